This is an optimization exercise on Yosys and OpenROAD, whose aim is small area, not a production implementation. Where RTL was checked, it was by simulation tests only, not by an equivalence proof against the original. Runs are listed by start time; runs that overlapped did not see each other's results, and the first one shown may already differ from the original design. Not every run is shown, and edits may drop behaviour that the tests do not exercise. Only the layout flow was run in runs 2 and 4 to 8; the RTL was not checked for function there. The clock port is modelled as an ideal driver; clocking choices that lean on that would not hold on a real chip.

==> design.v <==
module iic #(
    parameter CLK_MAIN = 50000000,    
    parameter SCL_DIV = 800000,      
    parameter MAX_IIC_SEND_BYTE = 2
)(
    input  wire clk, 
    input  wire rst_n,
    input  wire iic_start,
    input  wire iic_read_now,
    input  wire [15:0] iic_send_cnt,
    input  wire [15:0] iic_read_cnt,
    input  wire [MAX_IIC_SEND_BYTE * 8 - 1 : 0] iic_cmd_pack,   
    output reg iic_data_valid,
    output reg [7:0] iic_data,
    input wire iic_error_reset,
    output reg iic_error,
    output wire scl,
    output wire sda_oe,
    output wire sda_out,
    input  wire sda_in,
    input  wire [6:0] slave_address
);
    wire [7:0] cmd_array [MAX_IIC_SEND_BYTE-1 : 0];
    genvar i;
    generate
        for (i = 0; i < MAX_IIC_SEND_BYTE; i = i + 1) begin
            assign cmd_array[i] = iic_cmd_pack[i*8 +:8];
        end
    endgenerate
    localparam [63:0] PHASE_INC_WIDE = (64'd1 << 32) * SCL_DIV / CLK_MAIN;
    localparam [31:0] ACC_INC = PHASE_INC_WIDE[31:0];
    reg [31:0] acc; 
    wire [32:0] next_acc = acc + ACC_INC;            
    wire tick = next_acc[32];
    reg scl_en;      
    always @(posedge clk or negedge rst_n) begin
        if (!rst_n) begin
            acc <= 0;
        end else begin
            acc <= scl_en ? next_acc[31:0] : 0;
        end
    end
    reg scl_shadow;
    always @(posedge clk or negedge rst_n) begin
        if (!rst_n) 
            scl_shadow <= 1;
        else if (tick) 
            scl_shadow <=  ~scl_shadow;
    end
    assign scl = scl_shadow;
    wire one_quarter_scl = (acc[31] && !acc[30]);   
    reg pre_one_quarter_scl;
    always @(posedge clk or negedge rst_n) begin
        if (!rst_n) pre_one_quarter_scl <= 0;
        else pre_one_quarter_scl <= one_quarter_scl;
    end
    wire one_quarter_scl_tick = (one_quarter_scl && !pre_one_quarter_scl); 
    reg one_quarter_scl_tick_delay;
    always @(posedge clk or negedge rst_n) begin
        if (!rst_n) one_quarter_scl_tick_delay <= 0;
        else one_quarter_scl_tick_delay <= one_quarter_scl_tick;
    end
    localparam  IDLE    = 4'h0,
                START   = 4'h1,
                SEND    = 4'h2,
                R_ACK   = 4'h3,
                READ    = 4'h4,
                W_ACK   = 4'h5,
                RESTART = 4'h6,
                STOP    = 4'h7,
                ERROR   = 4'h8;
    reg [3:0] state;
    reg [3:0] next_state;
    reg [7:0] data_shift;
    reg [3:0] bit_cnt_send;
    reg [3:0] bit_cnt_read;
    reg [16:0] var_send_cnt;
    reg [15:0] var_read_cnt;
    reg [16:0] CONST_SEND_CNT;  
    reg restart_once;
    reg read_now;
    reg sda_shadow;
    assign sda_oe = (state == START)    ||
                    (state == SEND)     ||
                    (state == STOP)     ||
                    (state == RESTART)  ||
                    (state == W_ACK);
    assign sda_out = sda_shadow;
    always @(posedge clk or negedge rst_n) begin
        if (!rst_n) begin
            sda_shadow <= 1;
            scl_en <= 0;
            state <= IDLE;
            next_state <= R_ACK;
            bit_cnt_send <= 0;
            bit_cnt_read <= 0;
            var_send_cnt <= 0;
            var_read_cnt <= 0;
            CONST_SEND_CNT <= 0;
            restart_once <= 0;
            iic_data_valid <= 0;
            read_now <= 0;
            data_shift <= 0;
            iic_data <= 0;
            iic_error <= 0;
        end else case (state)
            IDLE:  
                begin
                    if (iic_start) begin
                        scl_en <= 1;                         
                        read_now <= iic_read_now;
                        var_send_cnt <= iic_send_cnt + 1;    
                        var_read_cnt <= iic_read_cnt;
                        CONST_SEND_CNT <= iic_send_cnt + 1;      
                        sda_shadow <= 1;
                        state <= START;
                    end
                end
            START:  
                begin
                    if (scl_shadow && one_quarter_scl_tick) begin
                        data_shift <= {slave_address, 1'b0};
                        sda_shadow <= 0;
                    end
                    if (!scl_shadow && one_quarter_scl_tick) begin
                        state <= SEND;
                    end
                end
            SEND:  
                begin
                    sda_shadow <= data_shift[7 - bit_cnt_send]; 
                    if (!scl_shadow && one_quarter_scl_tick) begin
                        if (bit_cnt_send == 7) begin
                            bit_cnt_send <= 0;
                            state <= R_ACK;
                        end else begin
                            bit_cnt_send <= bit_cnt_send + 1;
                        end
                    end
                end
            R_ACK:  
                begin
                    if (scl_shadow && one_quarter_scl_tick) begin
                        if (!sda_in) begin                   
                            if (var_send_cnt == 0) begin     
                                if (read_now) begin          
                                    if (restart_once) begin
                                        next_state <= READ;
                                    end else begin
                                        sda_shadow <= 1;
                                        next_state <= RESTART;
                                    end
                                end else begin               
                                    sda_shadow <= 0;
                                    next_state <= STOP;
                                end
                            end else begin               
                                var_send_cnt <= var_send_cnt - 1;
                                data_shift <= cmd_array[CONST_SEND_CNT - var_send_cnt];
                                next_state <= SEND;
                            end
                        end else begin                   
                            iic_error <= 1;
                            sda_shadow <= 0;
                            next_state <= STOP;
                        end
                    end
                    if (!scl_shadow && one_quarter_scl_tick) state <= next_state;
                end
            READ:  
                begin
                    if (scl_shadow && one_quarter_scl_tick) iic_data[7-bit_cnt_read] <= sda_in;  
                    if (!scl_shadow && one_quarter_scl_tick) begin
                        if (bit_cnt_read == 7) begin
                            state <= W_ACK;
                            bit_cnt_read <= 0;
                            sda_shadow <= (var_read_cnt == 0) ? 1 : 0;  
                        end else begin
                            bit_cnt_read <= bit_cnt_read + 1;
                        end
                    end
                end
            W_ACK:  
                begin
                    iic_data_valid <= (scl_shadow && one_quarter_scl_tick) ? 1 : 0;
                    if (!scl_shadow && one_quarter_scl_tick) begin
                        if (var_read_cnt == 0) begin
                            sda_shadow <= 0; 
                            state <= STOP;
                        end else begin
                            var_read_cnt <= var_read_cnt - 1;
                            state <= READ;
                        end
                    end
                end
            RESTART:  
                begin
                    if (scl_shadow && one_quarter_scl_tick) begin
                        data_shift <= {slave_address, 1'b1};
                        sda_shadow <= 0;
                    end
                    if (!scl_shadow && one_quarter_scl_tick) state <= SEND;
                    restart_once <= 1;
                end
            STOP:  
                begin
                    if (scl_shadow && one_quarter_scl_tick) begin
                        scl_en <= 0;         
                        sda_shadow <= 1;
                    end
                    if (scl_shadow && one_quarter_scl_tick_delay) begin
                        read_now <= 0;
                        restart_once <= 0;
                        state <= iic_error ? ERROR : IDLE;   
                    end
                end
            ERROR:
                begin
                    if (iic_error_reset) begin
                        iic_error <= 0;
                        state <= IDLE;
                    end
                end
            default: state <= IDLE;
        endcase
    end
endmodule
==> run.sh <==
#!/bin/bash
# synth_recipe.tcl (not shown) runs the flow's synth.tcl, then flattens the netlist and writes it again
# the make line also repeats each setting of config.mk as NAME=value (left out here)
make -C /OpenROAD-flow-scripts/flow DESIGN_CONFIG=/design/flow/config.mk WORK_HOME=/design/flow/orfs CLKGATE_MAP_FILE= SYNTH_SCRIPT=/design/flow/synth_recipe.tcl finish
==> config.mk <==
export PLATFORM = sky130hd
export DESIGN_NAME = iic
export DESIGN_NICKNAME = iic
export VERILOG_FILES = /design/flow/design.v
export SDC_FILE = /design/flow/constraint.sdc
export NUM_CORES = 4
export LEC_CHECK = 0
export CAP_MARGIN = 20
export CORE_MARGIN = 2
export CORE_UTILIZATION = 40
export SLEW_MARGIN = 20
==> constraint.sdc <==
create_clock -name core_clock -period 20.0 [get_ports {clk}]
set_input_delay 4.0000 -clock core_clock [delete_from_list [all_inputs] [get_ports {clk}]]
set_output_delay 4.0000 -clock core_clock [all_outputs]
set_load 0.01 [all_outputs]
==> impl_metrics.csv, run 1 <==
group,metric,value,unit
timing,hold_viol,0,
place,io_buffers,73,
critical_path,path_max_fanout,16,
timing,clock_skew,5.20,ps
routing,dr_total_vias,5279,
synth,syn_inst,696,
routing,wirelength,14.2,mm
synth,synth_edf_count,0,
clock_tree,cts_max_level,3,
critical_path,end_kind,"output pin",
synth,async_flop_share,100,%
global_routing,grt_pass1_wl,23.8,mm
floorplanning,die_x,129,um
synth,synth_flop_cell,"dfrtp_1",
critical_path,cpPeakStageDelay,620,ps
synth,yosysSeqAreaShare,41.8,%
global_routing,antenna_found_initial,0,
final_layout,finalNetCount,827,
synth,ys_ff_latch,104,
routing,wl_per_cell,14.9,um
timing,grt_setup_unrepaired,"no",
floorplanning,core_area,0.0152,sq mm
global_routing,grt_usage,17.5,%
critical_path,crit_family,"flip-flops",
global_routing,grt_max_degree,66,
final_layout,area_delta_synth_final,19.0,%
final_layout,num_antenna_cells,0,
critical_path,r2r_setup_slack,17240,ps
final_layout,stdcell_count,948,
synth,synth.avg_cell_area,8.95,sq um
place,place_congestion,0.824,
floorplanning,row_count,45,
synth,netlist_area,0.00623,sq mm
critical_path,crit_type,"flop to output pin",
floorplanning,start_util,41.0,%
global_routing,grt_pass1_vias,5052,
clock_tree,cts_resized,0,
floorplanning,io_pins,74,
clock_tree,cts_hold_buf,0,
timing,fmax,0.163,GHz
place,dp.cells,932,
clock_tree,cts_root_buf,"clkbuf_16",
routing,vias_per_cell,5.57,
run_status,outcome,"timing/DRC/antenna clean",
routing,ant_nets,0,
final_layout,layout-drive-gt1-share,7.76,%
timing,setup-violations-final,0,
synth,yosysWarnings,1,
hold_path,holdCritPathClass,"flop to flop",
routing,dr.pass1.iters,5,
timing,drv_slew,0,
synth,synth_cell_types,68,
clock_tree,path_clk_slew,70,ps
critical_path,crit_buf_inv,1,
synth,synth_fp_nets,768,
routing,drt_iter0_drc,407,
floorplanning,dieArea,0.0166,sq mm
clock_tree,clock_latency,350,ps
clock_tree,clk_path_buf_depth,2,
critical_path,cp.arrival,2150,ps
critical_path,cp.required,16000,ps
critical_path,critPathLaunchType,"flop",
routing,drc,0,
timing,worst_slew_margin_rel,32.9,%
clock_tree,numCtsBuffers,9,
run,cap_violations,0,
timing,tightest_slew,1010,ps
critical_path,crit_chain,"nor2_1 -> a211oi_1 -> clkdlybuf4s50_1",
timing,tns,0,ps
timing,finalCriticalPeriod,6150,ps
timing,fin_crit_sh,30.7,%
floorplanning,die_h,129,um
clock_tree,tritoncts,"done",
place,place_hpwl,10.1,mm
clock_tree,post_cts_buffers,0,
critical_path,crit_slowest_cell,"dfrtp_1",
clock_tree,clock-sinks,104,
global_routing,gr-total-overflow,0,
kinds of logic after synthesis:
group	count (synthesis)	share of synthesized area (%)
AO/OA/AOI/OAI	185	18.1
multiplexers	35	6.39
XOR/XNOR	34	4.78
buffers and inverters	39	2.59
AND/OR/NAND/NOR	288	24.1
flip-flops	104	41.8
adder cells (fa/ha/maj)	11	2.21
final timing paths:
path,cells past startpoint,endpoint,startpoint
setup / recovery,3,sda_oe,state[0]
hold / removal,1,one_quarter_scl_tick_delay,pre_one_quarter_scl
setup reg to reg,5,var_read_cnt[15],state[3]
hold reg to reg,1,one_quarter_scl_tick_delay,pre_one_quarter_scl
max in group asynchronous,2,var_send_cnt[6],rst_n
min in group asynchronous,1,var_read_cnt[8],rst_n
routing by layer:
| metal | up-vias | GRT usage, % | part of all wire [%] | wire length [um] |
|---|---|---|---|---|
| met5 | - | 0 | 0 | 0 |
| met1 | 2510 | 24.1 | 48 | 6810 |
| met2 | 110 | 28.4 | 47 | 6630 |
| li1 | 2644 | - | - | - |
| met3 | 15 | 2.37 | 3.4 | 486 |
| met4 | 0 | 6.01 | 1.6 | 222 |
state kept, by name, indices dropped and copies added (netlist names):
signal / cells
sda_shadow: 1
bit_cnt_send: 4
one_quarter_scl_tick_delay: 1
bit_cnt_read: 4
iic_data_valid: 1
state: 4
iic_error: 1
var_send_cnt: 17
acc: 30
iic_data: 8
restart_once: 1
CONST_SEND_CNT: 1
pre_one_quarter_scl: 1
var_read_cnt: 16
scl_shadow: 1
read_now: 1
data_shift: 8
next_state: 3
scl_en: 1
cell usage after synthesis (3+ instances only):
master    instances  share of area (%)
inv_1            11               0.66
a21oi_1          62                5.0
dfstp_2           4                1.7
and2_1           22                2.2
o211ai_1          4               0.48
a21boi_0          9                1.1
and3_1            9               0.90
nand3b_1          3               0.36
or4_1             4               0.48
xor2_1           14                2.0
or2_2             4               0.40
ha_1             11                2.2
o32ai_1           3               0.42
nor3b_1           3               0.36
nor2_1           39                2.3
dfrtp_1         100                 40
nand2b_1         17                1.7
nand2_1          86                5.2
o21ai_0          58                4.7
o21a_1            3               0.36
buf_2             6               0.48
a21o_1            3               0.36
nor3_1           21                1.7
nor2b_1           7               0.70
buf_1             4               0.24
a22o_1            5               0.70
nor4_1            7               0.70
mux2i_1          15                2.4
xnor2_1          20                2.8
o31ai_1           5               0.60
a31oi_1           7               0.70
o22ai_1           4               0.40
nand4_1          10                1.0
clkbuf_1         17                1.0
nand3_1          35                2.8
mux2_2           18                3.3
or3_1             6               0.60
final cells by class:
type                    instances  area [sq um]
fillers                      1413          7790
well taps                     188           235
inverters                      11          41.3
flip-flops and latches        104          2610
multi-input cells             553          3460
clock inverters                 3          65.1
repair buffers                 76           751
clock buffers                  13           250
cell usage in the layout, fill, tap and decap left out, drive strengths merged, types with 14 or more instances in the layout:
| cell type | count |
|---|---|
| dfrtp | 100 |
| nand2 | 87 |
| nor3 | 23 |
| nor2 | 39 |
| o21ai | 59 |
| a21oi | 64 |
| nand2b | 17 |
| mux2i | 15 |
| nand3 | 35 |
| and2 | 22 |
| mux2 | 18 |
| clkdlybuf4s50 | 72 |
| xor2 | 14 |
| xnor2 | 20 |
per-stage QoR:
stage / util [%] / setup slack [ps] / instance area (sq um) / hold slack, ps
floorplan: - / 14710 / 6230 / 433
global placement: 46.7 / 13810 / 7100 / 457
detailed placement: 46.7 / 13770 / 7100 / 452
CTS: 48.8 / 13860 / 7410 / 463
global route: 48.8 / 13730 / 7410 / 502
finish: 48.8 / 13850 / 7410 / 463
Power of run 1 is not shown: the default activity estimate is doubtful for this run.
==> run 2, diff against run 1 <==
==> design.v (replaced) <==
module iic #(
    parameter CLK_MAIN = 50000000,
    parameter SCL_DIV = 800000,
    parameter MAX_IIC_SEND_BYTE = 2
)(
    input  wire clk,
    input  wire rst_n,
    input  wire iic_start,
    input  wire iic_read_now,
    input  wire [15:0] iic_send_cnt,
    input  wire [15:0] iic_read_cnt,
    input  wire [MAX_IIC_SEND_BYTE * 8 - 1 : 0] iic_cmd_pack,
    output reg iic_data_valid,
    output reg [7:0] iic_data,
    input wire iic_error_reset,
    output reg iic_error,
    output wire scl,
    output wire sda_oe,
    output wire sda_out,
    input  wire sda_in,
    input  wire [6:0] slave_address
);
    localparam [63:0] PHASE_INC_WIDE = (64'd1 << 32) * SCL_DIV / CLK_MAIN;
    localparam [29:0] INC = PHASE_INC_WIDE[31:2];
    localparam [3:0] IDLE    = 4'd0,
                     START   = 4'd1,
                     SEND    = 4'd2,
                     R_ACK   = 4'd3,
                     READ    = 4'd4,
                     W_ACK   = 4'd5,
                     RESTART = 4'd6,
                     STOP    = 4'd7,
                     STOP2   = 4'd8;    
    reg [3:0] state;
    wire run = (state != IDLE) && (state != STOP2);
    reg  [29:0] acc;
    wire [30:0] acc_c;
    wire [29:0] acc_s;
    assign acc_c[0] = 1'b0;
    genvar gi;
    generate
        for (gi = 0; gi < 30; gi = gi + 1) begin : g_acc
            if (INC[gi]) begin : g_one
                assign acc_s[gi] = ~(acc[gi] ^ acc_c[gi]);
                assign acc_c[gi+1] = acc[gi] | acc_c[gi];
            end else begin : g_zero
                assign acc_s[gi] = acc[gi] ^ acc_c[gi];
                assign acc_c[gi+1] = acc[gi] & acc_c[gi];
            end
        end
    endgenerate
    wire [30:0] next_acc = {acc_c[30], acc_s};
    wire tick = next_acc[30];
    always @(posedge clk)
        acc <= run ? next_acc[29:0] : 30'd0;
    reg qt;
    always @(posedge clk)
        qt <= run & ~acc[29] & next_acc[29];
    reg scl_shadow;
    always @(posedge clk or negedge rst_n)
        if (!rst_n) scl_shadow <= 1'b1;
        else if (tick) scl_shadow <= ~scl_shadow;
    assign scl = scl_shadow;
    wire qh = qt & scl_shadow;
    wire ql = qt & ~scl_shadow;
    reg [7:0]  data_shift;
    reg [2:0]  bit_cnt;
    reg [15:0] var_read_cnt;
    reg [1:0]  sendc;        
    reg        read_now;
    reg        restart_once;
    reg        sda_shadow;
    assign sda_oe = (state == START) || (state == SEND) || (state == STOP) ||
                    (state == STOP2) || (state == RESTART) || (state == W_ACK);
    assign sda_out = sda_shadow;
    wire [16:0] rcnt_b;
    wire [15:0] rcnt_dec;
    assign rcnt_b[0] = 1'b1;
    generate
        for (gi = 0; gi < 16; gi = gi + 1) begin : g_rc
            assign rcnt_dec[gi] = var_read_cnt[gi] ^ rcnt_b[gi];
            assign rcnt_b[gi+1] = ~var_read_cnt[gi] & rcnt_b[gi];
        end
    endgenerate
    wire rcnt_zero = rcnt_b[16];
    always @(posedge clk) begin
        if (state == IDLE) begin
            read_now     <= iic_read_now;
            var_read_cnt <= iic_read_cnt;
            sendc        <= iic_send_cnt[0] ? 2'd2 : 2'd1;
        end
        if (state == IDLE || state == STOP2)
            restart_once <= 1'b0;
        if (state == RESTART)
            restart_once <= 1'b1;
        if ((state == START && qh))
            data_shift <= {slave_address, 1'b0};
        if ((state == RESTART && qh))
            data_shift <= {slave_address, 1'b1};
        if (state == R_ACK && qh && !sda_in && sendc != 2'd0)
            data_shift <= (sendc == 2'd3) ? iic_cmd_pack[15:8] : iic_cmd_pack[7:0];
        if (state == R_ACK && ql && !iic_error && sendc != 2'd0)
            sendc <= (sendc == 2'd2) ? 2'd3 : 2'd0;
        if (state == W_ACK && ql)
            var_read_cnt <= rcnt_dec;
    end
    always @(posedge clk or negedge rst_n) begin
        if (!rst_n) begin
            state <= IDLE;
            sda_shadow <= 1'b1;
            bit_cnt <= 3'd0;
            iic_data_valid <= 1'b0;
            iic_data <= 8'd0;
            iic_error <= 1'b0;
        end else begin
            iic_data_valid <= (state == W_ACK) && qh;
            case (state)
                IDLE:
                    if (iic_error) begin
                        if (iic_error_reset) iic_error <= 1'b0;
                    end else if (iic_start)
                        state <= START;
                START: begin
                    if (qh) sda_shadow <= 1'b0;
                    if (ql) state <= SEND;
                end
                SEND: begin
                    sda_shadow <= data_shift[~bit_cnt];
                    if (ql) begin
                        bit_cnt <= bit_cnt + 3'd1;
                        if (bit_cnt == 3'd7) state <= R_ACK;
                    end
                end
                R_ACK: begin
                    if (qh) begin
                        if (sda_in) begin
                            iic_error <= 1'b1;
                            sda_shadow <= 1'b0;
                        end else if (sendc == 2'd0) begin
                            if (!read_now) sda_shadow <= 1'b0;
                            else if (!restart_once) sda_shadow <= 1'b1;
                        end
                    end
                    if (ql) begin
                        if (iic_error) state <= STOP;
                        else if (sendc != 2'd0) state <= SEND;
                        else if (!read_now) state <= STOP;
                        else if (restart_once) state <= READ;
                        else state <= RESTART;
                    end
                end
                READ: begin
                    if (qh) iic_data[~bit_cnt] <= sda_in;
                    if (ql) begin
                        bit_cnt <= bit_cnt + 3'd1;
                        if (bit_cnt == 3'd7) begin
                            state <= W_ACK;
                            sda_shadow <= rcnt_zero;
                        end
                    end
                end
                W_ACK:
                    if (ql) begin
                        if (rcnt_zero) begin
                            sda_shadow <= 1'b0;
                            state <= STOP;
                        end else
                            state <= READ;
                    end
                RESTART: begin
                    if (qh) sda_shadow <= 1'b0;
                    if (ql) state <= SEND;
                end
                STOP:
                    if (qh) begin
                        sda_shadow <= 1'b1;
                        state <= STOP2;
                    end
                STOP2:
                    state <= IDLE;
                default: state <= IDLE;
            endcase
        end
    end
endmodule
==> run 2 against run 1 <==
Sequential share of layout area grew 4.2 points. Maximum frequency shrank 6.4%. Cell area shrank 34%. Still clean. Critical path type unchanged. Flip-flop and latch count shrank 26.
==> impl_metrics.csv, run 2 <==
group,metric,value,unit
run_status,outcome,"timing/DRC/antenna clean",
clock_tree,path_clk_slew,80,ps
synth,synthXorXnorAreaFrac,0.866,%
critical_path,crit_type,"flop to output pin",
clock_tree,cts_root_buf,"clkbuf_8",
synth,yosysWarnings,1,
timing,finalCriticalPeriod,6570,ps
critical_path,cpPeakStageDelay,740,ps
place,place_congestion,0.828,
final_layout,largestRegisters,"acc x30, var_read_cnt x16",
final_layout,num_antenna_cells,0,
timing,tightest_slew,972,ps
global_routing,gr-total-overflow,0,
clock_tree,clock-sinks,78,
synth,yosysSeqAreaShare,47.7,%
final_layout,largest_reg_flops,30,
global_routing,grt_max_degree,34,
floorplanning,io_pins,74,
floorplanning,row_count,36,
place,place_ws,13770,ps
clock_tree,cts_hold_buf,0,
synth,synth.avg_cell_area,10.3,sq um
routing,wirelength,7.19,mm
critical_path,cp.arrival,2570,ps
synth,yosys.area_share.adder,15.2,%
synth,async_flop_share,24.4,%
timing,setup-violations-final,0,
run,cap_violations,0,
global_routing,antenna_found_initial,0,
timing,clock_skew,18.6,ps
critical_path,end_kind,"output pin",
clock_tree,numCtsBuffers,9,
floorplanning,start_util,41.2,%
synth,synth_cell_types,51,
synth,ys_ff_latch,78,
synth,synth_fp_nets,503,
final_layout,seqCellArea,0.00193,sq mm
synth,synth_flop_cell,"dfxtp_1",
synth,synth.area.mux_share,4.98,%
clock_tree,clk_path_buf_depth,2,
routing,dr.pass1.iters,4,
synth,yosysMostFrequentCell,"ha_1",
floorplanning,dieArea,0.0109,sq mm
synth,synth-compound-area-share,9.71,%
final_layout,regMostFlops,"acc",
routing,drc,0,
timing,drv_slew,0,
routing,ant_nets,0,
timing,fmax,0.152,GHz
clock_tree,post_cts_buffers,0,
final_layout,final_cell_mix,"clkdlybuf4s50_1, ha_1, inv_1",
place,io_buffers,58,
final_layout,multi_input_area,0.00185,sq mm
final_layout,layout-drive-gt1-share,7.30,%
synth,syn_inst,393,
final_layout,layout_commonest_cell,"clkdlybuf4s50_1",
clock_tree,tritoncts,"done",
clock_tree,cts_max_level,3,
synth,netlist_area,0.00405,sq mm
critical_path,critPathLaunchType,"flop",
synth,synthSimpleGateAreaFrac,15.1,%
routing,drt_iter0_drc,94,
routing,dr_total_vias,2843,
timing,grt_setup_unrepaired,"no",
clock_tree,clock_latency,350,ps
synth,synth_top_area_cell,"edfxtp_1",
critical_path,cp.required,16000,ps
clock_tree,cts_resized,0,
global_routing,grt_pass1_wl,12.8,mm
critical_path,crit_slowest_cell,"or3_1",
timing,tns,0,ps
place,place_hpwl,5.21,mm
hold_path,holdCritPathClass,"flop to flop",
synth,synth_top_family_by_area,"adder cells",
timing,fin_crit_sh,32.8,%
synth,synth_edf_count,27,
floorplanning,die_x,105,um
final_layout,finalNetCount,557,
critical_path,path_max_fanout,22,
final_layout,nFillCells,973,
synth,synthTopCellsByArea,"edfxtp_1, dfxtp_1, ha_1",
floorplanning,core_area,0.00982,sq mm
global_routing,grt_usage,14.4,%
final_layout,area_delta_synth_final,21.0,%
timing,worst_slew_margin_rel,34.7,%
synth,synth_common_cells,"ha_1, inv_1, nand2_1",
synth,synth.top_cell.area_share,20.0,%
timing,hold_viol,0,
floorplanning,die_h,105,um
critical_path,crit_chain,"or3_1 -> a21oi_1 -> clkdlybuf4s50_1",
timing,setup_ws,13430,ps
routing,wl_per_cell,12.3,um
routing,vias_per_cell,4.86,
global_routing,grt_pass1_vias,2759,
[run 2: cell types whose count changed after synthesis, moves of 17 or more]
cell / previous run / this run
inv_1: 11 / 47
ha_1: 11 / 49
dfrtp_1: 100 / 17
edfxtp_1: 0 / 27
a21oi_1: 62 / 11
xnor2_1: 20 / 3
nand2_1: 86 / 34
dfxtp_1: 0 / 32
o21ai_0: 58 / 25
nand3_1: 35 / 1
[run 2: final timing paths]
path / slack, ps / depth (start not counted) / startpoint / endpoint
worst max-delay path: 13430 / 3 / state[1] / sda_oe
worst max register to register: 14050 / 43 / acc[0] / qt
max in group asynchronous: 15310 / 1 / rst_n / state[1]
worst min register to register: 430 / 1 / acc[0] / acc[0]
worst min-delay path: 430 / 1 / acc[0] / acc[0]
min in group asynchronous: 4130 / 1 / rst_n / iic_data[7]
[run 2: layout make-up]
type	instances	share of cell area, %
multi-input cells	251	37.9
clock inverters	5	0.690
flip-flops and latches	78	39.4
inverters	47	3.60
repair buffers	60	12.2
well taps	133	3.40
clock buffers	11	2.89
[run 2: cells by family after synthesis]
kind of cell    count (synthesis)
compound gates                 63
xor+xnor                        4
fa+ha+maj                      49
buf+inv                        64
flops                          78
mux                            17
simple gates                  118
[run 2: layer usage]
metal	track usage, %	vias up	part of all wire [%]
met1	19.5	1323	50
met2	21.5	55	44
met5	0	-	0
met4	6.76	0	1.9
li1	-	1454	-
met3	3.68	11	4.5
[run 2: stage by stage]
stage,utilization [%],area (sq um),hold WS [ps],instances
5_1_grt,49.9,4900,438,585
2_1_floorplan,-,4050,398,393
4_1_cts,49.9,4900,425,585
3_5_place_dp,48.1,4720,414,569
3_3_place_gp,48.1,4720,409,569
6_report,49.9,4900,426,585
[run 2: critical path, delay by kind of cell (launching register included)]
family	cells	cell delay (ps)
DFF	1	650
and+or+nand+nor	1	740
AOI/OAI and AO/OA	1	260
buffers and inverters	1	570
Power of run 2 is not shown: the default activity estimate is doubtful for this run.
==> run 3, diff against run 2 <==
--- a/design.v
+++ b/design.v
@@ -23,13 +23,13 @@
     localparam [63:0] PHASE_INC_WIDE = (64'd1 << 32) * SCL_DIV / CLK_MAIN;
     localparam [29:0] INC = PHASE_INC_WIDE[31:2];
-    localparam [3:0] IDLE    = 4'd0,
-                     START   = 4'd1,
-                     SEND    = 4'd2,
-                     R_ACK   = 4'd3,
-                     READ    = 4'd4,
-                     W_ACK   = 4'd5,
-                     RESTART = 4'd6,
-                     STOP    = 4'd7,
-                     STOP2   = 4'd8;    
+    localparam [3:0] IDLE    = 4'b0000,
+                     R_ACK   = 4'b0001,
+                     READ    = 4'b0010,
+                     START   = 4'b1000,
+                     SEND    = 4'b1001,
+                     RESTART = 4'b1010,
+                     W_ACK   = 4'b1011,
+                     STOP    = 4'b1100,
+                     STOP2   = 4'b1101;    
     reg [3:0] state;
     wire run = (state != IDLE) && (state != STOP2);
@@ -71,6 +71,5 @@
     reg        restart_once;
     reg        sda_shadow;
-    assign sda_oe = (state == START) || (state == SEND) || (state == STOP) ||
-                    (state == STOP2) || (state == RESTART) || (state == W_ACK);
+    assign sda_oe = state[3];
     assign sda_out = sda_shadow;
     wire [16:0] rcnt_b;
@@ -84,4 +83,10 @@
     endgenerate
     wire rcnt_zero = rcnt_b[16];
+    wire bit_last = (bit_cnt == 3'd0);
+    always @(posedge clk)
+        if (state != SEND && state != READ)
+            bit_cnt <= 3'd7;
+        else if (ql)
+            bit_cnt <= {bit_cnt[2] ^ (bit_cnt[1:0] == 2'b00), bit_cnt[1] ^ ~bit_cnt[0], ~bit_cnt[0]};
     always @(posedge clk) begin
         if (state == IDLE) begin
@@ -109,5 +114,4 @@
             state <= IDLE;
             sda_shadow <= 1'b1;
-            bit_cnt <= 3'd0;
             iic_data_valid <= 1'b0;
             iic_data <= 8'd0;
@@ -126,9 +130,6 @@
                 end
                 SEND: begin
-                    sda_shadow <= data_shift[~bit_cnt];
-                    if (ql) begin
-                        bit_cnt <= bit_cnt + 3'd1;
-                        if (bit_cnt == 3'd7) state <= R_ACK;
-                    end
+                    sda_shadow <= data_shift[bit_cnt];
+                    if (ql && bit_last) state <= R_ACK;
                 end
                 R_ACK: begin
@@ -151,8 +152,7 @@
                 end
                 READ: begin
-                    if (qh) iic_data[~bit_cnt] <= sda_in;
+                    if (qh) iic_data[bit_cnt] <= sda_in;
                     if (ql) begin
-                        bit_cnt <= bit_cnt + 3'd1;
-                        if (bit_cnt == 3'd7) begin
+                        if (bit_last) begin
                             state <= W_ACK;
                             sda_shadow <= rcnt_zero;
==> flow/run.sh (new file) <==
#!/bin/bash
# Own layout flow: the standard synthesis, then the combinational logic re-mapped
# with a stronger ABC script (registers untouched), then the standard ORFS layout
# with the port buffers made of the smallest buffer.
set -euo pipefail
W=$(pwd)
R=$W/orfs/results/$FLOW_PLATFORM/iic/base
LIB=$FLOW_HOME/platforms/$FLOW_PLATFORM/lib/sky130_fd_sc_hd__tt_025C_1v80.lib
YOSYS=yosys
[ -x "$FLOW_HOME/../tools/install/yosys/bin/yosys" ] && YOSYS=$FLOW_HOME/../tools/install/yosys/bin/yosys

bash standard.sh "$R/1_2_yosys.v" > synth_standard.log 2>&1
cp "$R/1_2_yosys.v" "$W/1_2_yosys_standard.v"

sed -e "s|@LIB@|$LIB|g" -e "s|@IN@|$W/1_2_yosys_standard.v|g" -e "s|@TOP@|$FLOW_TOP|g" \
    -e "s|@ABC@|$W/flow/reopt.abc|g" -e "s|@STAT@|$W/reopt_stat.txt|g" -e "s|@OUT@|$W/1_2_yosys_reopt.v|g" \
    flow/reopt.ys > reopt_run.ys
"$YOSYS" -s reopt_run.ys > reopt.log 2>&1
cp "$W/1_2_yosys_reopt.v" "$R/1_2_yosys.v"

bash standard.sh BUFFER_PORTS_ARGS="-buffer_cell sky130_fd_sc_hd__buf_1" finish > layout.log 2>&1
==> flow/reopt.abc (new file) <==
strash
&get -n
&deepsyn -T 60
&put
strash
&get -n
&dch -f
&nf -R 1000
&put
topo
==> flow/reopt.ys (new file) <==
# Re-map the combinational logic of the standard synthesis netlist with a stronger
# ABC script. Registers (cell instances, names and types) are left untouched.
read_liberty -ignore_miss_func @LIB@
read_verilog @IN@
hierarchy -top @TOP@
setattr -mod -set keep_hierarchy 1 sky130_fd_sc_hd__df* sky130_fd_sc_hd__edf* sky130_fd_sc_hd__sdf* sky130_fd_sc_hd__dl*
flatten
opt_clean -purge
opt
abc -script @ABC@ -liberty @LIB@ -dont_use *probe* -dont_use *lpflow* -dont_use *clkbuf* -dont_use *clkinv* -dont_use *clkdly* -dont_use *dlygate* -dont_use *dlymetal*
opt_clean -purge
setundef -zero
splitnets
opt_clean -purge
hilomap -singleton -hicell sky130_fd_sc_hd__conb_1 HI -locell sky130_fd_sc_hd__conb_1 LO
select @TOP@
tee -o @STAT@ stat -liberty @LIB@
write_verilog -noattr -nohex -nodec -selected @OUT@
==> standard.sh (new file) <==
#!/bin/bash
# synth_recipe.tcl (not shown) runs the flow's synth.tcl, then flattens the netlist and writes it again
# the make line also repeats each setting of config.mk as NAME=value (left out here)
make -C /OpenROAD-flow-scripts/flow DESIGN_CONFIG=/design/flow/config.mk WORK_HOME=/design/flow/orfs CLKGATE_MAP_FILE= SYNTH_SCRIPT=/design/flow/synth_recipe.tcl "${@:-finish}"
removed: run.sh
==> run 3 against run 2 <==
Hold slack gained 16 ps. Sequential share of layout area grew 8.5 points. Global-route usage is 1.0 points higher. Clock skew fell by 9.5 ps. Clock-buffer cell count grew 1. Setup slack gained 1300 ps. Register-to-register slack better by 980 ps. Utilization fell by 1.5 points. Synthesized area fell by 15%.
==> impl_metrics.csv, run 3 <==
group,metric,value,unit
critical_path,cp.arrival,5380,ps
critical_path,rr_endpoint,"qt",
global_routing,grt_pass1_wl,11.9,mm
global_routing,grt_max_degree,32,
clock_tree,path_clk_slew,80,ps
critical_path,crit_buf_inv,2,
final_layout,regMostFlops,"acc",
timing,timing.hold.ws,442,ps
synth,synth_fp_nets,422,
critical_path,crit_chain,"buf_1 -> nor4_1 -> buf_4 -> nand3_1 -> o22ai_1 -> nor2_1",
place,place_congestion,0.805,
routing,wirelength,6.94,mm
global_routing,grt_usage,15.4,%
clock_tree,clk_path_buf_depth,2,
run_status,outcome,"timing/DRC/antenna clean",
critical_path,cpPeakStageDelay,430,ps
routing,drt_iter0_drc,129,
timing,setup-violations-final,0,
critical_path,cp.required,20100,ps
timing,grt_setup_unrepaired,"no",
timing,clock_skew,9.14,ps
run,cap_violations,0,
synth,yosysWarnings,1,
clock_tree,tritoncts,"done",
synth,synth.avg_cell_area,9.52,sq um
clock_tree,cts_resized,0,
hold_path,hold_path_startpoint,"acc[0]",
routing,dr_total_vias,2804,
timing,finalCriticalPeriod,5280,ps
routing,vias_per_cell,5.18,
clock_tree,cts_hold_buf,0,
place,io_buffers,58,
critical_path,r2r_setup_slack,15030,ps
clock_tree,cts_root_buf,"clkbuf_8",
critical_path,end_kind,"flop",
clock_tree,numCtsBuffers,9,
critical_path,path_max_fanout,10,
clock_tree,clock_latency,340,ps
final_layout,layout-drive-gt1-share,4.82,%
routing,ant_nets,0,
global_routing,antenna_found_initial,0,
timing,worst_slew_margin_rel,33.0,%
floorplanning,io_pins,74,
critical_path,crit_slowest_cell,"nor4_1",
final_layout,num_antenna_cells,0,
timing,drv_slew,0,
hold_path,whs_path_depth,1,
floorplanning,dieArea,0.00935,sq mm
final_layout,layout_commonest_cell,"nor2_1",
clock_tree,post_cts_buffers,0,
critical_path,reg2regPathDepth,20,
place,place_hpwl,5.04,mm
critical_path,crit_type,"input port to flop",
timing,hold_viol,0,
timing,fin_crit_sh,26.4,%
hold_path,hold_end,"acc[0]",
critical_path,critPathLaunchType,"input port",
routing,dr.pass1.iters,4,
timing,tightest_slew,1000,ps
final_layout,finalNetCount,492,
final_layout,area_delta_synth_final,16.3,%
floorplanning,row_count,33,
routing,drc,0,
hold_path,holdCritPathClass,"flop to flop",
final_layout,nFillCells,834,
final_layout,final_cell_mix,"nor2_1, buf_1, dfxtp_1",
global_routing,grt_pass1_vias,2689,
floorplanning,start_util,41.6,%
global_routing,gr-total-overflow,0,
synth,netlist_area,0.00344,sq mm
critical_path,crit_family,"simple AND/OR/NAND/NOR gates",
clock_tree,clock-sinks,78,
synth,syn_inst,361,
final_layout,largest_reg_flops,30,
clock_tree,cts_max_level,3,
floorplanning,die_x,96.7,um
final_layout,largestRegisters,"acc x30, var_read_cnt x16",
routing,wl_per_cell,12.8,um
timing,fmax,0.189,GHz
timing,tns,0,ps
floorplanning,die_h,96.7,um
floorplanning,core_area,0.00826,sq mm
critical_path,reg2reg_from,"acc[0]",
run 3: cell type report:
| cell class | count | area, sq um | share of cell area [%] |
|---|---|---|---|
| clock buffer | 12 | 176 | 4.41 |
| clock inverter | 4 | 25.0 | 0.626 |
| inverter | 6 | 22.5 | 0.564 |
| multi-input combinational | 277 | 1500 | 37.6 |
| sequential | 78 | 1910 | 47.9 |
| tap | 105 | 131 | 3.29 |
| timing repair buffer | 59 | 225 | 5.64 |
run 3: routing by layer:
layer  routed length [um]  part of all wire (%)  GRT usage, %  up-vias
met5                    0                     0             0        -
met4                  107                   1.5          5.96        0
met3                  278                   4.0          4.12        9
met2                 3390                    49          25.9       42
met1                 3160                    46          18.9     1298
li1                     -                     -             -     1455
run 3: through the flow:
stage                     setup WS [ps]  cell area (sq um)  std cells  utilization (%)
after CTS                         14730               4000        541             48.4
after detailed placement          14360               3790        525             46.0
after floorplan                   14210               3440        361                -
after global placement            14380               3790        525             46.0
final                             14720               4000        541             48.4
after global routing              14560               4000        541             48.4
run 3: worst max path at each step:
stage	start	endpoint	cells past startpoint
2_1_floorplan	sda_in	data_shift[1]	4
3_3_place_gp	sda_in	data_shift[5]	6
3_5_place_dp	sda_in	data_shift[5]	6
4_1_cts	sda_in	data_shift[5]	6
5_1_grt	acc[0]	qt	20
6_report	sda_in	data_shift[1]	6
Power of run 3 is not shown: the default activity estimate is doubtful for this run.
==> run 4, diff against run 3 <==
--- a/design.v
+++ b/design.v
@@ -56,5 +56,5 @@
     reg qt;
     always @(posedge clk)
-        qt <= run & ~acc[29] & next_acc[29];
+        qt <= ~acc[29] & next_acc[29];
     reg scl_shadow;
     always @(posedge clk or negedge rst_n)
@@ -66,4 +66,5 @@
     reg [7:0]  data_shift;
     reg [2:0]  bit_cnt;
+    wire bit_last = (bit_cnt == 3'd0);
     reg [15:0] var_read_cnt;
     reg [1:0]  sendc;        
@@ -73,7 +74,8 @@
     assign sda_oe = state[3];
     assign sda_out = sda_shadow;
+    wire rcnt_step = (state == READ) && ql && bit_last;
     wire [16:0] rcnt_b;
     wire [15:0] rcnt_dec;
-    assign rcnt_b[0] = 1'b1;
+    assign rcnt_b[0] = rcnt_step;
     generate
         for (gi = 0; gi < 16; gi = gi + 1) begin : g_rc
@@ -82,15 +84,16 @@
         end
     endgenerate
-    wire rcnt_zero = rcnt_b[16];
-    wire bit_last = (bit_cnt == 3'd0);
+    wire rcnt_zero = rcnt_b[16];    
     always @(posedge clk)
         if (state != SEND && state != READ)
             bit_cnt <= 3'd7;
-        else if (ql)
-            bit_cnt <= {bit_cnt[2] ^ (bit_cnt[1:0] == 2'b00), bit_cnt[1] ^ ~bit_cnt[0], ~bit_cnt[0]};
+        else
+            bit_cnt <= {bit_cnt[2] ^ (ql & ~bit_cnt[1] & ~bit_cnt[0]),
+                        bit_cnt[1] ^ (ql & ~bit_cnt[0]),
+                        bit_cnt[0] ^ ql};
     always @(posedge clk) begin
+        var_read_cnt <= (state == IDLE) ? iic_read_cnt : rcnt_dec;
         if (state == IDLE) begin
             read_now     <= iic_read_now;
-            var_read_cnt <= iic_read_cnt;
             sendc        <= iic_send_cnt[0] ? 2'd2 : 2'd1;
         end
@@ -107,6 +110,4 @@
         if (state == R_ACK && ql && !iic_error && sendc != 2'd0)
             sendc <= (sendc == 2'd2) ? 2'd3 : 2'd0;
-        if (state == W_ACK && ql)
-            var_read_cnt <= rcnt_dec;
     end
     always @(posedge clk or negedge rst_n) begin
@@ -162,5 +163,5 @@
                 W_ACK:
                     if (ql) begin
-                        if (rcnt_zero) begin
+                        if (sda_shadow) begin    
                             sda_shadow <= 1'b0;
                             state <= STOP;
--- a/flow/run.sh
+++ b/flow/run.sh
@@ -19,3 +19,4 @@
 cp "$W/1_2_yosys_reopt.v" "$R/1_2_yosys.v"
 
-bash standard.sh BUFFER_PORTS_ARGS="-buffer_cell sky130_fd_sc_hd__buf_1" finish > layout.log 2>&1
+CTS="-sink_clustering_enable -repair_clock_nets -dont_use_dummy_load -buf_list sky130_fd_sc_hd__clkbuf_4 -root_buf sky130_fd_sc_hd__clkbuf_4 -sink_clustering_size 12 -sink_clustering_max_diameter 50"
+bash standard.sh BUFFER_PORTS_ARGS="-buffer_cell sky130_fd_sc_hd__buf_1" CTS_ARGS="$CTS" finish > layout.log 2>&1
--- a/flow/reopt.ys
+++ b/flow/reopt.ys
@@ -8,5 +8,5 @@
 opt_clean -purge
 opt
-abc -script @ABC@ -liberty @LIB@ -dont_use *probe* -dont_use *lpflow* -dont_use *clkbuf* -dont_use *clkinv* -dont_use *clkdly* -dont_use *dlygate* -dont_use *dlymetal*
+abc -script @ABC@ -liberty @LIB@ -dont_use *probe* -dont_use *lpflow* -dont_use *clkbuf* -dont_use *clkinv* -dont_use *clkdly* -dont_use *dlygate* -dont_use *dlymetal* @TOP@
 opt_clean -purge
 setundef -zero
--- a/config.mk
+++ b/config.mk
@@ -8,4 +8,4 @@
 export CAP_MARGIN = 20
 export CORE_MARGIN = 2
-export CORE_UTILIZATION = 40
+export CORE_UTILIZATION = 60
 export SLEW_MARGIN = 20
==> run 4 against run 3 <==
Global-route usage is 7.0 points higher. Flip-flop and latch count stayed put. Register-to-register slack worse by 110 ps. Clock-buffer cell count is 3 lower. Largest cell class unchanged. Highest routed layer unchanged. Critical path depth is 5 lower. Sequential share of layout area is 0.28 points higher.
==> impl_metrics.csv, run 4 <==
group,metric,value,unit
timing,grt_setup_unrepaired,"no",
timing,fin_crit_sh,25.9,%
timing,setup-violations-final,0,
final_layout,num_antenna_cells,0,
critical_path,end_kind,"output pin",
floorplanning,core_area,0.00517,sq mm
floorplanning,die_x,77.6,um
clock_tree,post_cts_buffers,0,
clock_tree,cts_root_buf,"clkbuf_4",
floorplanning,die_h,77.6,um
synth,yosysWarnings,1,
synth,synth_fp_nets,424,
routing,vias_per_cell,5.50,
timing,hold_viol,0,
global_routing,grt_pass1_wl,10.7,mm
final_layout,finalNetCount,495,
timing,finalCriticalPeriod,5190,ps
critical_path,crit_family,"flip-flops",
clock_tree,tritoncts,"done",
critical_path,cpPeakStageDelay,590,ps
global_routing,grt_pass1_vias,2544,
final_layout,regMostFlops,"acc",
synth,syn_inst,363,
clock_tree,cts_hold_buf,0,
floorplanning,row_count,26,
global_routing,grt_max_degree,34,
floorplanning,io_pins,74,
final_layout,final_cell_mix,"nor2_1, buf_1, dfxtp_1",
clock_tree,cts_max_level,3,
place,io_buffers,58,
floorplanning,dieArea,0.00602,sq mm
critical_path,crit_slowest_cell,"dfstp_2",
clock_tree,cts_resized,0,
global_routing,antenna_found_initial,0,
final_layout,largest_reg_flops,30,
routing,drc,0,
clock_tree,clock_latency,420,ps
global_routing,grt_usage,22.4,%
place,place_hpwl,4.56,mm
critical_path,cp.required,16000,ps
timing,drv_slew,0,
run,cap_violations,0,
timing,worst_slew_margin_rel,34.7,%
floorplanning,start_util,62.8,%
routing,drt_iter0_drc,142,
timing,tightest_slew,980,ps
hold_path,holdCritPathClass,"flop to flop",
place,place_congestion,0.887,
final_layout,largestRegisters,"acc x30, var_read_cnt x16",
clock_tree,numCtsBuffers,9,
critical_path,path_max_fanout,6,
run_status,outcome,"timing/DRC/antenna clean",
final_layout,layout-drive-gt1-share,3.24,%
synth,synth.avg_cell_area,8.95,sq um
critical_path,crit_buf_inv,1,
routing,wirelength,6.25,mm
global_routing,gr-total-overflow,0,
routing,ant_nets,0,
routing,dr.pass1.iters,5,
timing,tns,0,ps
clock_tree,clock-sinks,78,
critical_path,crit_chain,"buf_1",
critical_path,cp.arrival,1190,ps
routing,wl_per_cell,12.5,um
critical_path,crit_type,"flop to output pin",
critical_path,critPathLaunchType,"flop",
timing,clock_skew,35.4,ps
timing,fmax,0.193,GHz
routing,dr_total_vias,2760,
clock_tree,clk_path_buf_depth,2,
clock_tree,path_clk_slew,120,ps
final_layout,layout_commonest_cell,"nor2_1",
synth,netlist_area,0.00325,sq mm
final_layout,area_delta_synth_final,12.1,%
run 4: worst paths after layout:
check	to	depth (start not counted)	from	slack (ps)
hold / removal	acc[0]	1	acc[0]	440
setup / recovery	scl	1	scl_shadow	14810
hold reg to reg	acc[0]	1	acc[0]	440
min in group asynchronous	iic_data[2]	1	rst_n	3640
max in group asynchronous	iic_error	1	rst_n	15800
setup reg to reg	acc[29]	19	acc[0]	14920
run 4: stage by stage:
| step | util, % | hold WS, ps | instances | setup slack, ps | area (sq um) |
|---|---|---|---|---|---|
| 6_report | 70.4 | 439 | 502 | 14810 | 3640 |
| 3_3_place_gp | 69.1 | 418 | 493 | 14610 | 3570 |
| 3_5_place_dp | 69.1 | 428 | 493 | 14580 | 3570 |
| 4_1_cts | 70.4 | 446 | 502 | 14790 | 3640 |
| 5_1_grt | 70.4 | 474 | 502 | 14540 | 3640 |
| 2_1_floorplan | - | 409 | 363 | 14210 | 3250 |
run 4: layer usage:
layer / routed length (um) / global-route usage (%)
met5: 0 / 0
met4: 102 / 10.7
met3: 257 / 4.77
met2: 2930 / 36.6
met1: 2960 / 28.2
run 4: area by class of cell:
class,instances,area (sq um)
Timing Repair Buffer,60,233
Fill cell,411,1530
Tap cell,70,87.6
Inverter,5,18.8
Multi-Input combinational cell,280,1480
Sequential cell,78,1750
Clock buffer,9,67.6
Power of run 4 is not shown: the default activity estimate is doubtful for this run.
==> run 5, diff against run 4 <==
--- a/design.v
+++ b/design.v
@@ -108,4 +108,6 @@
         if (state == R_ACK && qh && !sda_in && sendc != 2'd0)
             data_shift <= (sendc == 2'd3) ? iic_cmd_pack[15:8] : iic_cmd_pack[7:0];
+        if (state == SEND && ql)
+            data_shift <= {data_shift[6:0], 1'b0};
         if (state == R_ACK && ql && !iic_error && sendc != 2'd0)
             sendc <= (sendc == 2'd2) ? 2'd3 : 2'd0;
@@ -131,5 +133,5 @@
                 end
                 SEND: begin
-                    sda_shadow <= data_shift[bit_cnt];
+                    sda_shadow <= data_shift[7];
                     if (ql && bit_last) state <= R_ACK;
                 end
==> run 5 against run 4 <==
Still clean on timing, DRC and antenna. Synthesized area down 1.0%. Maximum frequency down 3.7%. Setup slack worse by 200 ps. Sequential share of layout area up 0.22 points. Flip-flop and latch count unchanged.
==> impl_metrics.csv, run 5 <==
group,metric,value,unit
run_status,outcome,"timing/DRC/antenna clean",
final_layout,num_antenna_cells,0,
critical_path,reg2reg_from,"scl_shadow",
routing,wirelength,6.27,mm
timing,drv_slew,0,
critical_path,crit_chain,"buf_1 -> nor2_1 -> nand4_1 -> inv_1 -> nor2_1 -> o31ai_1 -> buf_4 -> a222oi_1 -> o21ai_0",
place,io_buffers,58,
timing,grt_setup_unrepaired,"no",
critical_path,rr_endpoint,"sda_shadow",
critical_path,cp.required,20270,ps
global_routing,grt_max_degree,28,
hold_path,hold_end,"acc[0]",
timing,finalCriticalPeriod,5390,ps
synth,synth_fp_nets,413,
final_layout,finalNetCount,484,
hold_path,whs_path_depth,1,
routing,wl_per_cell,12.8,um
hold_path,hold_path_startpoint,"acc[0]",
routing,ant_nets,0,
critical_path,r2r_setup_slack,15070,ps
routing,dr_total_vias,2788,
synth,yosysWarnings,1,
floorplanning,dieArea,0.00596,sq mm
critical_path,path_max_fanout,9,
final_layout,area_delta_synth_final,12.1,%
final_layout,layout_commonest_cell,"buf_1",
timing,worst_slew_margin_rel,38.1,%
clock_tree,path_clk_slew,90,ps
global_routing,grt_pass1_vias,2577,
clock_tree,clk_path_buf_depth,2,
floorplanning,io_pins,74,
clock_tree,cts_hold_buf,0,
final_layout,fin_area,0.00360,sq mm
critical_path,crit_type,"input port to flop",
clock_tree,cts_resized,0,
floorplanning,core_area,0.00514,sq mm
critical_path,cpPeakStageDelay,440,ps
routing,drt_iter0_drc,192,
floorplanning,start_util,62.6,%
final_layout,regMostFlops,"acc",
clock_tree,clock_latency,400,ps
global_routing,grt_pass1_wl,11.0,mm
routing,drc,0,
clock_tree,numCtsBuffers,9,
timing,hold_viol,0,
routing,vias_per_cell,5.68,
critical_path,cp_common_cell,"nor2_1",
clock_tree,cts_root_buf,"clkbuf_4",
critical_path,reg2regPathDepth,12,
final_layout,final_cell_mix,"buf_1, dfxtp_1, o21ai_0",
timing,tns,0,ps
floorplanning,die_h,77.2,um
critical_path,critPathLaunchType,"input port",
routing,dr.pass1.iters,5,
critical_path,crit_slowest_cell,"nor2_1",
global_routing,antenna_found_initial,0,
final_layout,largestRegisters,"acc x30, var_read_cnt x16",
floorplanning,die_x,77.2,um
floorplanning,row_count,26,
synth,netlist_area,0.00322,sq mm
critical_path,cp.arrival,5650,ps
run,cap_violations,0,
synth,synth.avg_cell_area,9.14,sq um
timing,fin_crit_sh,26.9,%
clock_tree,cts_max_level,3,
final_layout,utilization,70.1,%
clock_tree,clock-sinks,78,
timing,fmax,0.186,GHz
clock_tree,tritoncts,"done",
hold_path,holdCritPathClass,"flop to flop",
place,place_hpwl,4.43,mm
place,place_congestion,0.858,
final_layout,largest_reg_flops,30,
final_layout,nFillCells,440,
global_routing,gr-total-overflow,0,
timing,tightest_slew,922,ps
critical_path,end_kind,"flop",
place,dpl-instance-area,0.00354,sq mm
synth,syn_inst,352,
global_routing,grt_usage,22.5,%
timing,clock_skew,30.3,ps
final_layout,layout-drive-gt1-share,3.09,%
timing,setup-violations-final,0,
clock_tree,post_cts_buffers,0,
==> run 5: critical path: cells and delay by family <==
| kind | cells | cell delay [ps] |
|---|---|---|
| AOI/OAI and AO/OA | 3 | 500 |
| and+or+nand+nor | 3 | 660 |
| buffers and inverters | 3 | 480 |
==> run 5: stage by stage <==
stage | hold slack [ps] | instances | setup slack (ps)
floorplan | 409 | 352 | 14700
global placement | 418 | 482 | 14220
detailed placement | 427 | 482 | 14200
CTS | 439 | 491 | 14640
global route | 446 | 491 | 14400
finish | 436 | 491 | 14610
==> run 5: metal layers <==
metal | vias up | share of wire (%) | GRT usage [%]
li1 | 1428 | - | -
met1 | 1294 | 49 | 29.9
met2 | 58 | 46 | 36.0
met3 | 8 | 4.4 | 3.88
met4 | 0 | 0.85 | 10.0
met5 | - | 0 | 0
==> run 5: worst max path at each step <==
stage	start	endpoint	slack, ps	cells past startpoint
after floorplan	sda_in	data_shift[0]	14700	7
after global placement	sda_in	data_shift[0]	14220	9
after detailed placement	sda_in	data_shift[0]	14200	9
after CTS	sda_in	data_shift[0]	14640	9
after global routing	sda_in	data_shift[0]	14400	9
final	sda_in	data_shift[0]	14610	9
==> run 5: final cells by class <==
cell class | instances | area, sq um | area share [%]
flip-flops and latches | 78 | 1740 | 48.4
multi-input cells | 266 | 1440 | 40.0
repair buffers | 60 | 233 | 6.46
well taps | 70 | 87.6 | 2.43
clock buffers | 9 | 67.6 | 1.87
inverters | 8 | 30.0 | 0.833
Power of run 5 is not shown: the default activity estimate is doubtful for this run.
==> run 6, diff against run 5 <==
--- a/flow/run.sh
+++ b/flow/run.sh
@@ -19,4 +19,8 @@
 cp "$W/1_2_yosys_reopt.v" "$R/1_2_yosys.v"
 
-CTS="-sink_clustering_enable -repair_clock_nets -dont_use_dummy_load -buf_list sky130_fd_sc_hd__clkbuf_4 -root_buf sky130_fd_sc_hd__clkbuf_4 -sink_clustering_size 12 -sink_clustering_max_diameter 50"
-bash standard.sh BUFFER_PORTS_ARGS="-buffer_cell sky130_fd_sc_hd__buf_1" CTS_ARGS="$CTS" finish > layout.log 2>&1
+# clock: the sinks split into 3 groups, each driven by one clkbuf_8 placed at its centre
+# (flow/clock_buffers.tcl, run before CTS); CTS itself then only checks the port net
+export CLK_GX=2 CLK_GY=2 CLK_BUF=sky130_fd_sc_hd__clkbuf_8
+CTS="-clk_nets clk -dont_use_dummy_load -buf_list sky130_fd_sc_hd__clkbuf_8"
+bash standard.sh BUFFER_PORTS_ARGS="-buffer_cell sky130_fd_sc_hd__buf_1" CTS_ARGS="$CTS" \
+    PRE_CTS_TCL="$W/flow/clock_buffers.tcl" finish > layout.log 2>&1
==> flow/clock_buffers.tcl (new file) <==
# Split the clock sinks into a grid of groups and drive each group with one clock buffer
set dbu [[ord::get_db_tech] getDbUnitsPerMicron]
set gx $::env(CLK_GX); set gy $::env(CLK_GY); set cb $::env(CLK_BUF)
set sinks {}
foreach pin [get_pins -hierarchical */CLK] {
  set inst [[sta::sta_to_db_pin $pin] getInst]
  set loc [$inst getLocation]
  lappend sinks [list [get_full_name $pin] [expr [lindex $loc 0]/double($dbu)] [expr [lindex $loc 1]/double($dbu)]]
}
set n [llength $sinks]
set sx [lsort -real -index 1 $sinks]
set per [expr int(ceil($n / double($gx)))]
set g 0
for {set i 0} {$i < $gx} {incr i} {
  set col [lsort -real -index 2 [lrange $sx [expr $i*$per] [expr ($i+1)*$per-1]]]
  set per2 [expr int(ceil([llength $col] / double($gy)))]
  for {set j 0} {$j < $gy} {incr j} {
    set grp [lrange $col [expr $j*$per2] [expr ($j+1)*$per2-1]]
    if {[llength $grp] == 0} continue
    set xs 0; set ys 0; set pins {}
    foreach s $grp { set xs [expr $xs+[lindex $s 1]]; set ys [expr $ys+[lindex $s 2]]; lappend pins [get_pins [lindex $s 0]] }
    set cx [expr $xs/[llength $grp]]; set cy [expr $ys/[llength $grp]]
    insert_buffer -buffer_cell $cb -net clk -load_pins $pins -location [list $cx $cy] -buffer_name clkbuf_g$g
    puts "clock group $g: [llength $grp] sinks at $cx $cy"
    incr g
  }
}
--- a/config.mk
+++ b/config.mk
@@ -9,3 +9,4 @@
 export CORE_MARGIN = 2
 export CORE_UTILIZATION = 60
+export GPL_TIMING_DRIVEN = 0
 export SLEW_MARGIN = 20
==> run 6 against run 5 <==
Synthesized area stayed put. Synthesized cell count did not move. Sequential share of layout area up 0.25 points. Critical path type unchanged. Utilization fell by 0.37 points. Hold slack gained 11 ps. Flip-flop and latch count did not move. Wire length up 0.53%. Register-to-register slack gained 40 ps. Maximum frequency shrank 6.1%. Cell area shrank 0.52%. Largest cell class unchanged.
==> impl_metrics.csv, run 6 <==
group,metric,value,unit
critical_path,cp.arrival,5770,ps
floorplanning,core_area,0.00514,sq mm
floorplanning,row_count,26,
floorplanning,dieArea,0.00596,sq mm
synth,synth_fp_nets,413,
timing,worst_slew_margin_rel,37.7,%
final_layout,layout-drive-gt1-share,1.93,%
critical_path,cp-endpoint,"data_shift[0]",
global_routing,grt_max_degree,28,
run_status,outcome,"timing/DRC/antenna clean",
final_layout,num_antenna_cells,0,
synth,syn_inst,352,
synth,synth.avg_cell_area,9.14,sq um
critical_path,cp.required,20040,ps
place,place_congestion,0.873,
final_layout,largestRegisters,"acc x30, var_read_cnt x16",
hold_path,holdCritPathClass,"flop to flop",
final_layout,final_cell_mix,"buf_1, dfxtp_1, o21ai_0",
timing,clock_skew,6.97,ps
routing,vias_per_cell,5.76,
critical_path,crit_chain,"buf_1 -> nor2_1 -> nand4_1 -> inv_1 -> nor2_1 -> o31ai_2 -> a222oi_1 -> o21ai_0",
critical_path,crit_buf_inv,2,
global_routing,grt_usage,21.3,%
timing,setup-violations-final,0,
final_layout,layout_commonest_cell,"buf_1",
routing,wl_per_cell,13.0,um
clock_tree,path_clk_slew,110,ps
run,cap_violations,0,
global_routing,grt_pass1_vias,2589,
critical_path,end_kind,"flop",
routing,dr_total_vias,2790,
synth,yosysWarnings,1,
routing,ant_nets,0,
critical_path,cpPeakStageDelay,470,ps
routing,wirelength,6.30,mm
clock_tree,cts_resized,0,
hold_path,whs_path_depth,1,
clock_tree,cts_hold_buf,0,
place,place_hpwl,4.60,mm
timing,tightest_slew,927,ps
place,io_buffers,58,
global_routing,antenna_found_initial,0,
final_layout,finalNetCount,477,
critical_path,reg2regPathDepth,12,
critical_path,cp_common_cell,"nor2_1",
routing,dr.pass1.iters,5,
clock_tree,clock_latency,170,ps
floorplanning,die_h,77.2,um
critical_path,crit_cells,8,
final_layout,regMostFlops,"acc",
clock_tree,post_cts_buffers,0,
timing,drv_slew,0,
critical_path,path_max_fanout,9,
critical_path,crit_family,"compound AO/OA/AOI/OAI gates",
global_routing,grt_pass1_wl,10.9,mm
critical_path,crit_start,"sda_in",
global_routing,gr-total-overflow,0,
critical_path,crit_type,"input port to flop",
final_layout,area_delta_synth_final,11.5,%
timing,tns,0,ps
timing,fmax,0.174,GHz
critical_path,crit_slowest_cell,"nor2_1",
timing,fin_crit_sh,28.7,%
timing,finalCriticalPeriod,5730,ps
floorplanning,die_x,77.2,um
critical_path,r2r_setup_slack,15110,ps
timing,hold_viol,0,
critical_path,rr_endpoint,"sda_shadow",
floorplanning,io_pins,74,
synth,netlist_area,0.00322,sq mm
final_layout,largest_reg_flops,30,
timing,timing.hold.ws,447,ps
critical_path,critPathLaunchType,"input port",
routing,drc,0,
floorplanning,start_util,62.6,%
critical_path,reg2reg_from,"scl_shadow",
routing,drt_iter0_drc,204,
timing,grt_setup_unrepaired,"no",
## run 6: final cells by class, clock buffers not listed
type | instances | area [sq um]
multi-input cells | 266 | 1450
repair buffers | 58 | 218
fillers | 443 | 1560
inverters | 8 | 30.0
flip-flops and latches | 78 | 1740
well taps | 70 | 87.6
## run 6: worst min path at each step
stage,slack (ps),end,startpoint
global route,480,acc[0],acc[0]
global placement,420,acc[0],acc[0]
CTS,440,acc[0],acc[0]
finish,450,acc[0],acc[0]
detailed placement,440,acc[0],acc[0]
floorplan,410,acc[0],acc[0]
## run 6: per-stage QoR
stage          utilization (%)  cell area (sq um)  cells  setup slack, ps
2_1_floorplan                -               3220    352            14700
3_3_place_gp              68.5               3520    480            14020
3_5_place_dp              68.6               3520    480            13990
4_1_cts                   69.6               3580    484            13980
5_1_grt                   69.7               3580    484            14050
6_report                  69.7               3580    484            14270
## run 6: metal layers
metal  wire length [um]  track usage [%]  share of wire [%]  up-vias
li1                   -                -                  -     1410
met1               2830             27.9                 45     1258
met2               2970             38.6                 47      108
met3                407             1.41                6.5       14
met4                 85             4.29                1.3        0
met5                  0                0                  0        -
Power of run 6 is not shown: the default activity estimate is doubtful for this run.
==> run 7, diff against run 6 <==
--- a/flow/run.sh
+++ b/flow/run.sh
@@ -19,8 +19,4 @@
 cp "$W/1_2_yosys_reopt.v" "$R/1_2_yosys.v"
 
-# clock: the sinks split into 3 groups, each driven by one clkbuf_8 placed at its centre
-# (flow/clock_buffers.tcl, run before CTS); CTS itself then only checks the port net
-export CLK_GX=2 CLK_GY=2 CLK_BUF=sky130_fd_sc_hd__clkbuf_8
-CTS="-clk_nets clk -dont_use_dummy_load -buf_list sky130_fd_sc_hd__clkbuf_8"
-bash standard.sh BUFFER_PORTS_ARGS="-buffer_cell sky130_fd_sc_hd__buf_1" CTS_ARGS="$CTS" \
-    PRE_CTS_TCL="$W/flow/clock_buffers.tcl" finish > layout.log 2>&1
+CTS="-sink_clustering_enable -repair_clock_nets -dont_use_dummy_load -buf_list {sky130_fd_sc_hd__clkbuf_4 sky130_fd_sc_hd__clkbuf_8} -root_buf sky130_fd_sc_hd__clkbuf_8 -sink_clustering_size 12 -sink_clustering_max_diameter 50"
+bash standard.sh BUFFER_PORTS_ARGS="-buffer_cell sky130_fd_sc_hd__buf_1" CTS_ARGS="$CTS" finish > layout.log 2>&1
removed: flow/clock_buffers.tcl
==> run 7 against run 6 <==
First-iteration DRC count rose by 2.9%. Cell count grew 1.0%. Via count grew 0.97%. Register-to-register slack about the same. Still clean. Critical path type unchanged. Synthesized cell count unchanged.
==> impl_metrics.csv, run 7 <==
group,metric,value,unit
run_status,outcome,"timing/DRC/antenna clean",
critical_path,critPathLaunchType,"input port",
critical_path,cp.arrival,5760,ps
final_layout,final_cell_mix,"buf_1, dfxtp_1, o21ai_0",
routing,drc,0,
place,io_buffers,58,
global_routing,grt_pass1_wl,11.1,mm
final_layout,stdcell_count,489,
critical_path,rr_endpoint,"var_read_cnt[15]",
final_layout,fin_area,0.00365,sq mm
clock_tree,cts_max_level,3,
timing,grt_setup_unrepaired,"no",
final_layout,layout_commonest_cell,"buf_1",
final_layout,layout-drive-gt1-share,3.10,%
timing,finalCriticalPeriod,5570,ps
critical_path,crit_type,"input port to flop",
critical_path,reg2reg_from,"scl_shadow",
floorplanning,row_count,26,
final_layout,regMostFlops,"acc",
timing,tightest_slew,950,ps
global_routing,grt_pass1_vias,2578,
place,place_congestion,0.873,
timing,tns,0,ps
routing,wl_per_cell,13.1,um
floorplanning,io_pins,74,
global_routing,grt_max_degree,28,
hold_path,whs_path_depth,1,
routing,vias_per_cell,5.76,
timing,clock_skew,18.0,ps
run,cap_violations,0,
floorplanning,die_x,77.2,um
timing,setup_ws,14430,ps
floorplanning,start_util,62.6,%
routing,wirelength,6.41,mm
place,place_hpwl,4.60,mm
clock_tree,tritoncts,"done",
timing,drv_slew,0,
final_layout,num_antenna_cells,0,
timing,worst_slew_margin_rel,36.2,%
final_layout,area_delta_synth_final,13.6,%
global_routing,antenna_found_initial,0,
timing,fmax,0.179,GHz
critical_path,r2r_setup_slack,15110,ps
floorplanning,dieArea,0.00596,sq mm
timing,setup-violations-final,0,
hold_path,hold_end,"acc[0]",
final_layout,largest_reg_flops,30,
final_layout,finalNetCount,482,
floorplanning,die_h,77.2,um
clock_tree,clock-sinks,78,
timing,fin_crit_sh,27.9,%
hold_path,holdCritPathClass,"flop to flop",
synth,netlist_area,0.00322,sq mm
clock_tree,cts_root_buf,"clkbuf_8",
routing,dr.pass1.iters,5,
floorplanning,core_area,0.00514,sq mm
synth,synth.avg_cell_area,9.14,sq um
global_routing,gr-total-overflow,0,
critical_path,cp.required,20180,ps
timing,hold_viol,0,
synth,yosysWarnings,1,
routing,drt_iter0_drc,210,
global_routing,grt_usage,23.2,%
synth,syn_inst,352,
critical_path,reg2regPathDepth,12,
critical_path,path_max_fanout,9,
clock_tree,clk_path_buf_depth,2,
clock_tree,numCtsBuffers,9,
place,dpl-instance-area,0.00352,sq mm
critical_path,end_kind,"flop",
clock_tree,post_cts_buffers,0,
final_layout,largestRegisters,"acc x30, var_read_cnt x16",
synth,synth_fp_nets,413,
clock_tree,cts_resized,0,
place,place_ws,13990,ps
routing,ant_nets,0,
hold_path,hold_path_startpoint,"acc[0]",
clock_tree,clock_latency,340,ps
clock_tree,path_clk_slew,70,ps
routing,dr_total_vias,2817,
clock_tree,cts_hold_buf,0,
place,dp.cells,480,
[run 7: cell types whose count changed in the layout (fill, tap and decap cells not counted), sizes merged]
cell	change
clkbuf	+5
[run 7: worst max-delay path: stages]
cell and delay, ps:
buf_1 220, nor2_1 100, nand4_1 120, inv_1 60
nor2_1 460, o31ai_2 320, a222oi_1 330, o21ai_0 130
[run 7: final cells by class]
cell class | count | area (sq um)
inverter | 8 | 30.0
timing repair buffer | 58 | 218
multi-input combinational | 266 | 1450
fill | 431 | 1490
sequential | 78 | 1740
clock buffer | 9 | 124
tap | 70 | 87.6
[run 7: how the worst max path moves through the flow]
stage                start       endpoint  cells after the start
floorplan           sda_in  data_shift[0]                      7
global route        sda_in  data_shift[0]                      8
detailed placement  sda_in  data_shift[0]                      8
CTS                 sda_in  data_shift[0]                      8
global placement    sda_in  data_shift[0]                      8
finish              sda_in  data_shift[0]                      8
[run 7: per-layer routing]
layer | vias to the layer above | routed length, um | GRT usage (%) | part of all wire [%]
met5 | - | 0 | 0 | 0
met4 | 0 | 91 | 7.32 | 1.4
met3 | 14 | 460 | 7.88 | 7.2
met2 | 103 | 3010 | 38.5 | 47
met1 | 1279 | 2850 | 28.3 | 44
li1 | 1421 | - | - | -
[run 7: per-stage QoR]
step	hold WS (ps)	utilization (%)
finish	448	71.1
global placement	417	68.5
global route	474	71.1
CTS	447	71.0
detailed placement	435	68.6
floorplan	409	-
Power of run 7 is not shown: the default activity estimate is doubtful for this run.
==> run 8, diff against run 7 <==
==> flow/run.sh (replaced) <==
#!/bin/bash
# Own layout flow: the standard synthesis, then the combinational logic re-mapped
# with a stronger ABC script (registers untouched), then the standard ORFS layout
# with the port buffers made of the smallest buffer and a one-level clock tree.
set -euo pipefail
W=$(pwd)
R=$W/orfs/results/$FLOW_PLATFORM/iic/base
LIB=$FLOW_HOME/platforms/$FLOW_PLATFORM/lib/sky130_fd_sc_hd__tt_025C_1v80.lib
YOSYS=yosys
[ -x "$FLOW_HOME/../tools/install/yosys/bin/yosys" ] && YOSYS=$FLOW_HOME/../tools/install/yosys/bin/yosys

bash standard.sh "$R/1_2_yosys.v" > synth_standard.log 2>&1
cp "$R/1_2_yosys.v" "$W/1_2_yosys_standard.v"

# four re-mappings with different deepsyn seeds in parallel; the smallest is kept
for seed in 0 1 2 3; do
  sed -e "s|@SEED@|$seed|g" flow/reopt.abc > reopt_$seed.abc
  sed -e "s|@LIB@|$LIB|g" -e "s|@IN@|$W/1_2_yosys_standard.v|g" -e "s|@TOP@|$FLOW_TOP|g" \
      -e "s|@ABC@|$W/reopt_$seed.abc|g" -e "s|@STAT@|$W/reopt_stat_$seed.txt|g" \
      -e "s|@OUT@|$W/1_2_yosys_reopt_$seed.v|g" flow/reopt.ys > reopt_run_$seed.ys
  "$YOSYS" -s reopt_run_$seed.ys > reopt_$seed.log 2>&1 &
done
wait
best=""; best_area=""
for seed in 0 1 2 3; do
  a=$(sed -n "s/.*Chip area for module '.*': *\([0-9.]*\).*/\1/p" reopt_stat_$seed.txt | head -1)
  echo "seed $seed area $a" >> reopt_choice.txt
  if [ -n "$a" ] && { [ -z "$best" ] || awk -v a="$a" -v b="$best_area" 'BEGIN{exit !(a<b)}'; }; then
    best=$seed; best_area=$a
  fi
done
echo "kept seed $best area $best_area" >> reopt_choice.txt
cp "$W/1_2_yosys_reopt_$best.v" "$R/1_2_yosys.v"

# clock: the sinks split into a 2 x 2 grid of groups, each driven by one clkbuf_8 at its centre
# (flow/clock_buffers.tcl, run before CTS); CTS itself then only checks the port net
export CLK_GX=2 CLK_GY=2 CLK_BUF=sky130_fd_sc_hd__clkbuf_8
CTS="-clk_nets clk -dont_use_dummy_load -buf_list sky130_fd_sc_hd__clkbuf_8"
bash standard.sh BUFFER_PORTS_ARGS="-buffer_cell sky130_fd_sc_hd__buf_1" CTS_ARGS="$CTS" \
    PRE_CTS_TCL="$W/flow/clock_buffers.tcl" finish > layout.log 2>&1
==> flow/clock_buffers.tcl (new file) <==
# Split the clock sinks into a grid of groups and drive each group with one clock buffer
set dbu [[ord::get_db_tech] getDbUnitsPerMicron]
set gx $::env(CLK_GX); set gy $::env(CLK_GY); set cb $::env(CLK_BUF)
set sinks {}
foreach pin [get_pins -hierarchical */CLK] {
  set inst [[sta::sta_to_db_pin $pin] getInst]
  set loc [$inst getLocation]
  lappend sinks [list [get_full_name $pin] [expr [lindex $loc 0]/double($dbu)] [expr [lindex $loc 1]/double($dbu)]]
}
set n [llength $sinks]
set sx [lsort -real -index 1 $sinks]
set per [expr int(ceil($n / double($gx)))]
set g 0
for {set i 0} {$i < $gx} {incr i} {
  set col [lsort -real -index 2 [lrange $sx [expr $i*$per] [expr ($i+1)*$per-1]]]
  set per2 [expr int(ceil([llength $col] / double($gy)))]
  for {set j 0} {$j < $gy} {incr j} {
    set grp [lrange $col [expr $j*$per2] [expr ($j+1)*$per2-1]]
    if {[llength $grp] == 0} continue
    set xs 0; set ys 0; set pins {}
    foreach s $grp { set xs [expr $xs+[lindex $s 1]]; set ys [expr $ys+[lindex $s 2]]; lappend pins [get_pins [lindex $s 0]] }
    set cx [expr $xs/[llength $grp]]; set cy [expr $ys/[llength $grp]]
    insert_buffer -buffer_cell $cb -net clk -load_pins $pins -location [list $cx $cy] -buffer_name clkbuf_g$g
    puts "clock group $g: [llength $grp] sinks at $cx $cy"
    incr g
  }
}
==> flow/reopt.abc (replaced) <==
strash
&get -n
&deepsyn -T 90 -S @SEED@
&put
strash
&get -n
&dch -f
&nf -R 1000
&put
topo
==> run 8 against run 7 <==
Largest cell class unchanged. Synthesized cell count unchanged. Critical path depth is the same. Synthesized area is the same. Critical path type unchanged. Sequential share of layout area is 0.92 points higher. Still clean on timing, DRC and antenna.
==> impl_metrics.csv, run 8 <==
group,metric,value,unit
run_status,outcome,"timing/DRC/antenna clean",
timing,hold_viol,0,
global_routing,grt_usage,21.3,%
floorplanning,row_count,26,
run,cap_violations,0,
place,dp.cells,480,
global_routing,gr-total-overflow,0,
clock_tree,cts_hold_buf,0,
critical_path,path_max_fanout,9,
timing,grt_setup_unrepaired,"no",
synth,synth_fp_nets,413,
synth,synth.avg_cell_area,9.14,sq um
final_layout,stdcell_count,484,
floorplanning,die_h,77.2,um
clock_tree,post_cts_buffers,0,
timing,setup-violations-final,0,
critical_path,cpPeakStageDelay,470,ps
routing,wl_per_cell,13.0,um
clock_tree,path_clk_slew,110,ps
global_routing,antenna_found_initial,0,
timing,tightest_slew,927,ps
global_routing,grt_pass1_wl,10.9,mm
timing,finalCriticalPeriod,5730,ps
final_layout,nFillCells,443,
critical_path,crit_family,"compound AO/OA/AOI/OAI gates",
global_routing,grt_pass1_vias,2589,
routing,drt_iter0_drc,204,
synth,yosysWarnings,1,
synth,syn_inst,352,
timing,fmax,0.174,GHz
place,io_buffers,58,
timing,worst_slew_margin_rel,37.7,%
final_layout,num_antenna_cells,0,
routing,wirelength,6.30,mm
critical_path,rr_endpoint,"sda_shadow",
routing,dr.pass1.iters,5,
final_layout,final_cell_mix,"buf_1, dfxtp_1, o21ai_0",
hold_path,hold_end,"acc[0]",
clock_tree,clock_latency,170,ps
floorplanning,start_util,62.6,%
final_layout,area_delta_synth_final,11.5,%
timing,setup_ws,14270,ps
floorplanning,die_x,77.2,um
critical_path,crit_slowest_cell,"nor2_1",
floorplanning,io_pins,74,
routing,ant_nets,0,
final_layout,largestRegisters,"acc x30, var_read_cnt x16",
final_layout,largest_reg_flops,30,
critical_path,critPathLaunchType,"input port",
global_routing,grt_max_degree,28,
critical_path,crit_type,"input port to flop",
critical_path,cp.arrival,5770,ps
final_layout,regMostFlops,"acc",
critical_path,cp.required,20040,ps
final_layout,layout-drive-gt1-share,1.93,%
critical_path,crit_chain,"buf_1 -> nor2_1 -> nand4_1 -> inv_1 -> nor2_1 -> o31ai_2 -> a222oi_1 -> o21ai_0",
hold_path,hold_path_startpoint,"acc[0]",
critical_path,end_kind,"flop",
critical_path,r2r_setup_slack,15110,ps
place,place_hpwl,4.60,mm
routing,drc,0,
hold_path,whs_path_depth,1,
clock_tree,cts_resized,0,
timing,fin_crit_sh,28.7,%
critical_path,cp_common_cell,"nor2_1",
place,place_ws,13990,ps
hold_path,holdCritPathClass,"flop to flop",
place,place_congestion,0.873,
routing,vias_per_cell,5.76,
critical_path,reg2regPathDepth,12,
synth,netlist_area,0.00322,sq mm
floorplanning,core_area,0.00514,sq mm
floorplanning,dieArea,0.00596,sq mm
final_layout,finalNetCount,477,
timing,tns,0,ps
critical_path,crit_buf_inv,2,
timing,drv_slew,0,
timing,clock_skew,6.97,ps
routing,dr_total_vias,2790,
critical_path,reg2reg_from,"scl_shadow",
final_layout,layout_commonest_cell,"buf_1",
run 8: final cells by class, clock buffers not listed:
type,instances,area (sq um),area share [%]
Sequential cell,78,1740,48.7
Multi-Input combinational cell,266,1450,40.5
Timing Repair Buffer,58,218,6.07
Tap cell,70,87.6,2.44
Inverter,8,30.0,0.838
run 8: worst max-delay path by stage:
stage,to,start,cells past startpoint,slack (ps)
final,data_shift[0],sda_in,8,14270
after global routing,data_shift[0],sda_in,8,14050
after CTS,data_shift[0],sda_in,8,13980
after detailed placement,data_shift[0],sda_in,8,13990
after global placement,data_shift[0],sda_in,8,14020
after floorplan,data_shift[0],sda_in,7,14700
run 8: worst register-to-register path, cell delays in order, from the launching register on:
cell and delay, ps:
dfstp_2 430, nand2b_1 260, or3_1 400, or3_1 410, or3_1 400, or3_1 370
or2_0 310, or4_1 530, or4_1 510, or3_1 370, or2_0 290, or3_1 390
a31oi_1 170
run 8: routing by layer:
layer | vias to the layer above | share of wire, % | GRT usage, %
met5 | - | 0 | 0
met4 | 0 | 1.3 | 4.29
met3 | 14 | 6.5 | 1.41
met2 | 108 | 47 | 38.6
met1 | 1258 | 45 | 27.9
li1 | 1410 | - | -
run 8: per-stage QoR:
stage / utilization [%] / hold WS [ps] / instance area, sq um
2_1_floorplan: - / 409 / 3220
3_3_place_gp: 68.5 / 417 / 3520
3_5_place_dp: 68.6 / 435 / 3520
4_1_cts: 69.6 / 435 / 3580
5_1_grt: 69.7 / 485 / 3580
6_report: 69.7 / 447 / 3580
Power of run 8 is not shown: the default activity estimate is doubtful for this run.
==> run 9, diff against run 8 <==
--- a/design.v
+++ b/design.v
@@ -64,7 +64,6 @@
     wire qh = qt & scl_shadow;
     wire ql = qt & ~scl_shadow;
-    reg [7:0]  data_shift;
-    reg [2:0]  bit_cnt;
-    wire bit_last = (bit_cnt == 3'd0);
+    reg [8:0]  data_shift;
+    wire bit_last = (data_shift[6:0] == 7'd0);
     reg [15:0] var_read_cnt;
     reg [1:0]  sendc;        
@@ -85,11 +84,4 @@
     endgenerate
     wire rcnt_zero = rcnt_b[16];    
-    always @(posedge clk)
-        if (state != SEND && state != READ)
-            bit_cnt <= 3'd7;
-        else
-            bit_cnt <= {bit_cnt[2] ^ (ql & ~bit_cnt[1] & ~bit_cnt[0]),
-                        bit_cnt[1] ^ (ql & ~bit_cnt[0]),
-                        bit_cnt[0] ^ ql};
     always @(posedge clk) begin
         var_read_cnt <= (state == IDLE) ? iic_read_cnt : rcnt_dec;
@@ -102,15 +94,17 @@
         if (state == RESTART)
             restart_once <= 1'b1;
-        if ((state == START && qh))
-            data_shift <= {slave_address, 1'b0};
-        if ((state == RESTART && qh))
-            data_shift <= {slave_address, 1'b1};
-        if (state == R_ACK && qh && !sda_in && sendc != 2'd0)
-            data_shift <= (sendc == 2'd3) ? iic_cmd_pack[15:8] : iic_cmd_pack[7:0];
-        if (state == SEND && ql)
-            data_shift <= {data_shift[6:0], 1'b0};
+        if ((state == START || state == RESTART) && qh)
+            data_shift <= {slave_address, state == RESTART, 1'b1};
+        if (state == R_ACK && qh)
+            data_shift <= {(sendc == 2'd0) ? 8'd0 :
+                           (sendc == 2'd3) ? iic_cmd_pack[15:8] : iic_cmd_pack[7:0], 1'b1};
+        if (state == W_ACK && qh)
+            data_shift <= 9'd1;
+        if ((state == SEND || state == READ) && ql)
+            data_shift <= {data_shift[7:0], 1'b0};
         if (state == R_ACK && ql && !iic_error && sendc != 2'd0)
             sendc <= (sendc == 2'd2) ? 2'd3 : 2'd0;
     end
+    integer k;
     always @(posedge clk or negedge rst_n) begin
         if (!rst_n) begin
@@ -133,5 +127,5 @@
                 end
                 SEND: begin
-                    sda_shadow <= data_shift[7];
+                    sda_shadow <= data_shift[8];
                     if (ql && bit_last) state <= R_ACK;
                 end
@@ -155,5 +149,8 @@
                 end
                 READ: begin
-                    if (qh) iic_data[bit_cnt] <= sda_in;
+                    if (qh) begin
+                        for (k = 0; k < 8; k = k + 1)
+                            if (data_shift[7 - k]) iic_data[k] <= sda_in;
+                    end
                     if (ql) begin
                         if (bit_last) begin
==> run 9 against run 8 <==
Still clean on timing, DRC and antenna. Critical path depth rose by 5. Cell count fell by 1.0%. Synthesized area fell by 2.4%. Cell area fell by 2.1%. Setup slack improved by 610 ps. Wire length rose by 1.2%. Synthesized cell count fell by 1.7%. Flip-flop and latch count fell by 2. Register-to-register slack got worse by 230 ps. Maximum frequency rose by 12%.
==> impl_metrics.csv, run 9 <==
group,metric,value,unit
global_routing,grt_pass1_vias,2613,
floorplanning,io_pins,74,
timing,finalCriticalPeriod,5120,ps
synth,yosysWarnings,1,
final_layout,final_cell_mix,"buf_1, dfxtp_1, nor2_1",
clock_tree,post_cts_buffers,0,
hold_path,whs_path_depth,1,
critical_path,cp.required,20100,ps
final_layout,regMostFlops,"acc",
timing,setup-violations-final,0,
routing,dr.pass1.iters,7,
floorplanning,start_util,61.9,%
clock_tree,cts_hold_buf,0,
final_layout,largest_reg_flops,30,
synth,synth_fp_nets,407,
routing,dr_total_vias,2718,
final_layout,layout_commonest_cell,"buf_1",
critical_path,reg2regPathDepth,13,
critical_path,path_max_fanout,5,
run_status,outcome,"timing/DRC/antenna clean",
final_layout,nFillCells,427,
synth,syn_inst,346,
place,io_buffers,58,
global_routing,grt_max_degree,34,
critical_path,crit_type,"flop to flop",
floorplanning,dieArea,0.00583,sq mm
critical_path,crit_start,"data_shift[4]",
routing,drc,0,
global_routing,gr-total-overflow,0,
timing,drv_slew,0,
clock_tree,path_clk_slew,120,ps
final_layout,area_delta_synth_final,11.8,%
timing,hold_viol,0,
synth,synth.avg_cell_area,9.07,sq um
timing,grt_setup_unrepaired,"no",
routing,wirelength,6.38,mm
place,place_congestion,0.863,
final_layout,layout-drive-gt1-share,1.96,%
timing,fmax,0.195,GHz
floorplanning,row_count,26,
floorplanning,core_area,0.00507,sq mm
timing,fin_crit_sh,25.6,%
clock_tree,cts_resized,0,
global_routing,grt_usage,22.1,%
routing,vias_per_cell,5.67,
global_routing,grt_pass1_wl,11.2,mm
hold_path,hold_path_startpoint,"acc[0]",
timing,tightest_slew,1020,ps
critical_path,cp.arrival,5220,ps
critical_path,end_kind,"flop",
place,place_hpwl,4.69,mm
routing,drt_iter0_drc,233,
final_layout,largestRegisters,"acc x30, var_read_cnt x16, data_shift x9",
routing,wl_per_cell,13.3,um
final_layout,num_antenna_cells,0,
hold_path,holdCritPathClass,"flop to flop",
routing,ant_nets,0,
timing,tns,0,ps
critical_path,critPathLaunchType,"flop",
floorplanning,die_x,76.3,um
critical_path,reg2reg_from,"data_shift[4]",
synth,netlist_area,0.00314,sq mm
timing,worst_slew_margin_rel,31.5,%
clock_tree,clock_latency,170,ps
run,cap_violations,0,
final_layout,finalNetCount,472,
global_routing,antenna_found_initial,0,
floorplanning,die_h,76.3,um
timing,clock_skew,10.6,ps
## run 9: stage by stage
stage               setup WS [ps]  util, %  instances  hold slack [ps]  cell area (sq um)
global route                14570     69.2        479              484               3510
floorplan                   15290        -        346              409               3140
finish                      14880     69.2        479              454               3510
CTS                         14900     69.2        479              439               3510
global placement            14980     67.9        474              420               3440
detailed placement          14900     68.1        475              439               3460
## run 9: cell type report, clock buffers not listed
class / count / area, sq um / area share, %
inverter: 5 / 18.8 / 0.535
multi-input combinational: 265 / 1410 / 40.2
sequential: 76 / 1710 / 48.8
tap: 70 / 87.6 / 2.49
timing repair buffer: 59 / 223 / 6.34
## run 9: final timing paths
kind	endpoint	slack, ps
setup / recovery	var_read_cnt[15]	14880
hold / removal	acc[0]	450
setup reg to reg	var_read_cnt[15]	14880
hold reg to reg	acc[0]	450
max in group asynchronous	state[0]	15510
min in group asynchronous	iic_data[1]	3930
## run 9: critical path, stage by stage (launching register included)
cell and delay [ps]:
edfxtp_1 460, or4_1 520, nor4_1 390, nand2_1 180
or3_1 410, or4_1 510, or3_1 380, or2_0 280
or3_1 370, or2_0 270, or3_1 370, or3_1 390
or3_1 350, a31oi_1 170
## run 9: routing by layer
metal / vias to the layer above / wire (um) / track usage, %
li1: 1391 / - / -
met1: 1236 / 2850 / 30.0
met2: 86 / 3110 / 40.6
met3: 5 / 364 / 1.90
met4: 0 / 49 / 1.27
met5: - / 0 / 0
Power of run 9 is not shown: the default activity estimate is doubtful for this run.
==> run 10, diff against run 9 <==
==> design.v (replaced) <==
module iic #(
    parameter CLK_MAIN = 50000000,
    parameter SCL_DIV = 800000,
    parameter MAX_IIC_SEND_BYTE = 2
)(
    input  wire clk,
    input  wire rst_n,
    input  wire iic_start,
    input  wire iic_read_now,
    input  wire [15:0] iic_send_cnt,
    input  wire [15:0] iic_read_cnt,
    input  wire [MAX_IIC_SEND_BYTE * 8 - 1 : 0] iic_cmd_pack,
    output reg iic_data_valid,
    output reg [7:0] iic_data,
    input wire iic_error_reset,
    output reg iic_error,
    output wire scl,
    output wire sda_oe,
    output wire sda_out,
    input  wire sda_in,
    input  wire [6:0] slave_address
);
    localparam [63:0] PHASE_INC_WIDE = (64'd1 << 32) * SCL_DIV / CLK_MAIN;
    localparam [29:0] INC = PHASE_INC_WIDE[31:2];
    localparam [3:0] IDLE    = 4'b0000,
                     READ    = 4'b0001,
                     R_ACK   = 4'b0010,
                     STOP2   = 4'b1000,    
                     SEND    = 4'b1001,
                     W_ACK   = 4'b1010,
                     START   = 4'b1011,
                     STOP    = 4'b1100,
                     RESTART = 4'b1111;
    reg [3:0] state;
    wire st_idle    = ~state[3] & ~state[1] & ~state[0];
    wire st_stop2   =  state[3] & ~state[2] & ~state[1] & ~state[0];
    wire st_read    = ~state[3] &  state[0];
    wire st_send    =  state[3] & ~state[1] &  state[0];
    wire st_shift   = ~state[1] &  state[0];                
    wire st_rack    = ~state[3] &  state[1];
    wire st_wack    =  state[3] &  state[1] & ~state[0];
    wire st_ack     =  state[1] & ~state[0];                
    wire st_start   = ~state[2] &  state[1] &  state[0];
    wire st_restart =  state[2] &  state[1];
    wire st_addr    =  state[1] &  state[0];                
    wire st_stop    =  state[2] & ~state[1];
    wire run = |state[2:0];
    reg  [29:0] acc;
    wire [30:0] acc_c;
    wire [29:0] acc_s;
    assign acc_c[0] = 1'b0;
    genvar gi;
    generate
        for (gi = 0; gi < 30; gi = gi + 1) begin : g_acc
            if (INC[gi]) begin : g_one
                assign acc_s[gi] = ~(acc[gi] ^ acc_c[gi]);
                assign acc_c[gi+1] = acc[gi] | acc_c[gi];
            end else begin : g_zero
                assign acc_s[gi] = acc[gi] ^ acc_c[gi];
                assign acc_c[gi+1] = acc[gi] & acc_c[gi];
            end
        end
    endgenerate
    wire [30:0] next_acc = {acc_c[30], acc_s};
    wire tick = next_acc[30];
    always @(posedge clk)
        acc <= run ? next_acc[29:0] : 30'd0;
    reg qt;
    always @(posedge clk)
        qt <= ~acc[29] & next_acc[29];
    reg scl_shadow;
    always @(posedge clk or negedge rst_n)
        if (!rst_n) scl_shadow <= 1'b1;
        else if (tick) scl_shadow <= ~scl_shadow;
    assign scl = scl_shadow;
    wire qh = qt & scl_shadow;
    wire ql = qt & ~scl_shadow;
    reg [8:0]  data_shift;
    wire bit_last = (data_shift[6:0] == 7'd0);
    reg [15:0] var_read_cnt;
    reg [1:0]  sendc;        
    reg        read_now;
    reg        restart_once;
    reg        sda_shadow;
    assign sda_oe = state[3];
    assign sda_out = sda_shadow;
    wire rcnt_step = st_read && ql && bit_last;
    wire [16:0] rcnt_b;
    wire [15:0] rcnt_dec;
    assign rcnt_b[0] = rcnt_step;
    generate
        for (gi = 0; gi < 16; gi = gi + 1) begin : g_rc
            assign rcnt_dec[gi] = var_read_cnt[gi] ^ rcnt_b[gi];
            assign rcnt_b[gi+1] = ~var_read_cnt[gi] & rcnt_b[gi];
        end
    endgenerate
    wire rcnt_zero = rcnt_b[16];    
    always @(posedge clk) begin
        var_read_cnt <= st_idle ? iic_read_cnt : rcnt_dec;
        if (st_idle) begin
            read_now     <= iic_read_now;
            sendc        <= iic_send_cnt[0] ? 2'd2 : 2'd1;
        end
        if (st_idle || st_stop2)
            restart_once <= 1'b0;
        if (st_restart)
            restart_once <= 1'b1;
        if (st_addr && qh)
            data_shift <= {slave_address, state[2], 1'b1};
        if (st_rack && qh)
            data_shift <= {(sendc == 2'd0) ? 8'd0 :
                           (sendc == 2'd3) ? iic_cmd_pack[15:8] : iic_cmd_pack[7:0], 1'b1};
        if (st_wack && qh)
            data_shift <= 9'd1;
        if (st_shift && ql)
            data_shift <= {data_shift[7:0], 1'b0};
        if (st_rack && ql && !iic_error && sendc != 2'd0)
            sendc <= (sendc == 2'd2) ? 2'd3 : 2'd0;
    end
    integer k;
    always @(posedge clk or negedge rst_n) begin
        if (!rst_n) begin
            state <= IDLE;
            sda_shadow <= 1'b1;
            iic_data_valid <= 1'b0;
            iic_data <= 8'd0;
            iic_error <= 1'b0;
        end else begin
            iic_data_valid <= st_wack && qh;
            if (st_idle)
                if (iic_error) begin
                    if (iic_error_reset) iic_error <= 1'b0;
                end else if (iic_start)
                    state <= START;
            if (st_start) begin
                if (qh) sda_shadow <= 1'b0;
                if (ql) state <= SEND;
            end
            if (st_send) begin
                sda_shadow <= data_shift[8];
                if (ql && bit_last) state <= R_ACK;
            end
            if (st_rack) begin
                if (qh) begin
                    if (sda_in) begin
                        iic_error <= 1'b1;
                        sda_shadow <= 1'b0;
                    end else if (sendc == 2'd0) begin
                        if (!read_now) sda_shadow <= 1'b0;
                        else if (!restart_once) sda_shadow <= 1'b1;
                    end
                end
                if (ql) begin
                    if (iic_error) state <= STOP;
                    else if (sendc != 2'd0) state <= SEND;
                    else if (!read_now) state <= STOP;
                    else if (restart_once) state <= READ;
                    else state <= RESTART;
                end
            end
            if (st_read) begin
                if (qh) begin
                    for (k = 0; k < 8; k = k + 1)
                        if (data_shift[7 - k]) iic_data[k] <= sda_in;
                end
                if (ql) begin
                    if (bit_last) begin
                        state <= W_ACK;
                        sda_shadow <= rcnt_zero;
                    end
                end
            end
            if (st_wack)
                if (ql) begin
                    if (sda_shadow) begin    
                        sda_shadow <= 1'b0;
                        state <= STOP;
                    end else
                        state <= READ;
                end
            if (st_restart) begin
                if (qh) sda_shadow <= 1'b0;
                if (ql) state <= SEND;
            end
            if (st_stop)
                if (qh) begin
                    sda_shadow <= 1'b1;
                    state <= STOP2;
                end
            if (st_stop2)
                state <= IDLE;
        end
    end
endmodule
--- a/flow/run.sh
+++ b/flow/run.sh
@@ -35,5 +35,5 @@
 # clock: the sinks split into a 2 x 2 grid of groups, each driven by one clkbuf_8 at its centre
 # (flow/clock_buffers.tcl, run before CTS); CTS itself then only checks the port net
-export CLK_GX=2 CLK_GY=2 CLK_BUF=sky130_fd_sc_hd__clkbuf_8
+export CLK_GX=1 CLK_GY=3 CLK_BUF=sky130_fd_sc_hd__clkbuf_8
 CTS="-clk_nets clk -dont_use_dummy_load -buf_list sky130_fd_sc_hd__clkbuf_8"
 bash standard.sh BUFFER_PORTS_ARGS="-buffer_cell sky130_fd_sc_hd__buf_1" CTS_ARGS="$CTS" \
--- a/config.mk
+++ b/config.mk
@@ -8,5 +8,6 @@
 export CAP_MARGIN = 20
 export CORE_MARGIN = 2
-export CORE_UTILIZATION = 60
+export CORE_UTILIZATION = 80
 export GPL_TIMING_DRIVEN = 0
+export PLACE_DENSITY = 0.9
 export SLEW_MARGIN = 20
==> run 10 against run 9 <==
Synthesized area is 0.84% lower. Synthesized cell count is 2.0% lower. The run now fails in 3_3_place_gp.
==> impl_metrics.csv, run 10 <==
group,metric,value,unit
run_status,outcome,"did not finish",
run_status,haltStage,"3_3_place_gp",
floorplanning,row_count,22,
synth,syn_inst,339,
synth,netlist_area,0.00311,sq mm
floorplanning,io_pins,74,
floorplanning,die_h,66.4,um
run_status,error,"[ERROR GPL-0301] Utilization 102.106 % exceeds 100%.",
floorplanning,die_x,66.4,um
synth,synth_fp_nets,400,
synth,synth.avg_cell_area,9.18,sq um
place,io_buffers,58,
floorplanning,start_util,84.4,%
synth,yosysWarnings,1,
==> run 11, diff against run 10 <==
--- a/flow/run.sh
+++ b/flow/run.sh
@@ -35,5 +35,5 @@
 # clock: the sinks split into a 2 x 2 grid of groups, each driven by one clkbuf_8 at its centre
 # (flow/clock_buffers.tcl, run before CTS); CTS itself then only checks the port net
-export CLK_GX=1 CLK_GY=3 CLK_BUF=sky130_fd_sc_hd__clkbuf_8
+export CLK_GX=2 CLK_GY=2 CLK_BUF=sky130_fd_sc_hd__clkbuf_8
 CTS="-clk_nets clk -dont_use_dummy_load -buf_list sky130_fd_sc_hd__clkbuf_8"
 bash standard.sh BUFFER_PORTS_ARGS="-buffer_cell sky130_fd_sc_hd__buf_1" CTS_ARGS="$CTS" \
--- a/config.mk
+++ b/config.mk
@@ -8,6 +8,5 @@
 export CAP_MARGIN = 20
 export CORE_MARGIN = 2
-export CORE_UTILIZATION = 80
+export CORE_UTILIZATION = 60
 export GPL_TIMING_DRIVEN = 0
-export PLACE_DENSITY = 0.9
 export SLEW_MARGIN = 20
==> run 11 against run 10 <==
Now clean on timing, DRC and antenna. Synthesized area stayed put. Synthesized cell count did not move.
==> impl_metrics.csv, run 11 <==
group,metric,value,unit
timing,worst_slew_margin_rel,35.3,%
routing,wirelength,6.39,mm
floorplanning,row_count,26,
final_layout,regMostFlops,"acc",
synth,netlist_area,0.00311,sq mm
synth,syn_inst,339,
critical_path,end_kind,"output pin",
critical_path,cp.arrival,970,ps
clock_tree,clock_latency,170,ps
final_layout,final_cell_mix,"a21oi_1, buf_1, dfxtp_1",
routing,vias_per_cell,5.75,
routing,dr.pass1.iters,5,
place,place_congestion,0.902,
hold_path,hold_path_startpoint,"acc[0]",
floorplanning,dieArea,0.00578,sq mm
hold_path,holdCritPathClass,"flop to flop",
routing,dr_total_vias,2714,
timing,hold_viol,0,
synth,synth_fp_nets,400,
final_layout,area_delta_synth_final,12.1,%
critical_path,cp.required,16000,ps
final_layout,finalNetCount,465,
critical_path,crit_type,"flop to output pin",
final_layout,largestRegisters,"acc x30, var_read_cnt x16, data_shift x9",
hold_path,hold_end,"acc[0]",
timing,tightest_slew,963,ps
critical_path,cpPeakStageDelay,620,ps
place,io_buffers,58,
floorplanning,core_area,0.00504,sq mm
critical_path,critPathLaunchType,"flop",
floorplanning,io_pins,74,
routing,wl_per_cell,13.5,um
timing,grt_setup_unrepaired,"no",
routing,drt_iter0_drc,230,
clock_tree,cts_resized,0,
final_layout,nFillCells,425,
global_routing,grt_usage,21.8,%
critical_path,crit_chain,"buf_1",
timing,finalCriticalPeriod,4970,ps
critical_path,rr_endpoint,"acc[29]",
critical_path,crit_slowest_cell,"dfstp_2",
final_layout,seqCellArea,0.00171,sq mm
run_status,outcome,"timing/DRC/antenna clean",
global_routing,grt_max_degree,21,
routing,drc,0,
timing,fin_crit_sh,24.8,%
timing,drv_slew,0,
clock_tree,cts_hold_buf,0,
critical_path,crit_buf_inv,1,
critical_path,path_max_fanout,8,
critical_path,crit_family,"flip-flops",
routing,ant_nets,0,
critical_path,r2r_setup_slack,15050,ps
floorplanning,start_util,61.7,%
timing,setup-violations-final,0,
hold_path,whs_path_depth,1,
critical_path,reg2regPathDepth,20,
floorplanning,die_h,76.0,um
clock_tree,post_cts_buffers,0,
synth,synth.avg_cell_area,9.18,sq um
run,cap_violations,0,
final_layout,multi_input_area,0.00140,sq mm
place,place_hpwl,4.54,mm
final_layout,layout-drive-gt1-share,1.99,%
timing,fmax,0.201,GHz
global_routing,grt_pass1_wl,10.9,mm
floorplanning,die_x,76.0,um
final_layout,num_antenna_cells,0,
critical_path,reg2reg_from,"acc[0]",
timing,tns,0,ps
global_routing,antenna_found_initial,0,
final_layout,largest_reg_flops,30,
synth,yosysWarnings,1,
global_routing,grt_pass1_vias,2480,
clock_tree,path_clk_slew,110,ps
global_routing,gr-total-overflow,0,
timing,clock_skew,11.1,ps
[run 11: routing by layer]
| metal | global-route usage, % | share of wire, % | routed length [um] | vias up |
|---|---|---|---|---|
| li1 | - | - | - | 1372 |
| met1 | 30.3 | 46 | 2940 | 1254 |
| met2 | 38.4 | 48 | 3050 | 84 |
| met3 | 2.25 | 5.4 | 345 | 4 |
| met4 | 2.91 | 0.80 | 51 | 0 |
| met5 | 0 | 0 | 0 | - |
[run 11: area by class of cell, clock buffers not listed]
cell class / count / share of cell area [%]
sequential: 76 / 49.1
multi-input combinational: 261 / 40.0
timing repair buffer: 59 / 6.56
tap: 70 / 2.51
inverter: 2 / 0.215
[run 11: worst max path at each step]
stage               startpoint        to  slack [ps]  cells past startpoint
floorplan            iic_start  state[0]       15260                      5
global placement     iic_start  state[0]       15130                      6
detailed placement      acc[0]   acc[29]       15070                     20
CTS                     acc[0]   acc[29]       15040                     20
global route            acc[0]   acc[29]       14500                     20
finish              scl_shadow       scl       15030                      1
[run 11: per-stage QoR]
step | cells | hold WS, ps | setup slack, ps | cell area [sq um] | util, %
after global routing | 472 | 477 | 14500 | 3490 | 69.2
after floorplan | 339 | 409 | 15260 | 3110 | -
final | 472 | 449 | 15030 | 3490 | 69.2
after global placement | 467 | 425 | 15130 | 3420 | 67.8
after CTS | 472 | 433 | 15040 | 3490 | 69.2
after detailed placement | 468 | 433 | 15070 | 3430 | 68.1
Power of run 11 is not shown: the default activity estimate is doubtful for this run.
==> run 12, diff against run 11 <==
--- a/flow/run.sh
+++ b/flow/run.sh
@@ -13,6 +13,6 @@
 cp "$R/1_2_yosys.v" "$W/1_2_yosys_standard.v"
 
-# four re-mappings with different deepsyn seeds in parallel; the smallest is kept
-for seed in 0 1 2 3; do
+# eight re-mappings with different deepsyn seeds, four at a time; the smallest is kept
+for seed in 0 1 2 3 4 5 6 7; do
   sed -e "s|@SEED@|$seed|g" flow/reopt.abc > reopt_$seed.abc
   sed -e "s|@LIB@|$LIB|g" -e "s|@IN@|$W/1_2_yosys_standard.v|g" -e "s|@TOP@|$FLOW_TOP|g" \
@@ -20,8 +20,9 @@
       -e "s|@OUT@|$W/1_2_yosys_reopt_$seed.v|g" flow/reopt.ys > reopt_run_$seed.ys
   "$YOSYS" -s reopt_run_$seed.ys > reopt_$seed.log 2>&1 &
+  [ "$seed" = 3 ] && wait
 done
 wait
 best=""; best_area=""
-for seed in 0 1 2 3; do
+for seed in 0 1 2 3 4 5 6 7; do
   a=$(sed -n "s/.*Chip area for module '.*': *\([0-9.]*\).*/\1/p" reopt_stat_$seed.txt | head -1)
   echo "seed $seed area $a" >> reopt_choice.txt
==> run 12 against run 11 <==
First-iteration DRC count is the same. Global-route usage is the same. Wire length is the same. Critical path type unchanged. Still clean. Sequential share of layout area is the same. Utilization is the same. Setup slack is the same. Largest cell class unchanged. Critical endpoint unchanged. Die area is the same. Register-to-register slack is essentially flat. Flip-flop and latch count is the same.
==> impl_metrics.csv, run 12 <==
group,metric,value,unit
synth,yosysWarnings,1,
timing,hold_viol,0,
final_layout,area_delta_synth_final,12.1,%
critical_path,cp.arrival,970,ps
clock_tree,cts_hold_buf,0,
critical_path,crit_slowest_cell,"dfstp_2",
clock_tree,path_clk_slew,110,ps
critical_path,cp.required,16000,ps
timing,tightest_slew,963,ps
critical_path,crit_buf_inv,1,
place,place_hpwl,4.54,mm
routing,wirelength,6.39,mm
floorplanning,row_count,26,
floorplanning,dieArea,0.00578,sq mm
routing,dr.pass1.iters,5,
critical_path,r2r_setup_slack,15050,ps
floorplanning,core_area,0.00504,sq mm
critical_path,reg2regPathDepth,20,
floorplanning,die_x,76.0,um
critical_path,crit_chain,"buf_1",
hold_path,whs_path_depth,1,
routing,dr_total_vias,2714,
global_routing,gr-total-overflow,0,
floorplanning,start_util,61.7,%
timing,grt_setup_unrepaired,"no",
routing,drc,0,
routing,vias_per_cell,5.75,
timing,setup-violations-final,0,
critical_path,reg2reg_from,"acc[0]",
timing,clock_skew,11.1,ps
clock_tree,clock_latency,170,ps
critical_path,crit_type,"flop to output pin",
clock_tree,cts_resized,0,
timing,worst_slew_margin_rel,35.3,%
place,dpl-instance-area,0.00343,sq mm
critical_path,end_kind,"output pin",
final_layout,fin_area,0.00349,sq mm
floorplanning,io_pins,74,
synth,syn_inst,339,
final_layout,layout-drive-gt1-share,1.99,%
critical_path,crit_family,"flip-flops",
hold_path,hold_end,"acc[0]",
run,cap_violations,0,
critical_path,cpPeakStageDelay,620,ps
final_layout,largestRegisters,"acc x30, var_read_cnt x16, data_shift x9",
routing,drt_iter0_drc,230,
final_layout,finalNetCount,465,
place,place_congestion,0.902,
timing,tns,0,ps
synth,synth.avg_cell_area,9.18,sq um
run_status,outcome,"timing/DRC/antenna clean",
critical_path,rr_endpoint,"acc[29]",
final_layout,final_cell_mix,"a21oi_1, buf_1, dfxtp_1",
final_layout,nFillCells,425,
global_routing,antenna_found_initial,0,
timing,fin_crit_sh,24.8,%
routing,wl_per_cell,13.5,um
global_routing,grt_pass1_vias,2480,
routing,ant_nets,0,
timing,finalCriticalPeriod,4970,ps
critical_path,critPathLaunchType,"flop",
synth,synth_fp_nets,400,
final_layout,num_antenna_cells,0,
global_routing,grt_usage,21.8,%
timing,timing.hold.ws,449,ps
synth,netlist_area,0.00311,sq mm
critical_path,path_max_fanout,8,
final_layout,regMostFlops,"acc",
timing,fmax,0.201,GHz
global_routing,grt_max_degree,21,
timing,drv_slew,0,
place,io_buffers,58,
hold_path,holdCritPathClass,"flop to flop",
global_routing,grt_pass1_wl,10.9,mm
floorplanning,die_h,76.0,um
hold_path,hold_path_startpoint,"acc[0]",
clock_tree,post_cts_buffers,0,
final_layout,largest_reg_flops,30,
-- run 12: cell counts in the layout (fill, tap and decap cells not counted) --
Identical to the previous run, type by type.
-- run 12: how the worst max path moves through the flow --
stage                     depth (start not counted)        to        from  slack, ps
after floorplan                                   5  state[0]   iic_start      15260
after global placement                            6  state[0]   iic_start      15130
after detailed placement                         20   acc[29]      acc[0]      15070
after CTS                                        20   acc[29]      acc[0]      15040
after global routing                             20   acc[29]      acc[0]      14500
final                                             1       scl  scl_shadow      15030
-- run 12: cell type report, clock buffers not listed --
cell class / count / area [sq um] / area share (%)
Tap cell: 70 / 87.6 / 2.51
Sequential cell: 76 / 1710 / 49.1
Inverter: 2 / 7.51 / 0.215
Timing Repair Buffer: 59 / 229 / 6.56
Multi-Input combinational cell: 261 / 1400 / 40.0
-- run 12: layer usage --
metal | vias up | track usage (%) | part of all wire (%)
li1 | 1372 | - | -
met1 | 1254 | 30.3 | 46
met2 | 84 | 38.4 | 48
met3 | 4 | 2.25 | 5.4
met4 | 0 | 2.91 | 0.80
met5 | - | 0 | 0
-- run 12: stage by stage --
step,util [%],setup WS [ps],instances
finish,69.2,15030,472
global route,69.2,14500,472
CTS,69.2,15040,472
detailed placement,68.1,15070,468
global placement,67.8,15130,467
floorplan,-,15260,339
Power of run 12 is not shown: the default activity estimate is doubtful for this run.

==> static timing again, ports no longer ideal <==
No port has a modelled driver above. Below, the same layouts with a new extraction and two added sets of constraints. Step 1 (the two cells are an assumption about what drives the block):
set clk [get_ports {clk}]
set_driving_cell -lib_cell sky130_fd_sc_hd__clkbuf_16 $clk
set_driving_cell -lib_cell sky130_fd_sc_hd__buf_2 [delete_from_list [all_inputs] $clk]
Step 2, shift: input delay + t, output delay - t, t = (earliest + latest rising clock arrival at the registers) / 2. This alone moves slack from input paths to output paths. Three values: ideal, step 1, step 2; two values: the first two.
run	t, ns	setup slack, ns	slew at the worst register clock pin (ns)
run 1	0.385	13.854 / 13.814 / 13.741	0.07 / 0.07
run 2	0.376	13.434 / 13.404 / 13.780	0.09 / 0.09
run 3	0.371	14.718 / 14.729 / 14.357	0.08 / 0.08
run 4	0.431	14.811 / 14.785 / 14.590	0.12 / 0.12
run 5	0.415	14.614 / 14.615 / 14.199	0.12 / 0.12
run 6	0.220	14.266 / 14.301 / 14.081	0.11 / 0.11
run 7	0.358	14.426 / 14.433 / 14.075	0.07 / 0.07
run 8	0.220	14.266 / 14.301 / 14.081	0.11 / 0.11
run 9	0.219	14.877 / 14.877 / 14.877	0.12 / 0.12
run 11	0.215	15.034 / 14.979 / 15.051	0.11 / 0.11
run 12	0.215	15.034 / 14.979 / 15.051	0.11 / 0.11
After both steps every run listed still meets setup and hold. For run 5, which loses most, drivers alone change the setup slack by +0.001 ns; drivers and shift together by -0.415 ns.
